From an optimization exercise on the open Yosys and OpenROAD flow, aimed at small area; shortcuts taken in it are not production practice. Function was checked by simulation only, so behaviour that the tests miss may differ from the original. Runs are listed by start time; runs that overlapped did not see each other's results, and the first one shown may already differ from the original design. Some runs may be left out. An edit can pass the tests and still lose a function that they never use. Power figures rest on the tool's default switching activity, not on a simulated workload.

## design/flow/design.v

```verilog
`timescale 1ns/1ps
module master_ahb(
  input  logic        clk_master,
  input  logic        rst_master,
  input  logic        HREADY,          
  input  logic [31:0] HRDATA,          
  input  logic [31:0] data_top,
  input  logic        write_top,       
  input  logic [3:0]  beat_length,     
  input  logic        enb,             
  input  logic [31:0] addr_top,
  input  logic        wrap_enb,        
  output logic [31:0] HADDR,
  output logic        HWRITE,
  output logic [2:0]  HSIZE,
  output logic [31:0] HWDATA,
  output logic [2:0]  HBURST,
  output logic [1:0]  HTRANS,
  output logic fifo_empty,
  output logic fifo_full
);
  typedef enum logic [2:0] {
    S_IDLE                = 3'b000,
    S_WRITE_ADDR          = 3'b001,
    S_WRITE_DATA          = 3'b010
  } state_t;
  state_t present_state, next_state;
  logic [31:0] addr_internal;
  logic [3:0]  count;         
  logic [3:0]  wr_ptr;
  logic [3:0]  rd_ptr;
  localparam int MEM_DEPTH = 16;
  logic [31:0] mem [0:MEM_DEPTH-1];
  logic next_HWRITE;
  logic [2:0] next_HSIZE;                
  logic [31:0] next_HWDATA;
  logic [2:0] next_HBURST;
  logic [1:0] next_HTRANS;
  logic [4:0] fifo_count;  
  logic push, pop;
  assign push = write_top && (fifo_count < MEM_DEPTH);
  assign pop  = (present_state == S_WRITE_DATA) && HREADY &&
                (HBURST == 3'b011 || HBURST == 3'b000) && (fifo_count > 0);
  assign fifo_empty = (fifo_count == 0);
  assign fifo_full  = (fifo_count >= MEM_DEPTH-1);  
  always_ff @(posedge clk_master or posedge rst_master) begin
    if (rst_master) begin
      wr_ptr        <= 4'd0;
      rd_ptr        <= 4'd0;
      addr_internal <= 32'h0;
      count         <= 4'd0;
      present_state <= S_IDLE;
      HWRITE        <= 1'b0;
      HSIZE         <= 3'b010;
      HWDATA        <= 32'h0;
      HBURST        <= 3'b000;
      HTRANS        <= 2'b00;
      fifo_count    <= 5'd0;
      for (int i = 0; i < MEM_DEPTH; i = i + 1) mem[i] <= 32'h0;
    end else begin
      if (push) begin
        mem[wr_ptr] <= data_top;
        wr_ptr <= wr_ptr + 1'b1;
      end
      if (pop) begin
        rd_ptr <= rd_ptr + 1'b1;
      end
      if (push && !pop)
        fifo_count <= fifo_count + 1'b1;
      else if (pop && !push)
        fifo_count <= fifo_count - 1'b1;
      present_state <= next_state;
      HWRITE <= next_HWRITE;
      HSIZE  <= next_HSIZE;
      HWDATA <= next_HWDATA;
      HBURST <= next_HBURST;
      HTRANS <= next_HTRANS;
      if (present_state == S_IDLE && next_state == S_WRITE_ADDR) begin
        addr_internal <= addr_top;
        count <= 4'd0;
      end
      if (present_state == S_WRITE_DATA && HREADY) begin
        if (HBURST == 3'b011) begin  
          count <= count + 1'b1;
          if (!wrap_enb) begin
            addr_internal <= addr_internal + 32'h4;
          end else begin
            if (addr_internal[3:0] == 4'hC)  
              addr_internal <= addr_internal - 32'hC;  
            else
              addr_internal <= addr_internal + 32'h4;
          end
        end else if (HBURST == 3'b000) begin  
          count <= 4'd0;  
        end
      end
    end
  end
  always_comb begin
    next_state    = present_state;
    next_HWRITE   = 1'b0;
    next_HSIZE    = 3'b010;
    next_HWDATA   = 32'h0;                 
    next_HBURST   = 3'b000;
    next_HTRANS   = 2'b00;
    case (present_state)
      S_IDLE: begin
        if (enb && HREADY && (fifo_count > 0)) begin
          if (beat_length == 1 && !wrap_enb) begin
            next_HWRITE = 1'b1;
            next_HBURST = 3'b000;  
            next_state = S_WRITE_ADDR;
          end else if (beat_length == 4) begin
            next_HWRITE = 1'b1;
            next_HBURST = 3'b011;  
            next_state = S_WRITE_ADDR;
          end
        end
      end
      S_WRITE_ADDR: begin
        next_HWRITE = 1'b1;
        next_HSIZE  = 3'b010;   
        next_HBURST = HBURST;   
        next_HTRANS = 2'b10;    
        next_state = S_WRITE_DATA;
      end
      S_WRITE_DATA: begin
        next_HWRITE = 1'b1;
        next_HSIZE  = 3'b010;
        next_HBURST = HBURST;   
        if (HBURST == 3'b000) begin
          if (fifo_count > 0)
            next_HWDATA = mem[rd_ptr];   
          else
            next_HWDATA = data_top;
          next_HTRANS = 2'b10;
          if (HREADY) next_state = S_IDLE;
        end
        else if (HBURST == 3'b011) begin
          if (fifo_count > 0) begin
            next_HWDATA = mem[rd_ptr];
          end else begin
            next_HWDATA = 32'h0;  
          end
          next_HTRANS = 2'b11;  
          if ((count == 4'd3) && HREADY) next_state = S_IDLE;
        end
      end
      default: next_state = S_IDLE;
    endcase
  end
  assign HADDR = addr_internal;
endmodule
```

## design/flow/constraint.sdc

```tcl
create_clock -name core_clock -period 5.0 [get_ports {clk_master}]
set_input_delay 1.0000 -clock core_clock [delete_from_list [all_inputs] [get_ports {clk_master}]]
set_output_delay 1.0000 -clock core_clock [all_outputs]
set_load 0.01 [all_outputs]
```

## design/flow/config.mk

```make
export PLATFORM = sky130hd
export DESIGN_NAME = master_ahb
export DESIGN_NICKNAME = master_ahb
export VERILOG_FILES = /design/flow/design.v
export SDC_FILE = /design/flow/constraint.sdc
export NUM_CORES = 4
export LEC_CHECK = 0
export CAP_MARGIN = 20
export CORE_MARGIN = 2
export CORE_UTILIZATION = 40
export PLACE_DENSITY = 0.6
export SLEW_MARGIN = 20
```

## design/flow/run.sh

```bash
#!/bin/bash
# synth_recipe.tcl (not shown) runs the flow's synth.tcl, then flattens the netlist and writes it again
# the make line also repeats each setting of config.mk as NAME=value (left out here)
make -C /OpenROAD-flow-scripts/flow DESIGN_CONFIG=/design/flow/config.mk WORK_HOME=/design/flow/orfs CLKGATE_MAP_FILE= SYNTH_SCRIPT=/design/flow/synth_recipe.tcl finish
```

==> results.toml, run 1 <==
[sta]
period_share = 0.7441
min_period_ns = 3.720
fin_tns_setup_ns = 0
clock_skew_ns = 0.03060
finalHoldViolCount = 0
maxSlewViolCount = 0
setup_viol = 0
worst_pin_slew_ns = 1.168
fmax_mhz = 268.8
rsz0062_at_grt = "false"
slew_headroom = 0.2195

[layout]
syn_to_final_growth_pct = 17.55
final-instance-count-excl-fill = 3198
layout.cells.most_common = "dfrtp_1"
fillerInstances = 5877
drive_gt1_frac = 0.3181
fin_area_mm2 = 0.03192
seqCellArea_mm2 = 0.01502
multi_input_area_mm2 = 0.01135
layout_common_cells = "dfrtp_1, mux2_2, clkdlybuf4s50_1"
final_nets = 2392

[hold_path]
holdPathStages = 1
hold_class = "reg2reg"
holdPathEnd = "present_state[1]"
hold_start = "present_state[2]"

[clock_network]
path_clk_slew_ns = 0.06
clockBufferDepth = 3
insertion_delay_ns = 0.62
cts_tree = "done"
ctsResizeCount = 0
cts-buffers-inserted = 67
clock_sinks = 600
cts_root_buf = "clkbuf_16"
ctsHoldBuffers = 0
cts_max_level = 3
post_cts_buffers = 0

[power_and_ir_drop]
total_power_w = 0.01766
leakagePower_nw = 14.18
peakVddDrop_uv = 282.9
power_density_mw_per_mm2 = 553.2

[worst_setup_path]
worst_setup_path_end_kind = "output port"
crit_slowest_cell = "clkdlybuf4s50_1"
path_delay_family = "buffers and inverters"
reg2reg_setup_slack_ns = 1.30
reg2reg_from = "rd_ptr[0]"
required_ns = 4.00
cp_max_fo = 7
cp.arrival_ns = 2.72
r2r_end = "HWDATA[30]"
critPathBufInv = 2
slowest_delay_ns = 0.61
critPathKind = "reg2out"
reg2regPathDepth = 8
startpoint_type = "flop"
cp_cell_sequence = "or4_1 > or2_1 > inv_2 > clkdlybuf4s50_1"

[place]
io_buffers = 144
hpwl_mm = 50.35
routabilityCongestion = 0.8631
dp.cells = 3074
placedInstanceArea_mm2 = 0.02960

[synth]
synth_top_area_frac = 0.5529
syn-mean-instance-area_um2 = 12.43
async_flop_share = 1.000
synthTopCellsByArea = "dfrtp_1, mux2_2, a22oi_1"
synth_top_cell_by_area = "dfrtp_1"
yosys_warnings = 2
ys.flop_type = "dfrtp_1"
synth_cell_type_count = 74
netlist_instances = 2185
ys_seq_elements = 600
netlist_area_mm2 = 0.02715
ys_seq_area_frac = 0.5529
synth-edff-count = 0

[route]
firstDrtPassIters = 8
drtAntennaViolNets = 0
vias_per_cell = 6.066
routed_wl_mm = 87.87
drc = 0
vias = 19398
drtIter0Drc = 1719
drt-wirelength-per-cell_um = 27.48

[global_route]
grt_pass1_vias = 20143
grt_usage = 0.2506
antenna_found_initial = 5
grt-ovfl-total = 0
grt_pass1_wl_mm = 131.0
grt_max_degree = 112

[floorplanning]
die_w_um = 264.5
core_area_mm2 = 0.06716
initial_core_util = 0.4043
die_area_mm2 = 0.06998
fp-row-count = 95
boundaryPins = 181
die_h_um = 264.5

[flow_run]
maxCapViolations = 0

[status]
status = "timing/DRC/antenna clean"
==> through the flow <==
step | hold WS (ns) | util | setup slack, ns
floorplan | 0.4369 | - | -4.183
global placement | 0.4534 | 0.4407 | 1.046
detailed placement | 0.4554 | 0.4407 | 1.045
CTS | 0.4651 | 0.4749 | 1.240
global route | 0.4920 | 0.4752 | 1.141
finish | 0.4711 | 0.4753 | 1.280
==> synthesized netlist by cell type (16+ instances only) <==
library cell,instances
nor2_1,65
a21oi_1,58
clkbuf_1,106
a31oi_1,16
nand4_1,28
a211oi_1,18
a22oi_1,96
and3_1,17
inv_1,18
buf_1,60
o22ai_1,19
dfrtp_1,600
a221oi_1,24
buf_2,26
nand3_1,50
nand2_1,115
nor2b_1,22
mux2_2,524
a222oi_1,25
nor3_1,27
a22o_1,32
o21ai_0,71
==> sequential cells by signal, summed over array words and instances, names as in the netlist, 2 cells and up <==
register       count
HTRANS             2
wr_ptr             4
rd_ptr             4
fifo_count         5
HWDATA            32
mem              512
present_state      3
count              4
addr_internal     32
==> worst max path at each step <==
stage                   from            end  slack, ns  depth (start not counted)
2_1_floorplan     rst_master      HBURST[0]      -4.18                          1
3_3_place_gp          HREADY  fifo_count[4]       1.05                         12
3_5_place_dp          HREADY  fifo_count[4]       1.05                         12
4_1_cts        fifo_count[1]     fifo_empty       1.24                          4
5_1_grt            rd_ptr[0]     HWDATA[30]       1.14                          8
6_report       fifo_count[1]     fifo_empty       1.28                          4
==> final cells by class <==
class / instances / share of cell area
clock buffer: 101 / 0.06354
inverter: 20 / 0.002470
clock inverter: 20 / 0.008310
sequential: 600 / 0.4705
antenna: 2 / 0.0001568
timing repair buffer: 211 / 0.06523
tap: 873 / 0.03422
multi-input combinational: 1371 / 0.3555
==> power by group <==
group,total [W],internal (W),switching [W]
sequential,0.00802,0.00688,0.00113
clock,0.00513,0.00308,0.00205
combinational,0.00451,0.00242,0.00209
total,0.0177,0.0124,0.00528
==> metal layers <==
metal | up-vias | track usage | routed length, µm
li1 | 8265 | - | -
met1 | 10254 | 0.3333 | 37160
met2 | 683 | 0.4070 | 41810
met3 | 190 | 0.04152 | 5459
met4 | 6 | 0.1060 | 3411
met5 | - | 0 | 34
==> cells by family (layout without fill, tap and decap cells) <==
logic type | Yosys count | in the layout | synth area share
buffers and inverters | 217 | 352 | 0.03189
xor gates and xnor gates | 13 | 13 | 0.004193
muxes | 536 | 536 | 0.2222
adders and majority gates | 15 | 15 | 0.007188
DFF | 600 | 600 | 0.5529
other | 2 | 7 | 0.0002766
AOI/OAI and AO/OA | 428 | 428 | 0.1131
and+or+nand+nor | 374 | 374 | 0.06824
==> run 2: changes to the inputs <==
==> design/flow/design.v (replaced) <==
`timescale 1ns/1ps
module master_ahb(
  input  logic        clk_master,
  input  logic        rst_master,
  input  logic        HREADY,
  input  logic [31:0] HRDATA,
  input  logic [31:0] data_top,
  input  logic        write_top,
  input  logic [3:0]  beat_length,
  input  logic        enb,
  input  logic [31:0] addr_top,
  input  logic        wrap_enb,
  output logic [31:0] HADDR,
  output logic        HWRITE,
  output logic [2:0]  HSIZE,
  output logic [31:0] HWDATA,
  output logic [2:0]  HBURST,
  output logic [1:0]  HTRANS,
  output logic fifo_empty,
  output logic fifo_full
);
  logic [31:0] mem [0:15];
  logic [4:0]  fifo_count;    
  logic [3:0]  hw_ptr;        
  logic        hw_valid;      
  logic        st_addr, st_data;   
  logic        burst;              
  logic [1:0]  count;              
  logic push, pop, empty, shift, start;
  assign empty = (fifo_count == 5'd0);
  assign push  = write_top && !fifo_count[4];
  assign pop   = st_data && HREADY && !empty;
  assign start = !st_addr && !st_data && enb && HREADY && !empty &&
                 ((beat_length == 4'd1 && !wrap_enb) || beat_length == 4'd4);
  assign shift = push || empty;
  assign fifo_empty = empty;
  assign fifo_full  = fifo_count[4] || (fifo_count[3:0] == 4'hF);
  always_ff @(posedge clk_master) begin
    if (shift) begin
      mem[0] <= data_top;
      for (int i = 1; i < 16; i++) mem[i] <= mem[i-1];
    end
  end
  always_ff @(posedge clk_master) begin
    if (empty) hw_ptr <= 4'd0;
    else       hw_ptr <= fifo_count[3:0] - 4'd1 + {3'b0, push};
  end
  always_ff @(posedge clk_master or posedge rst_master) begin
    if (rst_master) begin
      fifo_count <= 5'd0;
      hw_valid   <= 1'b0;
      st_addr    <= 1'b0;
      st_data    <= 1'b0;
      burst      <= 1'b0;
      count      <= 2'd0;
      HADDR      <= 32'h0;
      HWRITE     <= 1'b0;
      HTRANS     <= 2'b00;
    end else begin
      if (push && !pop)      fifo_count <= fifo_count + 5'd1;
      else if (pop && !push) fifo_count <= fifo_count - 5'd1;
      hw_valid <= st_data && (!empty || !burst);
      HWRITE    <= start || st_addr || st_data;
      HTRANS[1] <= st_addr || st_data;
      HTRANS[0] <= st_data && burst;
      if (start) begin
        burst <= (beat_length == 4'd4);
        HADDR <= addr_top;
        count <= 2'd0;
      end else if (!st_addr && !st_data) begin
        burst <= 1'b0;
      end
      st_addr <= start;
      if (st_addr)
        st_data <= 1'b1;
      else if (st_data && HREADY && (!burst || count == 2'd3))
        st_data <= 1'b0;
      if (st_data && HREADY && burst) begin
        count <= count + 2'd1;
        if (wrap_enb && HADDR[3:0] == 4'hC)
          HADDR[3:2] <= 2'b00;
        else
          HADDR[31:2] <= HADDR[31:2] + 30'd1;
      end
    end
  end
  logic [15:0] rsel;
  always_comb begin
    for (int i = 0; i < 16; i++) rsel[i] = hw_valid && (hw_ptr == i[3:0]);
  end
  always_comb begin
    HWDATA = 32'h0;
    for (int i = 0; i < 16; i++) HWDATA = HWDATA | (mem[i] & {32{rsel[i]}});
  end
  assign HSIZE  = 3'b010;
  assign HBURST = {1'b0, burst, burst};
endmodule
==> results.toml, run 2 <==
[worst_setup_path]
cp.arrival_ns = 3.67
required_ns = 4.00
startpoint_type = "flop"
critPathBufInv = 2
cp_cell_sequence = "nand3_1 > nor2_4 > buf_4 > a22oi_1 > nand2_1 > or4_1 > clkdlybuf4s50_1"
reg2reg_from = "fifo_count[1]"
critPathKind = "reg2out"
r2r_end = "HADDR[14]"
reg2reg_setup_slack_ns = 1.89
path_delay_family = "simple AND/OR/NAND/NOR gates"
crit_slowest_cell = "nor2_4"
cp_max_fo = 23
worst_setup_path_end_kind = "output port"
reg2regPathDepth = 6
slowest_delay_ns = 0.91

[layout]
fillerInstances = 4364
largest_reg_flops = 512
multi_input_area_mm2 = 0.004324
largest_register = "mem"
final_nets = 1600
layout.cells.most_common = "edfxtp_1"
diodes = 0
syn_to_final_growth_pct = 21.35
drive_gt1_frac = 0.1005
seqCellArea_mm2 = 0.01661
layout_common_cells = "edfxtp_1, a22oi_1, nand2_1"
top_regs = "mem: 512 flops, HADDR: 32 flops, fifo_count: 5 flops"

[sta]
worst_pin_slew_ns = 1.045
min_period_ns = 4.669
slew_headroom = 0.2998
finalHoldViolCount = 0
setup_viol = 0
fin_tns_setup_ns = 0
fmax_mhz = 214.2
rsz0062_at_grt = "false"
period_share = 0.9337
clock_skew_ns = 0.03173
maxSlewViolCount = 0

[power_and_ir_drop]
total_power_w = 0.01471
peakVddDrop_uv = 286.6
swShare = 0.2696
p_clk_frac = 0.305
power_density_mw_per_mm2 = 573.4
seq_power_share = 0.578
switching_power_w = 0.003964
p_int_w = 0.01074
leakagePower_nw = 9.090
combPwrFrac = 0.117

[synth]
netlist_instances = 1311
netlist_area_mm2 = 0.02113
async_flop_share = 0.08185
synth-edff-count = 512
synthTopCellsByArea = "edfxtp_1, a22oi_1, dfrtp_1"
synth_cell_type_count = 62
synth_top_area_frac = 0.7275
ys_seq_area_frac = 0.7857
ys_seq_elements = 562
synth.most_common_cell = "edfxtp_1"
synth_top_cell_by_area = "edfxtp_1"
ys.flop_type = "edfxtp_1"
yosys_warnings = 2
yosys-top-cells-count = "edfxtp_1, a22oi_1, nand2_1, clkbuf_1, dfrtp_1"
syn-mean-instance-area_um2 = 16.12

[floorplanning]
die_h_um = 233.9
die_w_um = 233.9
boundaryPins = 181
core_area_mm2 = 0.05245
initial_core_util = 0.4030
die_area_mm2 = 0.05469
fp-row-count = 84

[route]
vias = 12733
drtIter0Drc = 1180
vias_per_cell = 5.736
routed_wl_mm = 51.38
drt-wirelength-per-cell_um = 23.15
drtAntennaViolNets = 0
firstDrtPassIters = 5
drc = 0

[clock_network]
insertion_delay_ns = 0.62
clockBufferDepth = 3
cts_root_buf = "clkbuf_16"
ctsHoldBuffers = 0
clock_sinks = 562
path_clk_slew_ns = 0.06
cts-buffers-inserted = 57
cts_tree = "done"
post_cts_buffers = 0
cts_max_level = 2
ctsResizeCount = 0

[hold_path]
holdPathStages = 0
hold_start = "mem[9][21]"
holdPathEnd = "mem[10][21]"
hold_class = "reg2reg"

[place]
routabilityCongestion = 0.8304
io_buffers = 144
hpwl_mm = 28.48

[global_route]
grt_usage = 0.1872
grt-ovfl-total = 0
grt_pass1_vias = 12602
grt_pass1_wl_mm = 77.13
antenna_found_initial = 3
grt_max_degree = 118

[status]
status = "timing/DRC/antenna clean"

[flow_run]
maxCapViolations = 0
[run 2: changes by cell type after synthesis, moves of 55 or more]
cell | before | now
edfxtp_1 | 0 | 512
mux2_2 | 524 | 3
o21ai_0 | 71 | 16
buf_1 | 60 | 0
a22oi_1 | 96 | 256
dfrtp_1 | 600 | 46
[run 2: cells by family (layout without fill, tap and decap cells)]
group,Yosys count,after routing,share of synthesized area
AO/OA/AOI/OAI,327,327,0.1140
XOR/XNOR,8,8,0.003315
adder cells (fa/ha/maj),9,9,0.005684
buffers and inverters,79,298,0.01593
flip-flops,562,562,0.7857
multiplexers,4,4,0.002072
other,2,4,0.0003554
AND/OR/NAND/NOR,320,320,0.07288
[run 2: worst max-delay path by stage]
stage                   start  cells after the start    endpoint  slack [ns]
CTS                 hw_ptr[2]                      7  HWDATA[15]        0.26
detailed placement  hw_ptr[2]                      7  HWDATA[15]        0.95
global placement    hw_ptr[2]                      7   HWDATA[3]        0.99
finish              hw_ptr[2]                      7  HWDATA[15]        0.33
global route        hw_ptr[2]                      7  HWDATA[15]        0.20
floorplan           write_top                      2   mem[0][0]        1.41
[run 2: layer usage]
| layer | track usage | wire, µm | vias to the layer above |
|---|---|---|---|
| met5 | 0 | 43 | - |
| met1 | 0.2689 | 22100 | 6439 |
| li1 | - | - | 5596 |
| met4 | 0.06131 | 1277 | 6 |
| met2 | 0.2828 | 23350 | 597 |
| met3 | 0.04304 | 4606 | 95 |
[run 2: cell type report]
| cell class | count | share of cell area |
|---|---|---|
| repair buffers | 177 | 0.07074 |
| multi-input cells | 672 | 0.1686 |
| flip-flops and latches | 562 | 0.6475 |
| clock buffers | 70 | 0.05835 |
| well taps | 688 | 0.03357 |
| inverters | 15 | 0.002293 |
| clock inverters | 36 | 0.01893 |
[run 2: power by group through the flow]
stage	sequential, W	combinational, W	clock, W
after global placement	0.00850	0.00170	0
after floorplan	0.00835	0.000920	0
after global routing	0.00870	0.00190	0.00474
final	0.00850	0.00173	0.00448
after detailed placement	0.00854	0.00175	0
after CTS	0.00850	0.00175	0.00458
[run 2: through the flow]
step,utilization,std cells,setup WS [ns],hold slack (ns),instance area (µm²)
6_report,0.4890,2220,0.3313,0.4271,25650
2_1_floorplan,-,1313,1.410,0.4268,21160
4_1_cts,0.4890,2220,0.2557,0.4239,25640
3_5_place_dp,0.4512,2114,0.9493,0.4335,23660
5_1_grt,0.4890,2220,0.1977,0.4271,25650
3_3_place_gp,0.4512,2114,0.9873,0.4297,23660
==> run 3: changes to the inputs <==
--- a/design/flow/config.mk
+++ b/design/flow/config.mk
@@ -7,6 +7,7 @@
 export LEC_CHECK = 0
 export CAP_MARGIN = 20
 export CORE_MARGIN = 2
-export CORE_UTILIZATION = 40
+export CORE_UTILIZATION = 60
+export CTS_BUF_LIST = sky130_fd_sc_hd__clkbuf_4
 export PLACE_DENSITY = 0.6
 export SLEW_MARGIN = 20
==> results.toml, run 3 <==
[sta]
maxSlewViolCount = 0
fmax_mhz = 212.2
min_period_ns = 4.712
setup_slack_ns = 0.2881
slew_headroom = 0.4127
period_share = 0.9424
rsz0062_at_grt = "false"
clock_skew_ns = 0.04801
setup_viol = 0
worst_pin_slew_ns = 0.8742
fin_tns_setup_ns = 0
finalHoldViolCount = 0

[floorplanning]
core_area_mm2 = 0.03463
boundaryPins = 181
die_w_um = 191.7
fp-row-count = 68
initial_core_util = 0.6103
die_area_mm2 = 0.03674
die_h_um = 191.7

[worst_setup_path]
required_ns = 4.00
cp.arrival_ns = 3.71
critPathBufInv = 2
startpoint_type = "flop"
crit_path_start = "hw_ptr[2]"
reg2reg_from = "fifo_count[1]"
worst_setup_path_end_kind = "output port"
path_delay_family = "simple AND/OR/NAND/NOR gates"
crit_slowest_cell = "nor2_4"
critPathKind = "reg2out"
cp_cell_sequence = "or3b_2 > nor2_4 > buf_12 > a22oi_1 > nand2_1 > or4_1 > clkdlybuf4s50_1"
cp_max_fo = 17
slowest_delay_ns = 0.65

[synth]
yosys-top-cells-count = "edfxtp_1, a22oi_1, nand2_1, clkbuf_1, dfrtp_1"
netlist_instances = 1311
ys_seq_area_frac = 0.7857
synth_cell_type_count = 62
async_flop_share = 0.08185
netlist_area_mm2 = 0.02113
ys_seq_elements = 562
yosys_warnings = 2
synthTopCellsByArea = "edfxtp_1, a22oi_1, dfrtp_1"
synth-edff-count = 512
ys.flop_type = "edfxtp_1"
synth_top_cell_by_area = "edfxtp_1"
synth.most_common_cell = "edfxtp_1"
syn-mean-instance-area_um2 = 16.12
synth_top_area_frac = 0.7275

[clock_network]
clockBufferDepth = 3
cts_tree = "done"
cts-buffers-inserted = 141
ctsHoldBuffers = 0
cts_root_buf = "clkbuf_4"
clock_sinks = 562
cts_max_level = 4
path_clk_slew_ns = 0.07
insertion_delay_ns = 0.82

[layout]
multi_input_area_mm2 = 0.004334
final_nets = 1686
largest_reg_flops = 512
largest_register = "mem"
seqCellArea_mm2 = 0.01661
fillerInstances = 2224
top_regs = "mem: 512 flops, HADDR: 32 flops, fifo_count: 5 flops"
layout.cells.most_common = "edfxtp_1"
syn_to_final_growth_pct = 19.00
drive_gt1_frac = 0.1674
layout_common_cells = "edfxtp_1, a22oi_1, clkbuf_4"

[global_route]
antenna_found_initial = 2
grt_pass1_vias = 13274
grt_pass1_wl_mm = 74.84
grt-ovfl-total = 0
grt_usage = 0.2742
grt_max_degree = 107

[route]
drt-wirelength-per-cell_um = 23.09
routed_wl_mm = 48.78
firstDrtPassIters = 5
vias = 13094
drtAntennaViolNets = 0
drtIter0Drc = 1256
vias_per_cell = 6.200
drc = 0

[power_and_ir_drop]
leakagePower_nw = 9.185
power_density_mw_per_mm2 = 553.9
peakVddDrop_uv = 316.0

[place]
routabilityCongestion = 0.8055
io_buffers = 144
hpwl_mm = 27.16
post-place-ws_ns = 0.9921

[status]
status = "timing/DRC/antenna clean"

[flow_run]
maxCapViolations = 0

[hold_path]
hold_start = "mem[3][0]"
hold_class = "reg2reg"
[run 3: cell count changes in the layout (fill, tap and decap cells not counted), moves of 4 or more]
cell / before / now
bufinv_16: 9 / 3
clkinv_2: 11 / 4
clkinvlp_4: 6 / 2
inv_2: 1 / 6
clkbuf_4: 0 / 197
clkbuf_1: 12 / 0
clkinv_1: 6 / 17
buf_12: 10 / 15
clkbuf_16: 58 / 0
[run 3: final timing paths]
path	to	cells past startpoint	slack, ns
max	HWDATA[2]	7	0.29
min	mem[4][0]	0	0.42
max reg2reg	fifo_count[4]	11	2.14
min reg2reg	mem[4][0]	0	0.42
max in group asynchronous	count[1]	2	3.83
min in group asynchronous	fifo_count[0]	2	0.66
[run 3: what timing repair did]
item / 4_1_cts / 5_1_grt
resized for setup: 0 / 2
setup buffers: 0 / 0
setup endpoints to repair: 0 / 3
[run 3: per-stage QoR]
step	total power (W)	utilization	cell area (µm²)	hold WS [ns]	cells
after floorplan	0.009265	-	21160	0.4268	1313
after global placement	0.01017	0.6770	23440	0.4289	1883
after detailed placement	0.01027	0.6770	23440	0.4324	1883
after CTS	0.01403	0.7257	25130	0.4202	2110
after global routing	0.01462	0.7263	25150	0.4171	2112
final	0.01393	0.7263	25150	0.4197	2112
[run 3: per-layer routing]
| metal | wire, µm | GRT usage |
|---|---|---|
| met4 | 1011 | 0.09527 |
| met5 | 0 | 0 |
| met2 | 22990 | 0.4149 |
| met3 | 4645 | 0.07181 |
| met1 | 20130 | 0.3912 |
[run 3: cell families (layout without fill, tap and decap cells)]
kind of cell    count (synthesis)  count (layout)  share of synthesized area
compound gates                327             327                     0.1140
xor+xnor                        8               8                   0.003315
fa+ha+maj                       9               9                   0.005684
buf+inv                        79             421                    0.01593
flops                         562             562                     0.7857
mux                             4               4                   0.002072
other cells                     2               6                  0.0003554
simple gates                  320             320                    0.07288
[run 3: final cells by class]
class,instances,area share
sequential,562,0.6603
multi-input combinational,672,0.1723
timing repair buffer,179,0.07522
clock buffer,197,0.05880
tap,455,0.02264
clock inverter,30,0.008209
inverter,15,0.002338
antenna,2,0.0001990
[run 3: worst reg2reg max path, cell delays in order (launching register included)]
cell and delay, ns:
dfrtp_1 0.45, or2_1 0.24, or4_4 0.48, nand3_1 0.12
ha_1 0.18, inv_1 0.10, fa_1 0.41, a21o_1 0.20
a21oi_1 0.18, xnor2_1 0.13, nor2_1 0.06, xor2_1 0.14
[run 3: where the power goes]
part	switching, W	internal (W)	leakage, nW
Sequential	0.000974	0.00751	5.47
Clock	0.00177	0.00196	1.01
Combinational	0.00110	0.000616	2.71
==> run 4: changes to the inputs <==
==> design/flow/flow/run.sh (new file) <==
#!/bin/bash
set -euo pipefail
cd "$(dirname "$0")/.."
export BUFFER_PORTS_ARGS="-buffer_cell sky130_fd_sc_hd__buf_1"
export CTS_ARGS="-sink_clustering_enable -repair_clock_nets -dont_use_dummy_load -buf_list sky130_fd_sc_hd__clkbuf_16 -sink_clustering_size 24 -sink_clustering_max_diameter 60"
bash standard.sh finish > flow_make.log 2>&1
==> design/flow/standard.sh (new file) <==
#!/bin/bash
# synth_recipe.tcl (not shown) runs the flow's synth.tcl, then flattens the netlist and writes it again
# the make line also repeats each setting of config.mk as NAME=value (left out here)
make -C /OpenROAD-flow-scripts/flow DESIGN_CONFIG=/design/flow/config.mk WORK_HOME=/design/flow/orfs CLKGATE_MAP_FILE= SYNTH_SCRIPT=/design/flow/synth_recipe.tcl "${@:-finish}"
--- a/design/flow/config.mk
+++ b/design/flow/config.mk
@@ -8,6 +8,5 @@
 export CAP_MARGIN = 20
 export CORE_MARGIN = 2
 export CORE_UTILIZATION = 60
-export CTS_BUF_LIST = sky130_fd_sc_hd__clkbuf_4
 export PLACE_DENSITY = 0.6
 export SLEW_MARGIN = 20
removed: design/flow/run.sh
==> results.toml, run 4 <==
[status]
status = "timing/DRC/antenna clean"

[global_route]
grt_max_degree = 108
grt_pass1_vias = 12174
grt-ovfl-total = 0
antenna_found_initial = 0
grt_pass1_wl_mm = 71.79
grt_usage = 0.2634

[worst_setup_path]
cp.arrival_ns = 3.08
critPathKind = "reg2out"
startpoint_type = "flop"
reg2regPathDepth = 11
reg2reg_from = "fifo_count[2]"
r2r_end = "fifo_count[4]"
required_ns = 4.00
slowest_delay_ns = 0.60
cp_cell_sequence = "or3b_2 > nor2_4 > buf_4 > a22oi_1 > nand2_1 > or4_1 > buf_1"
cp_max_fo = 21
crit_slowest_cell = "or3b_2"
reg2reg_setup_slack_ns = 2.14
worst_setup_path_end_kind = "output port"

[sta]
worst_pin_slew_ns = 0.9517
clock_skew_ns = 0.04322
maxSlewViolCount = 0
min_period_ns = 4.084
fmax_mhz = 244.9
whs_ns = 0.4066
period_share = 0.8168
finalHoldViolCount = 0
rsz0062_at_grt = "false"
slew_headroom = 0.3607
fin_tns_setup_ns = 0
setup_viol = 0

[route]
firstDrtPassIters = 6
vias = 12420
drt-wirelength-per-cell_um = 24.89
routed_wl_mm = 47.80
drtIter0Drc = 1192
drc = 0
drtAntennaViolNets = 0
vias_per_cell = 6.469

[clock_network]
cts_max_level = 2
post_cts_buffers = 0
insertion_delay_ns = 0.56
cts_tree = "done"
cts_root_buf = "clkbuf_16"
clock_sinks = 562
path_clk_slew_ns = 0.08
clockBufferDepth = 3
ctsHoldBuffers = 0
ctsResizeCount = 0
cts-buffers-inserted = 37

[flow_run]
maxCapViolations = 0

[synth]
ys_seq_area_frac = 0.7857
yosys-top-cells-count = "edfxtp_1, a22oi_1, nand2_1, clkbuf_1, dfrtp_1"
synth.most_common_cell = "edfxtp_1"
yosys_warnings = 2
netlist_instances = 1311
synth-edff-count = 512
netlist_area_mm2 = 0.02113
syn-mean-instance-area_um2 = 16.12
ys_seq_elements = 562
synth_cell_type_count = 62
synth_top_cell_by_area = "edfxtp_1"
synthTopCellsByArea = "edfxtp_1, a22oi_1, dfrtp_1"
async_flop_share = 0.08185
ys.flop_type = "edfxtp_1"
synth_top_area_frac = 0.7275

[layout]
layout_common_cells = "edfxtp_1, a22oi_1, nand2_1"
diodes = 0
drive_gt1_frac = 0.07099
multi_input_area_mm2 = 0.004319
syn_to_final_growth_pct = 10.52
layout.cells.most_common = "edfxtp_1"
seqCellArea_mm2 = 0.01661
largest_reg_flops = 512
fillerInstances = 2434
largest_register = "mem"
final_nets = 1582
top_regs = "mem: 512 flops, HADDR: 32 flops, fifo_count: 5 flops"

[floorplanning]
die_w_um = 191.7
fp-row-count = 68
core_area_mm2 = 0.03463
die_h_um = 191.7
initial_core_util = 0.6103
boundaryPins = 181
die_area_mm2 = 0.03674

[power_and_ir_drop]
power_density_mw_per_mm2 = 543.0
peakVddDrop_uv = 442.4
leakagePower_nw = 8.228

[place]
hpwl_mm = 27.08
io_buffers = 144
routabilityCongestion = 0.8190

[hold_path]
holdPathStages = 0
hold_start = "mem[9][17]"
hold_class = "reg2reg"
holdPathEnd = "mem[10][17]"
## run 4: cell counts after synthesis
Identical to the previous run, type by type.
## run 4: per-layer routing
| metal | vias to the layer above | track usage | routed length [µm] |
|---|---|---|---|
| li1 | 5519 | - | - |
| met1 | 6262 | 0.3944 | 19970 |
| met2 | 568 | 0.4041 | 22690 |
| met3 | 71 | 0.04586 | 4136 |
| met4 | 0 | 0.07515 | 1002 |
| met5 | - | 0 | 0 |
## run 4: critical path, delay by kind of cell (launching register included)
family	cells	cell delay (ns)
AOI/OAI and AO/OA	1	0.17
buffers and inverters	2	0.75
DFF	1	0.40
and+or+nand+nor	4	1.21
## run 4: kinds of logic (layout without fill, tap and decap cells)
kind of cell    count (synthesis)  after routing  synth area share
xor+xnor                        8              8          0.003315
buf+inv                        79            231           0.01593
other cells                     2              4         0.0003554
flops                         562            562            0.7857
mux                             4              4          0.002072
simple gates                  320            320           0.07288
compound gates                327            327            0.1140
fa+ha+maj                       9              9          0.005684
## run 4: how the worst max path moves through the flow
| stage | end | from | cells past startpoint |
|---|---|---|---|
| final | HWDATA[20] | hw_ptr[2] | 7 |
| after global routing | HWDATA[3] | hw_ptr[2] | 7 |
| after CTS | HWDATA[0] | hw_ptr[2] | 7 |
| after detailed placement | HWDATA[0] | hw_ptr[2] | 7 |
| after global placement | HWDATA[0] | hw_ptr[2] | 7 |
| after floorplan | mem[0][0] | write_top | 2 |
## run 4: power breakdown
group          total, W  internal [W]  switching, W  leakage, nW
logic           0.00146      0.000374       0.00109         2.30
clock network   0.00275       0.00132       0.00143        0.456
registers       0.00847       0.00751      0.000960         5.47
## run 4: layout make-up
| type | instances | area share |
|---|---|---|
| inverters | 15 | 0.002518 |
| repair buffers | 179 | 0.03760 |
| well taps | 455 | 0.02437 |
| flip-flops and latches | 562 | 0.7109 |
| multi-input cells | 672 | 0.1849 |
| clock buffers | 37 | 0.03964 |
## run 4: through the flow
| step | worst slack, ns | utilization | cell area (µm²) | power, W | std cells |
|---|---|---|---|---|---|
| 2_1_floorplan | 1.410 | - | 21160 | 0.009265 | 1313 |
| 6_report | 0.9159 | 0.6745 | 23360 | 0.01268 | 1920 |
| 3_3_place_gp | 1.427 | 0.6477 | 22430 | 0.009919 | 1883 |
| 4_1_cts | 0.8295 | 0.6745 | 23360 | 0.01278 | 1920 |
| 5_1_grt | 0.7458 | 0.6745 | 23360 | 0.01325 | 1920 |
| 3_5_place_dp | 1.416 | 0.6477 | 22430 | 0.01002 | 1883 |
==> run 5: changes to the inputs <==
==> design/flow/flow/run.sh (replaced) <==
#!/bin/bash
set -euo pipefail
cd "$(dirname "$0")/.."
export BUFFER_PORTS_ARGS="-buffer_cell sky130_fd_sc_hd__buf_1"
export CTS_ARGS="-sink_clustering_enable -repair_clock_nets -dont_use_dummy_load -buf_list sky130_fd_sc_hd__clkbuf_8 -sink_clustering_size 16 -sink_clustering_max_diameter 50"
bash standard.sh finish > flow_make.log 2>&1
==> results.toml, run 5 <==
[synth]
synth_fa_ha_area_frac = 0.005684
synth_top_family_by_area = "compound AO/OA/AOI/OAI gates"
ys_seq_elements = 562
ys.flop_type = "edfxtp_1"
synthTopCellsByArea = "edfxtp_1, a22oi_1, dfrtp_1"
synthMuxAreaShare = 0.002072
synthXorXnorAreaFrac = 0.003315
netlist_area_mm2 = 0.02113
ys_seq_area_frac = 0.7857
synth_top_cell_by_area = "edfxtp_1"
synth_compound_area_frac = 0.1140
syn-mean-instance-area_um2 = 16.12
synth-simple-area-share = 0.07288
synth-edff-count = 512
async_flop_share = 0.08185
synth_top_area_frac = 0.7275
synth_cell_type_count = 62
synth.most_common_cell = "edfxtp_1"
yosys_warnings = 2
netlist_instances = 1311
yosys-top-cells-count = "edfxtp_1, a22oi_1, nand2_1, clkbuf_1, dfrtp_1"

[layout]
diodes = 0
fillerInstances = 2493
final_nets = 1593
drive_gt1_frac = 0.07791
syn_to_final_growth_pct = 9.265
largest_register = "mem"
multi_input_area_mm2 = 0.004319
final_core_util = 0.6669
layout_common_cells = "edfxtp_1, a22oi_1, nand2_1"
top_regs = "mem: 512 flops, HADDR: 32 flops, fifo_count: 5 flops"
seqCellArea_mm2 = 0.01661
layout.cells.most_common = "edfxtp_1"
largest_reg_flops = 512

[power_and_ir_drop]
leakagePower_nw = 8.117
power_density_mw_per_mm2 = 528.0
peakVddDrop_uv = 301.3

[floorplanning]
core_area_mm2 = 0.03463
die_h_um = 191.7
initial_core_util = 0.6103
fp-row-count = 68
die_w_um = 191.7
die_area_mm2 = 0.03674
boundaryPins = 181

[global_route]
grt_max_degree = 108
grt_pass1_vias = 12202
grt_pass1_wl_mm = 72.17
grt-ovfl-total = 0
antenna_found_initial = 0
grt_usage = 0.2644

[sta]
rsz0062_at_grt = "false"
fmax_mhz = 240.1
min_period_ns = 4.165
worst_pin_slew_ns = 0.9499
clock_skew_ns = 0.06668
fin_tns_setup_ns = 0
maxSlewViolCount = 0
slew_headroom = 0.3652
period_share = 0.8329
setup_viol = 0
finalHoldViolCount = 0

[worst_setup_path]
worst_setup_path_end_kind = "output port"
required_ns = 4.00
path_delay_family = "simple AND/OR/NAND/NOR gates"
critPathKind = "reg2out"
startpoint_type = "flop"
critPathBufInv = 2
cp.arrival_ns = 3.16
slowest_delay_ns = 0.83
cp_max_fo = 22
crit_slowest_cell = "nor2_4"
cp_cell_sequence = "nand3_1 > nor2_4 > buf_4 > a22oi_1 > nand2_1 > or4_1 > buf_1"

[clock_network]
post_cts_buffers = 0
clock_sinks = 562
ctsHoldBuffers = 0
clockBufferDepth = 3
insertion_delay_ns = 0.65
cts_max_level = 2
cts_root_buf = "clkbuf_8"
cts_tree = "done"
path_clk_slew_ns = 0.10
ctsResizeCount = 0
cts-buffers-inserted = 48

[route]
drt-wirelength-per-cell_um = 24.85
vias = 12451
drtIter0Drc = 1223
vias_per_cell = 6.448
drc = 0
firstDrtPassIters = 5
routed_wl_mm = 47.98
drtAntennaViolNets = 0

[place]
routabilityCongestion = 0.8190
hpwl_mm = 27.08
io_buffers = 144

[flow_run]
maxCapViolations = 0

[status]
status = "timing/DRC/antenna clean"

[hold_path]
hold_class = "reg2reg"
[run 5: through the flow]
stage                     worst slack, ns  hold WS (ns)  std cells  total power, W  area, µm²
after floorplan                     1.410        0.4268       1313        0.009265      21160
after global placement              1.427        0.4290       1883        0.009919      22430
after detailed placement            1.416        0.4342       1883         0.01002      22430
after CTS                          0.7161        0.4234       1931         0.01228      23090
after global routing               0.6503        0.4330       1931         0.01276      23090
final                              0.8353        0.4258       1931         0.01219      23090
[run 5: cells by family after synthesis]
logic type      count (synthesis)
mux                             4
buf+inv                        79
compound gates                327
xor+xnor                        8
other cells                     2
flops                         562
simple gates                  320
fa+ha+maj                       9
[run 5: cell type report]
| class | instances | area share |
|---|---|---|
| sequential | 562 | 0.7191 |
| multi-input combinational | 672 | 0.1870 |
| timing repair buffer | 179 | 0.03804 |
| clock buffer | 48 | 0.02861 |
| tap | 455 | 0.02465 |
| inverter | 15 | 0.002547 |
[run 5: worst paths after layout]
check                              startpoint       endpoint  slack [ns]  cells past startpoint
worst max-delay path                hw_ptr[2]      HWDATA[3]        0.84                      7
worst min register to register     mem[10][0]     mem[11][0]        0.43                      0
worst max register to register  fifo_count[1]  fifo_count[4]        2.08                     11
min in group asynchronous          rst_master  fifo_count[1]        0.48                      2
max in group asynchronous          rst_master      HTRANS[0]        3.97                      2
worst min-delay path               mem[10][0]     mem[11][0]        0.43                      0
[run 5: metal layers]
metal  wire length [µm]  up-vias  share of wire  track usage
li1                   -     5524              -            -
met1              20150     6262           0.42       0.3989
met2              22420      582           0.47       0.4022
met3               4493       83          0.094      0.05463
met4                921        0          0.019      0.06183
met5                  0        -              0            0
[run 5: where the power goes]
| part | internal [W] | total, W | switching [W] | leakage, nW |
|---|---|---|---|---|
| Combinational | 0.000374 | 0.00146 | 0.00109 | 2.30 |
| Clock | 0.000858 | 0.00226 | 0.00140 | 0.345 |
| Sequential | 0.00751 | 0.00847 | 0.000960 | 5.47 |
[run 5: worst register-to-register path: stages, from the launching register on]
cell and delay (ns):
dfrtp_1 0.49, or2_1 0.25, or4_4 0.47, nand3_1 0.12, ha_1 0.18, inv_1 0.10, fa_1 0.42, a21o_1 0.20
a21oi_1 0.17, xnor2_1 0.13, nor2_1 0.06, xor2_1 0.15
==> run 6: changes to the inputs <==
--- a/design/flow/design.v
+++ b/design/flow/design.v
@@ -54,13 +54,11 @@
       burst      <= 1'b0;
       count      <= 2'd0;
       HADDR      <= 32'h0;
-      HWRITE     <= 1'b0;
       HTRANS     <= 2'b00;
     end else begin
       if (push && !pop)      fifo_count <= fifo_count + 5'd1;
       else if (pop && !push) fifo_count <= fifo_count - 5'd1;
       hw_valid <= st_data && (!empty || !burst);
-      HWRITE    <= start || st_addr || st_data;
       HTRANS[1] <= st_addr || st_data;
       HTRANS[0] <= st_data && burst;
       if (start) begin
@@ -92,6 +90,7 @@
     HWDATA = 32'h0;
     for (int i = 0; i < 16; i++) HWDATA = HWDATA | (mem[i] & {32{rsel[i]}});
   end
+  assign HWRITE = st_addr || HTRANS[1];
   assign HSIZE  = 3'b010;
   assign HBURST = {1'b0, burst, burst};
 endmodule
==> results.toml, run 6 <==
[route]
drc = 0
vias_per_cell = 6.458
drtAntennaViolNets = 0
drt-wirelength-per-cell_um = 24.65
vias = 12412
firstDrtPassIters = 5
routed_wl_mm = 47.38
drtIter0Drc = 1379

[clock_network]
ctsResizeCount = 0
ctsHoldBuffers = 0
post_cts_buffers = 0
path_clk_slew_ns = 0.10
clockBufferDepth = 3
cts-buffers-inserted = 47
cts_tree = "done"
clock_sinks = 561
cts_root_buf = "clkbuf_8"
cts_max_level = 2
insertion_delay_ns = 0.64

[sta]
fmax_mhz = 239.2
clock_skew_ns = 0.05343
slew_headroom = 0.4165
whs_ns = 0.3944
maxSlewViolCount = 0
min_period_ns = 4.181
period_share = 0.8361
setup_viol = 0
finalHoldViolCount = 0
rsz0062_at_grt = "false"
worst_pin_slew_ns = 0.8732
setup_slack_ns = 0.8194

[layout]
diodes = 0
drive_gt1_frac = 0.07907
seqCellArea_mm2 = 0.01658
syn_to_final_growth_pct = 9.256
final-instance-count-excl-fill = 1922
largest_register = "mem"
top_regs = "mem: 512 flops, HADDR: 32 flops, fifo_count: 5 flops"
layout.cells.most_common = "edfxtp_1"
multi_input_area_mm2 = 0.004334
fin_area_mm2 = 0.02310
layout_common_cells = "edfxtp_1, a22oi_1, nand2_1"
fillerInstances = 2412
largest_reg_flops = 512
final_nets = 1584

[synth]
synth-edff-count = 512
yosys-top-cells-count = "edfxtp_1, a22oi_1, nand2_1, clkbuf_1, dfrtp_1"
synth_compound_area_frac = 0.1168
synth_cell_type_count = 65
synth-simple-area-share = 0.07137
netlist_instances = 1305
ys_seq_area_frac = 0.7842
ys.flop_type = "edfxtp_1"
synth_top_cell_by_area = "edfxtp_1"
synth.most_common_cell = "edfxtp_1"
yosys_warnings = 2
async_flop_share = 0.08021
netlist_area_mm2 = 0.02114
synth_top_family_by_area = "compound AO/OA/AOI/OAI gates"
synthXorXnorAreaFrac = 0.002900
synth_top_area_frac = 0.7272
synthTopCellsByArea = "edfxtp_1, a22oi_1, dfrtp_1"
ys_seq_elements = 561
synthMuxAreaShare = 0.001479
synth_fa_ha_area_frac = 0.005681
syn-mean-instance-area_um2 = 16.20

[place]
post-place-ws_ns = 1.441
dp.cells = 1875
placedInstanceArea_mm2 = 0.02245
hpwl_mm = 27.76
io_buffers = 144
routabilityCongestion = 0.7857

[worst_setup_path]
worst_setup_path_end_kind = "output port"
cp_cell_sequence = "or3b_2 > nor3_4 > buf_4 > a22oi_1 > nand2_1 > or4_1 > buf_1"
reg2reg_setup_slack_ns = 2.16
crit_slowest_cell = "nor3_4"
crit_path_start = "hw_valid"
r2r_end = "fifo_count[4]"
reg2regPathDepth = 10
required_ns = 4.00
startpoint_type = "flop"
critPathKind = "reg2out"
reg2reg_from = "fifo_count[2]"
cp.arrival_ns = 3.18
critPathCapture = "HWDATA[24]"
slowest_delay_ns = 0.67
cp_max_fo = 12

[power_and_ir_drop]
total_power_w = 0.01219
power_density_mw_per_mm2 = 527.9
peakVddDrop_uv = 310.9
leakagePower_nw = 8.034

[global_route]
grt_usage = 0.2615
antenna_found_initial = 0
grt_util_met1 = 0.3850
grt-ovfl-total = 0
grtUsageMet3 = 0.05153
top_usage_layer = "met2"
grt_use_met2 = 0.3993
grt_max_degree = 137
grt_pass1_wl_mm = 71.40
grt_pass1_vias = 12068

[floorplanning]
core_area_mm2 = 0.03463
initial_core_util = 0.6106
boundaryPins = 181
die_w_um = 191.7
die_h_um = 191.7
fp-row-count = 68
die_area_mm2 = 0.03675

[hold_path]
hold_class = "reg2reg"

[flow_run]
maxCapViolations = 0

[status]
status = "timing/DRC/antenna clean"
-- run 6: cell types whose count changed after synthesis, moves of 4 or more --
cell,change
nor3_1,-10
nor2_1,-4
nand2_1,-6
and4_1,+5
a22oi_1,-6
or3_1,-4
nand4_1,+9
buf_2,+8
-- run 6: worst min-delay path by stage --
stage	slack (ns)	startpoint	depth (start not counted)	to
after floorplan	0.43	mem[13][20]	0	mem[14][20]
after global placement	0.43	mem[7][0]	0	mem[8][0]
after detailed placement	0.43	mem[2][25]	0	mem[3][25]
after CTS	0.39	mem[9][31]	0	mem[10][31]
after global routing	0.42	mem[7][19]	0	mem[8][19]
final	0.39	mem[9][31]	0	mem[10][31]
-- run 6: logic make-up after synthesis --
logic type / after synthesis
flip-flops: 561
XOR/XNOR: 7
AO/OA/AOI/OAI: 333
other: 2
multiplexers: 3
buffers and inverters: 82
adder cells (fa/ha/maj): 9
AND/OR/NAND/NOR: 308
-- run 6: cell type report --
| type | instances | share of cell area |
|---|---|---|
| sequential | 561 | 0.7178 |
| multi-input combinational | 664 | 0.1876 |
| timing repair buffer | 183 | 0.03987 |
| clock buffer | 47 | 0.02800 |
| tap | 455 | 0.02465 |
| inverter | 12 | 0.002058 |
-- run 6: layer usage --
| metal | share of wire | vias up |
|---|---|---|
| met5 | 0 | - |
| met4 | 0.023 | 0 |
| met3 | 0.088 | 70 |
| met2 | 0.47 | 575 |
| met1 | 0.42 | 6245 |
| li1 | - | 5522 |
-- run 6: through the flow --
step             util  setup TNS, ns
2_1_floorplan       -       -2432.43
3_3_place_gp   0.6484              0
3_5_place_dp   0.6484              0
4_1_cts        0.6671              0
5_1_grt        0.6671              0
6_report       0.6671              0
-- run 6: report_power, final --
group	leakage (nW)	internal, W	switching (W)
Sequential	5.46	0.00750	0.000973
Clock	0.338	0.000841	0.00139
Combinational	2.24	0.000399	0.00109
-- run 6: critical path, delay by kind of cell (launching register included) --
kind	cells	cell delay, ns
and+or+nand+nor	4	1.51
buffers and inverters	2	0.55
DFF	1	0.39
AOI/OAI and AO/OA	1	0.12
==> run 7: changes to the inputs <==
==> design/flow/flow/run.sh (replaced) <==
#!/bin/bash
set -euo pipefail
cd "$(dirname "$0")/.."
export BUFFER_PORTS_ARGS="-buffer_cell sky130_fd_sc_hd__buf_1"
export CTS_ARGS="-sink_clustering_enable -repair_clock_nets -dont_use_dummy_load -buf_list sky130_fd_sc_hd__clkbuf_4 -sink_clustering_size 10 -sink_clustering_max_diameter 40"
bash standard.sh finish > flow_make.log 2>&1
==> results.toml, run 7 <==
[worst_setup_path]
required_ns = 4.00
reg2reg_from = "fifo_count[3]"
cp.arrival_ns = 3.32
worst_setup_path_end_kind = "output port"
startpoint_type = "flop"
cp_max_fo = 12
crit_path_start = "hw_valid"
critPathKind = "reg2out"
reg2regPathDepth = 10

[route]
vias_per_cell = 6.467
vias = 12624
drtIter0Drc = 1367
drt-wirelength-per-cell_um = 24.44
firstDrtPassIters = 5
drc = 0
routed_wl_mm = 47.71
drtAntennaViolNets = 0

[synth]
yosys-top-cells-count = "edfxtp_1, a22oi_1, nand2_1, clkbuf_1, dfrtp_1"
synth.most_common_cell = "edfxtp_1"
synth_top_cell_by_area = "edfxtp_1"
ys_seq_elements = 561
ys.flop_type = "edfxtp_1"
syn-mean-instance-area_um2 = 16.20
netlist_area_mm2 = 0.02114
yosys_warnings = 2
synth-edff-count = 512
synth_top_area_frac = 0.7272
ys_seq_area_frac = 0.7842
synthTopCellsByArea = "edfxtp_1, a22oi_1, dfrtp_1"
async_flop_share = 0.08021
netlist_instances = 1305
synth_cell_type_count = 65

[layout]
fin_area_mm2 = 0.02303
final_nets = 1613
largest_register = "mem"
drive_gt1_frac = 0.09693
layout_common_cells = "edfxtp_1, a22oi_1, nand2_1"
largest_reg_flops = 512
syn_to_final_growth_pct = 8.906
final-instance-count-excl-fill = 1952
top_regs = "mem: 512 flops, HADDR: 32 flops, fifo_count: 5 flops"
layout.cells.most_common = "edfxtp_1"

[sta]
period_share = 0.8648
worst_pin_slew_ns = 0.8662
setup_slack_ns = 0.6759
rsz0062_at_grt = "false"
min_period_ns = 4.324
maxSlewViolCount = 0
fin_tns_setup_ns = 0
finalHoldViolCount = 0
clock_skew_ns = 0.1037
fmax_mhz = 231.3
setup_viol = 0
slew_headroom = 0.4212

[power_and_ir_drop]
total_power_w = 0.01207
power_density_mw_per_mm2 = 524.2
peakVddDrop_uv = 310.8
leakagePower_nw = 8.045

[global_route]
grt_max_degree = 137
grt_pass1_vias = 12253
grt-ovfl-total = 0
grt_pass1_wl_mm = 72.33
antenna_found_initial = 1
grt_usage = 0.2655

[clock_network]
clockBufferDepth = 3
path_clk_slew_ns = 0.10
cts_max_level = 3
cts_root_buf = "clkbuf_4"
clock_sinks = 561
ctsHoldBuffers = 0
post_cts_buffers = 0
ctsResizeCount = 0
cts_tree = "done"
cts-buffers-inserted = 76
insertion_delay_ns = 0.78

[floorplanning]
die_w_um = 191.7
initial_core_util = 0.6106
fp-row-count = 68
die_h_um = 191.7
die_area_mm2 = 0.03675
boundaryPins = 181
core_area_mm2 = 0.03463

[place]
post-place-ws_ns = 1.441
placedInstanceArea_mm2 = 0.02245
routabilityCongestion = 0.7857
hpwl_mm = 27.76
io_buffers = 144
dp.cells = 1875

[hold_path]
hold_start = "mem[9][15]"
holdPathStages = 0
hold_class = "reg2reg"

[flow_run]
maxCapViolations = 0

[status]
status = "timing/DRC/antenna clean"
==> run 7: path summary, 6_finish.rpt <==
check                                end  slack, ns
hold / removal               mem[10][15]       0.37
min in group asynchronous  fifo_count[1]       0.39
hold reg to reg              mem[10][15]       0.37
setup reg to reg           fifo_count[4]       2.15
max in group asynchronous      HTRANS[1]       4.16
setup / recovery              HWDATA[12]       0.68
==> run 7: where the power goes <==
group / internal, W / switching [W] / total [W]
combinational: 0.000399 / 0.00109 / 0.00149
clock: 0.000700 / 0.00141 / 0.00211
sequential: 0.00749 / 0.000978 / 0.00847
==> run 7: cell families (layout without fill, tap and decap cells) <==
kind of cell / Yosys count / count (layout) / share of synthesized area
AND/OR/NAND/NOR: 308 / 308 / 0.07137
AO/OA/AOI/OAI: 333 / 333 / 0.1168
flip-flops: 561 / 561 / 0.7842
multiplexers: 3 / 3 / 0.001479
adder cells (fa/ha/maj): 9 / 9 / 0.005681
other: 2 / 5 / 0.0003552
XOR/XNOR: 7 / 7 / 0.002900
buffers and inverters: 82 / 271 / 0.01716
==> run 7: stage by stage <==
step	utilization	hold slack, ns
6_report	0.6649	0.3663
5_1_grt	0.6649	0.2863
3_5_place_dp	0.6484	0.4335
3_3_place_gp	0.6484	0.4279
4_1_cts	0.6649	0.2976
2_1_floorplan	-	0.4264
==> run 7: metal layers <==
layer | share of wire | GRT usage
met2 | 0.47 | 0.4022
met5 | 0 | 0
met1 | 0.42 | 0.3891
met3 | 0.091 | 0.06486
met4 | 0.022 | 0.07544
==> run 7: final cells by class <==
type	count	area [µm²]
antenna	1	2.502
clock buffer	76	570.5
fill	2442	11600
inverter	12	47.55
multi-input combinational	664	4334
sequential	561	16580
tap	455	569.3
timing repair buffer	183	920.9
==> run 7: worst max-delay path: stages, from the launching register on <==
cell and delay [ns]:
dfrtp_1 0.39, or3b_2 0.59, nor3_4 0.67, buf_4 0.37, a22oi_1 0.12, nand2_1 0.11
or4_1 0.10, buf_1 0.24
==> run 8: changes to the inputs <==
==> design/flow/flow/run.sh (replaced) <==
#!/bin/bash
# The standard layout (standard.sh) with these changes:
#  - after the standard synthesis, its combinational cells are re-mapped for
#    area (flow/remap.tcl; registers untouched);
#  - port buffers use the smallest buffer (buf_1);
#  - clock tree synthesis without dummy loads, with small clkbuf_4 clusters.
# Each tool's output goes to a log file in this folder (and ORFS's own logs
# under orfs/logs).
set -euo pipefail
cd "$(dirname "$0")/.."
W=$PWD
export BUFFER_PORTS_ARGS="-buffer_cell sky130_fd_sc_hd__buf_1"
export CTS_ARGS="-sink_clustering_enable -repair_clock_nets -dont_use_dummy_load -buf_list sky130_fd_sc_hd__clkbuf_4 -sink_clustering_size 10 -sink_clustering_max_diameter 40"

# 1. standard synthesis, unchanged
bash standard.sh synth > flow_synth.log 2>&1

# 2. re-map the combinational logic
R=$W/orfs/results/$FLOW_PLATFORM/master_ahb/base
cp "$R/1_2_yosys.v" "$W/standard_synth.v"
YOSYS=yosys
if [[ -x "$FLOW_HOME/../tools/install/yosys/bin/yosys" ]]; then YOSYS="$FLOW_HOME/../tools/install/yosys/bin/yosys"; fi
export REMAP_LIB="$FLOW_HOME/platforms/$FLOW_PLATFORM/lib/sky130_fd_sc_hd__tt_025C_1v80.lib"
export REMAP_DONT_USE="$(sed -n '/DONT_USE_CELLS/,/^$/p' "$FLOW_HOME/platforms/$FLOW_PLATFORM/config.mk" | grep -o 'sky130_fd_sc_hd__[a-z0-9_]*' | tr '\n' ' ')"
export REMAP_IN="$W/standard_synth.v" REMAP_OUT="$W/remapped.v" REMAP_DIR="$W" REMAP_SCRIPT="$W/flow/remap.abc"
"$YOSYS" -c "$W/flow/remap.tcl" > remap_yosys.log 2>&1
cp "$W/remapped.v" "$R/1_2_yosys.v"
sleep 1
touch "$R/1_2_yosys.v"

# 3. the rest of the standard layout, from the re-mapped netlist
bash standard.sh finish > flow_finish.log 2>&1
==> design/flow/flow/remap.abc (new file) <==
strash
&get -n
&fraig -x
&put
scorr
dc2
strash
&get -n
&dch -f
&nf -a -R 1000
&put
==> design/flow/flow/remap.tcl (new file) <==
# Re-map the combinational cells of the standard synthesis netlist for area.
# Flip-flop cells are kept as black boxes, so every register keeps its
# instance name, its cell type and its connections; only the logic between
# registers and ports is re-mapped (ABC, area-oriented), with the platform's
# don't-use cells excluded.
yosys -import
set lib $::env(REMAP_LIB)
read_liberty -ignore_miss_func $lib
blackbox sky130_fd_sc_hd__df* sky130_fd_sc_hd__edf* sky130_fd_sc_hd__sdf* sky130_fd_sc_hd__sedf* sky130_fd_sc_hd__dl* sky130_fd_sc_hd__conb_1
read_verilog $::env(REMAP_IN)
hierarchy -top $::env(FLOW_TOP)
tee -o $::env(REMAP_DIR)/remap_before.txt stat -liberty $lib
flatten
opt -fast
set dont_use {}
foreach c $::env(REMAP_DONT_USE) { lappend dont_use -dont_use $c }
abc -liberty $lib {*}$dont_use -script $::env(REMAP_SCRIPT)
# flatten dropped the cell modules: read them back as black boxes so that
# the checks below know the cells' pin directions
read_liberty -lib -overwrite $lib
# wires named after the flattened cells' pins (cell.pin) get internal names
yosys rename -hide w:*.*
setundef -zero
splitnets
opt_clean -purge
hilomap -singleton -hicell sky130_fd_sc_hd__conb_1 HI -locell sky130_fd_sc_hd__conb_1 LO
insbuf -buf sky130_fd_sc_hd__buf_1 A X
opt_clean -purge
check -assert -mapped
hierarchy -top $::env(FLOW_TOP)
tee -o $::env(REMAP_DIR)/remap_after.txt stat -liberty $lib
write_verilog -noattr -nohex -nodec $::env(REMAP_OUT)
==> results.toml, run 8 <==
[status]
status = "timing/DRC/antenna clean"

[clock_network]
cts_tree = "done"
cts_root_buf = "clkbuf_4"
path_clk_slew_ns = 0.11
cts_max_level = 3
clockBufferDepth = 3
insertion_delay_ns = 0.73
ctsHoldBuffers = 0
post_cts_buffers = 0
cts-buffers-inserted = 71
ctsResizeCount = 0
clock_sinks = 561

[layout]
seqCellArea_mm2 = 0.01658
fillerInstances = 2274
syn_to_final_growth_pct = 10.34
final_nets = 1443
largest_reg_flops = 512
top_regs = "mem: 512 flops, HADDR: 32 flops, fifo_count: 5 flops"
layout.cells.most_common = "edfxtp_1"
largest_register = "mem"
layout_common_cells = "edfxtp_1, buf_1, a222oi_1"
drive_gt1_frac = 0.09288
multi_input_area_mm2 = 0.003573

[floorplanning]
core_area_mm2 = 0.03270
boundaryPins = 181
fp-row-count = 66
die_area_mm2 = 0.03492
initial_core_util = 0.6136
die_h_um = 186.9
die_w_um = 186.9

[sta]
min_period_ns = 4.278
slew_headroom = 0.3751
setup_viol = 0
finalHoldViolCount = 0
whs_ns = 0.3891
clock_skew_ns = 0.06556
worst_pin_slew_ns = 0.9316
rsz0062_at_grt = "false"
fin_tns_setup_ns = 0
maxSlewViolCount = 0
fmax_mhz = 233.8
period_share = 0.8556

[route]
drc = 0
drtAntennaViolNets = 0
routed_wl_mm = 44.73
drtIter0Drc = 1745
vias = 11876
firstDrtPassIters = 10
vias_per_cell = 6.676
drt-wirelength-per-cell_um = 25.14

[global_route]
grt_pass1_vias = 11592
grt_pass1_wl_mm = 68.34
antenna_found_initial = 2
grt_usage = 0.2578
grt-ovfl-total = 0
grt_max_degree = 97

[worst_setup_path]
worst_setup_path_end_kind = "output port"
critPathBufInv = 3
critPathKind = "reg2out"
cp.depth = 8
crit_slowest_cell = "nor3_2"
cp_common_cell = "buf_4"
path_delay_family = "simple AND/OR/NAND/NOR gates"
required_ns = 4.00
cp_max_fo = 11
slowest_delay_ns = 0.64
cp_cell_sequence = "nand3b_1 > nor3_2 > buf_4 > buf_4 > a22oi_1 > and4_1 > nand3_1 > buf_1"
reg2regPathDepth = 7
startpoint_type = "flop"
cp.arrival_ns = 3.28

[place]
io_buffers = 144
hpwl_mm = 25.66
routabilityCongestion = 0.7717

[synth]
netlist_area_mm2 = 0.02007
syn-mean-instance-area_um2 = 18.44
netlist_instances = 1088
yosys_warnings = 2

[power_and_ir_drop]
peakVddDrop_uv = 538.7
power_density_mw_per_mm2 = 509.3
leakagePower_nw = 7.207

[hold_path]
hold_class = "in2async"

[flow_run]
maxCapViolations = 0
## run 8: layer usage
layer | global-route usage | share of wire
met5 | 0 | 0
met4 | 0.07570 | 0.022
met3 | 0.05028 | 0.11
met2 | 0.3813 | 0.45
met1 | 0.3966 | 0.42
## run 8: metrics by stage
step	cells	setup slack, ns	utilization	area, µm²	total power, W
6_report	1779	0.7220	0.6771	22140	0.01128
5_1_grt	1778	0.5762	0.6770	22140	0.01182
4_1_cts	1777	0.6504	0.6769	22140	0.01136
3_5_place_dp	1706	1.152	0.6606	21600	0.009334
3_3_place_gp	1706	1.208	0.6606	21600	0.009264
2_1_floorplan	1090	0.8911	-	20090	0.008704
## run 8: final timing paths
kind | slack, ns | end | startpoint
worst max-delay path | 0.72 | HWDATA[26] | hw_ptr[0]
worst min-delay path | 0.39 | HADDR[27] | rst_master
worst max register to register | 1.57 | HADDR[21] | fifo_count[1]
worst min register to register | 0.39 | mem[4][0] | mem[3][0]
max in group asynchronous | 4.17 | HADDR[24] | rst_master
min in group core_clock | 0.39 | mem[4][0] | mem[3][0]
## run 8: area by class of cell
class,count,share of cell area
antenna,2,0.0002260
clock buffer,71,0.02407
inverter,6,0.001017
multi-input combinational,517,0.1614
sequential,561,0.7489
tap,442,0.02498
timing repair buffer,180,0.03944
## run 8: tightest hold or removal path: stages
cell and delay, ns:
buf_1 0.07, clkinv_1 0.04, buf_4 0.46
## run 8: where the power goes
part | internal, W | switching [W]
Sequential | 0.00723 | 0.000834
Combinational | 0.000278 | 0.000911
Clock | 0.000657 | 0.00137
==> run 9: changes to the inputs <==
--- a/design/flow/flow/run.sh
+++ b/design/flow/flow/run.sh
@@ -10,7 +10,7 @@
 cd "$(dirname "$0")/.."
 W=$PWD
 export BUFFER_PORTS_ARGS="-buffer_cell sky130_fd_sc_hd__buf_1"
-export CTS_ARGS="-sink_clustering_enable -repair_clock_nets -dont_use_dummy_load -buf_list sky130_fd_sc_hd__clkbuf_4 -sink_clustering_size 10 -sink_clustering_max_diameter 40"
+export CTS_ARGS="-sink_clustering_enable -repair_clock_nets -dont_use_dummy_load -buf_list \"sky130_fd_sc_hd__clkbuf_8 sky130_fd_sc_hd__clkbuf_16\" -root_buf sky130_fd_sc_hd__clkbuf_16 -sink_clustering_buffer sky130_fd_sc_hd__clkbuf_8 -sink_clustering_size 24 -sink_clustering_max_diameter 40"
 
 # 1. standard synthesis, unchanged
 bash standard.sh synth > flow_synth.log 2>&1
==> results.toml, run 9 <==
[status]
status = "timing/DRC/antenna clean"

[sta]
fin_tns_setup_ns = 0
slew_headroom = 0.3546
fmax_mhz = 242.8
period_share = 0.8238
whs_ns = 0.4302
setup_viol = 0
rsz0062_at_grt = "false"
maxSlewViolCount = 0
worst_pin_slew_ns = 0.9622
clock_skew_ns = 0.03864
finalHoldViolCount = 0
min_period_ns = 4.119

[floorplanning]
die_h_um = 186.9
initial_core_util = 0.6136
die_w_um = 186.9
boundaryPins = 181
fp-row-count = 66
core_area_mm2 = 0.03270
die_area_mm2 = 0.03492

[hold_path]
holdPathStages = 0
hold_start = "mem[6][22]"
holdPathEnd = "mem[7][22]"
hold_class = "reg2reg"

[clock_network]
ctsHoldBuffers = 0
cts_max_level = 2
path_clk_slew_ns = 0.09
post_cts_buffers = 0
cts_root_buf = "clkbuf_16"
cts_tree = "done"
clock_sinks = 561
clockBufferDepth = 3
ctsResizeCount = 0
cts-buffers-inserted = 56
insertion_delay_ns = 0.55

[layout]
top_regs = "mem: 512 flops, HADDR: 32 flops, fifo_count: 5 flops"
layout.cells.most_common = "edfxtp_1"
final_nets = 1428
layout_common_cells = "edfxtp_1, buf_1, a222oi_1"
fin_area_mm2 = 0.02243
fillerInstances = 2206
largest_register = "mem"
largest_reg_flops = 512
drive_gt1_frac = 0.08258
final_core_util = 0.6860
syn_to_final_growth_pct = 11.80

[worst_setup_path]
worst_setup_path_end_kind = "output port"
reg2reg_setup_slack_ns = 1.56
reg2regPathDepth = 7
reg2reg_from = "fifo_count[1]"
r2r_end = "HADDR[21]"
critPathKind = "reg2out"
startpoint_type = "flop"
required_ns = 4.00
cp_max_fo = 11
cp.arrival_ns = 3.12

[global_route]
grt_util_met1 = 0.3962
grtUsageMet3 = 0.04878
grt_usage = 0.2574
grt_pass1_vias = 11501
grt-ovfl-total = 0
grt_max_degree = 97
top_usage_layer = "met1"
grt_use_met2 = 0.3779
grt_pass1_wl_mm = 68.14
antenna_found_initial = 1

[route]
drt-wirelength-per-cell_um = 25.48
routed_wl_mm = 44.93
vias_per_cell = 6.652
drc = 0
drtAntennaViolNets = 0
vias = 11728
drtIter0Drc = 1729
firstDrtPassIters = 6

[place]
io_buffers = 144
placedInstanceArea_mm2 = 0.02160
routabilityCongestion = 0.7717
hpwl_mm = 25.66

[synth]
netlist_area_mm2 = 0.02007
netlist_instances = 1088
syn-mean-instance-area_um2 = 18.44
yosys_warnings = 2

[power_and_ir_drop]
peakVddDrop_uv = 518.6
leakagePower_nw = 7.309
power_density_mw_per_mm2 = 524.7

[flow_run]
maxCapViolations = 0
-- run 9: metal layers --
layer | part of all wire | vias to the layer above
met1 | 0.42 | 5886
met5 | 0 | -
met3 | 0.11 | 69
li1 | - | 5116
met4 | 0.020 | 0
met2 | 0.45 | 657
-- run 9: through the flow --
step | power, W | cells | setup slack (ns)
floorplan | 0.008704 | 1090 | 0.8911
global placement | 0.009264 | 1706 | 1.208
global route | 0.01229 | 1762 | 0.7680
CTS | 0.01184 | 1762 | 0.8603
detailed placement | 0.009334 | 1706 | 1.152
finish | 0.01177 | 1763 | 0.8811
-- run 9: critical path, stage by stage, from the launching register on --
cell and delay (ns):
dfxtp_1 0.33, nand3b_1 0.37, nor3_2 0.64, buf_4 0.34, buf_4 0.27, a22oi_1 0.12, and4_1 0.23, nand3_1 0.09
buf_1 0.18
-- run 9: worst max path at each step --
| stage | start | end | slack (ns) | depth (start not counted) |
|---|---|---|---|---|
| global route | hw_ptr[0] | HWDATA[26] | 0.77 | 8 |
| finish | hw_ptr[0] | HWDATA[26] | 0.88 | 8 |
| CTS | hw_ptr[0] | HWDATA[26] | 0.86 | 8 |
| global placement | HREADY | HADDR[27] | 1.21 | 14 |
| detailed placement | HREADY | HADDR[27] | 1.15 | 14 |
| floorplan | hw_valid | HWDATA[18] | 0.89 | 5 |
-- run 9: report_power, final --
part / internal [W] / total (W) / leakage (nW) / switching [W]
registers: 0.00724 / 0.00807 / 5.45 / 0.000834
clock network: 0.00109 / 0.00251 / 0.428 / 0.00142
logic: 0.000278 / 0.00119 / 1.43 / 0.000915
total: 0.00860 / 0.0118 / 7.31 / 0.00317
-- run 9: final cells by class --
| class | count | area (µm²) | share of cell area |
|---|---|---|---|
| Antenna cell | 1 | 2.502 | 0.0001116 |
| Clock buffer | 56 | 827.0 | 0.03687 |
| Inverter | 6 | 22.52 | 0.001004 |
| Timing Repair Buffer | 180 | 873.3 | 0.03893 |
| Sequential cell | 561 | 16580 | 0.7391 |
| Tap cell | 442 | 553.0 | 0.02465 |
| Multi-Input combinational cell | 517 | 3573 | 0.1593 |
==> run 10: changes to the inputs <==
--- a/design/flow/flow/run.sh
+++ b/design/flow/flow/run.sh
@@ -10,7 +10,7 @@
 cd "$(dirname "$0")/.."
 W=$PWD
 export BUFFER_PORTS_ARGS="-buffer_cell sky130_fd_sc_hd__buf_1"
-export CTS_ARGS="-sink_clustering_enable -repair_clock_nets -dont_use_dummy_load -buf_list \"sky130_fd_sc_hd__clkbuf_8 sky130_fd_sc_hd__clkbuf_16\" -root_buf sky130_fd_sc_hd__clkbuf_16 -sink_clustering_buffer sky130_fd_sc_hd__clkbuf_8 -sink_clustering_size 24 -sink_clustering_max_diameter 40"
+export CTS_ARGS="-sink_clustering_enable -repair_clock_nets -dont_use_dummy_load -buf_list sky130_fd_sc_hd__clkbuf_4 -sink_clustering_size 10 -sink_clustering_max_diameter 40"
 
 # 1. standard synthesis, unchanged
 bash standard.sh synth > flow_synth.log 2>&1
--- a/design/flow/config.mk
+++ b/design/flow/config.mk
@@ -7,6 +7,6 @@
 export LEC_CHECK = 0
 export CAP_MARGIN = 20
 export CORE_MARGIN = 2
-export CORE_UTILIZATION = 60
-export PLACE_DENSITY = 0.6
+export CORE_UTILIZATION = 75
+export PLACE_DENSITY = 0.8
 export SLEW_MARGIN = 20
==> results.toml, run 10 <==
[power_and_ir_drop]
seq_power_share = 0.721
switching_power_w = 0.003146
leakagePower_nw = 7.171
swShare = 0.2791
combPwrFrac = 0.105
p_clk_frac = 0.175
power_density_mw_per_mm2 = 513.9
p_int_w = 0.008126
peakVddDrop_uv = 550.0

[place]
hpwl_mm = 26.28
routabilityCongestion = 0.8294
post-place-ws_ns = 1.194
io_buffers = 144

[worst_setup_path]
path_delay_family = "simple AND/OR/NAND/NOR gates"
startpoint_type = "flop"
critPathKind = "reg2out"
cp_max_fo = 20
crit_slowest_cell = "nor2_4"
cp.arrival_ns = 3.26
required_ns = 4.00
cp_cell_sequence = "nand2b_1 > nor2_4 > buf_4 > a222oi_1 > and4_1 > nand3_1 > buf_1"
critPathBufInv = 2
worst_setup_path_end_kind = "output port"
slowest_delay_ns = 0.82

[layout]
largest_register = "mem"
top_regs = "mem: 512 flops, HADDR: 32 flops, fifo_count: 5 flops"
syn_to_final_growth_pct = 9.316
fillerInstances = 1187
layout_common_cells = "edfxtp_1, buf_1, a222oi_1"
final_nets = 1437
drive_gt1_frac = 0.08879
largest_reg_flops = 512
final_core_util = 0.8394
layout.cells.most_common = "edfxtp_1"

[global_route]
antenna_found_initial = 1
grt-ovfl-total = 0
grt_usage = 0.3228
grt_pass1_wl_mm = 67.83
grt_pass1_vias = 11895
grt_max_degree = 102

[clock_network]
clockBufferDepth = 3
ctsResizeCount = 0
path_clk_slew_ns = 0.11
post_cts_buffers = 0
cts_root_buf = "clkbuf_4"
ctsHoldBuffers = 0
cts-buffers-inserted = 67
insertion_delay_ns = 0.74
cts_tree = "done"
cts_max_level = 3
clock_sinks = 561

[floorplanning]
fp-row-count = 59
initial_core_util = 0.7678
core_area_mm2 = 0.02613
boundaryPins = 181
die_area_mm2 = 0.02808
die_w_um = 167.6
die_h_um = 167.6

[synth]
netlist_area_mm2 = 0.02007
netlist_instances = 1088
syn-mean-instance-area_um2 = 18.44
yosys_warnings = 2

[sta]
worst_pin_slew_ns = 0.9943
fin_tns_setup_ns = 0
fmax_mhz = 234.6
clock_skew_ns = 0.1030
period_share = 0.8524
setup_slack_ns = 0.7382
maxSlewViolCount = 0
setup_viol = 0
finalHoldViolCount = 0
min_period_ns = 4.262
slew_headroom = 0.3356
rsz0062_at_grt = "false"

[route]
drtAntennaViolNets = 0
routed_wl_mm = 44.77
firstDrtPassIters = 10
drc = 0
vias = 12095
drt-wirelength-per-cell_um = 26.89
drtIter0Drc = 2288
vias_per_cell = 7.264

[hold_path]
hold_class = "reg2reg"

[status]
status = "timing/DRC/antenna clean"

[flow_run]
maxCapViolations = 0
-- run 10: cell type report --
class | count | area, µm² | area share
sequential | 561 | 16580 | 0.7559
multi-input combinational | 517 | 3573 | 0.1629
timing repair buffer | 178 | 833.3 | 0.03799
clock buffer | 67 | 503.0 | 0.02293
tap | 335 | 419.2 | 0.01911
inverter | 6 | 22.52 | 0.001027
antenna | 1 | 2.502 | 0.0001141
-- run 10: per-layer routing --
layer	vias to the layer above	track usage	wire, µm
met5	-	0	0
met4	0	0.1127	1207
met3	116	0.07351	6553
met2	1004	0.4839	20640
met1	5829	0.4851	16370
li1	5146	-	-
-- run 10: path summary, 6_finish.rpt --
check / startpoint / to / cells after the start / slack [ns]
min reg2reg: mem[13][18] / mem[14][18] / 0 / 0.36
min: mem[13][18] / mem[14][18] / 0 / 0.36
max reg2reg: fifo_count[1] / HADDR[22] / 7 / 1.63
min in group asynchronous: rst_master / fifo_count[2] / 3 / 0.41
max in group asynchronous: rst_master / HADDR[16] / 3 / 4.14
max: hw_ptr[3] / HWDATA[7] / 7 / 0.74
-- run 10: power groups by stage --
| stage | combinational [W] | clock (W) | sequential [W] |
|---|---|---|---|
| floorplan | 0.000733 | 0 | 0.00797 |
| global placement | 0.00114 | 0 | 0.00806 |
| detailed placement | 0.00119 | 0 | 0.00817 |
| CTS | 0.00118 | 0.00200 | 0.00810 |
| global route | 0.00130 | 0.00217 | 0.00826 |
| finish | 0.00118 | 0.00197 | 0.00812 |
-- run 10: stage by stage --
step                      area [µm²]  total power [W]  instances  hold WS (ns)
after floorplan                20090         0.008704       1090        0.4211
after global placement         21430         0.009207       1597        0.4273
after detailed placement       21430         0.009353       1597        0.4334
after CTS                      21930          0.01127       1664        0.3505
after global routing           21930          0.01172       1665        0.3759
final                          21930          0.01127       1665        0.3640
==> run 11: changes to the inputs <==
==> design/flow/flow/remap.abc (replaced) <==
strash
 &get -n
 &fraig -x
 &put
 scorr
 dc2
 dc2
 dc2
 strash
 &get -n
 &dch -f
 &nf -a -R 1000
 &put
--- a/design/flow/config.mk
+++ b/design/flow/config.mk
@@ -7,6 +7,6 @@
 export LEC_CHECK = 0
 export CAP_MARGIN = 20
 export CORE_MARGIN = 2
-export CORE_UTILIZATION = 75
-export PLACE_DENSITY = 0.8
+export CORE_UTILIZATION = 60
+export PLACE_DENSITY = 0.6
 export SLEW_MARGIN = 20
==> results.toml, run 11 <==
[status]
status = "timing/DRC/antenna clean"

[route]
vias = 11691
drtAntennaViolNets = 0
firstDrtPassIters = 6
routed_wl_mm = 45.27
drtIter0Drc = 1773
drt-wirelength-per-cell_um = 25.68
vias_per_cell = 6.631
drc = 0

[layout]
drive_gt1_frac = 0.1015
syn_to_final_growth_pct = 10.83
final_nets = 1428
top_regs = "mem: 512 flops, HADDR: 32 flops, fifo_count: 5 flops"
largest_reg_flops = 512
largest_register = "mem"
layout_common_cells = "edfxtp_1, buf_1, a222oi_1"
final_core_util = 0.6776
layout.cells.most_common = "edfxtp_1"

[global_route]
grt-ovfl-total = 0
antenna_found_initial = 1
grt_usage = 0.2606
grt_max_degree = 107
grt_pass1_wl_mm = 68.17
grt_pass1_vias = 11424

[floorplanning]
initial_core_util = 0.6114
die_w_um = 186.5
boundaryPins = 181
fp-row-count = 66
die_h_um = 186.5
die_area_mm2 = 0.03480
core_area_mm2 = 0.03270

[sta]
slew_headroom = 0.3427
finalHoldViolCount = 0
clock_skew_ns = 0.06343
period_share = 0.8706
min_period_ns = 4.353
maxSlewViolCount = 0
rsz0062_at_grt = "false"
worst_pin_slew_ns = 0.9837
fin_tns_setup_ns = 0
setup_viol = 0
fmax_mhz = 229.7
whs_ns = 0.2641

[place]
hpwl_mm = 25.24
io_buffers = 144
routabilityCongestion = 0.7893

[worst_setup_path]
cp.arrival_ns = 3.35
required_ns = 4.00
critPathKind = "reg2out"
worst_setup_path_end_kind = "output port"
startpoint_type = "flop"
cp_max_fo = 24

[synth]
netlist_area_mm2 = 0.01999
syn-mean-instance-area_um2 = 18.72
netlist_instances = 1068
yosys_warnings = 2

[clock_network]
cts_tree = "done"
cts-buffers-inserted = 71
ctsHoldBuffers = 0
post_cts_buffers = 0
clockBufferDepth = 3
cts_max_level = 3
ctsResizeCount = 0
clock_sinks = 561
cts_root_buf = "clkbuf_4"
path_clk_slew_ns = 0.12
insertion_delay_ns = 0.76

[power_and_ir_drop]
power_density_mw_per_mm2 = 509.5
leakagePower_nw = 7.274
peakVddDrop_uv = 274.3

[hold_path]
hold_class = "in2async"

[flow_run]
maxCapViolations = 0
[run 11: worst paths after layout]
kind                                      end        from  slack [ns]  cells after the start
worst max-delay path                HWDATA[1]   hw_ptr[3]        0.65                      7
worst min-delay path            fifo_count[4]  rst_master        0.26                      2
worst max register to register      HADDR[31]       burst        0.66                     20
worst min register to register     mem[2][20]  mem[1][20]        0.40                      0
max in group asynchronous           HADDR[31]  rst_master        4.17                      3
min in group core_clock            mem[2][20]  mem[1][20]        0.40                      0
[run 11: final cells by class]
class | count | area, µm²
Antenna cell | 1 | 2.502
Clock buffer | 71 | 533.0
Fill cell | 2283 | 10540
Inverter | 6 | 27.53
Multi-Input combinational cell | 497 | 3506
Sequential cell | 561 | 16580
Tap cell | 442 | 553.0
Timing Repair Buffer | 185 | 955.9
[run 11: routing by layer]
| metal | track usage | part of all wire | up-vias |
|---|---|---|---|
| li1 | - | - | 5096 |
| met1 | 0.4003 | 0.42 | 5800 |
| met2 | 0.3756 | 0.45 | 729 |
| met3 | 0.06865 | 0.11 | 66 |
| met4 | 0.07265 | 0.019 | 0 |
| met5 | 0 | 0 | - |
[run 11: worst max-delay path, cell delays in order (launching register included)]
cell      delay (ns)
dfxtp_1         0.50
nand2_1         0.30
nor2_4          0.84
buf_4           0.36
a222oi_1        0.13
and4_1          0.20
nand3_1         0.09
buf_1           0.17
[run 11: power by group]
| part | switching (W) | total, W | internal, W |
|---|---|---|---|
| Sequential | 0.000815 | 0.00801 | 0.00719 |
| Clock | 0.00141 | 0.00206 | 0.000657 |
| Combinational | 0.000917 | 0.00122 | 0.000304 |
[run 11: per-stage QoR]
| stage | total power (W) | cell area [µm²] | setup WS [ns] | std cells |
|---|---|---|---|---|
| 2_1_floorplan | 0.008735 | 20030 | -0.4072 | 1070 |
| 3_3_place_gp | 0.009239 | 21600 | 0.2340 | 1690 |
| 3_5_place_dp | 0.009306 | 21600 | 0.1507 | 1690 |
| 4_1_cts | 0.01135 | 22130 | 0.5437 | 1761 |
| 5_1_grt | 0.01182 | 22160 | 0.1594 | 1763 |
| 6_report | 0.01129 | 22160 | 0.6469 | 1763 |
==> run 12: changes to the inputs <==
--- a/design/flow/flow/run.sh
+++ b/design/flow/flow/run.sh
@@ -10,7 +10,7 @@
 cd "$(dirname "$0")/.."
 W=$PWD
 export BUFFER_PORTS_ARGS="-buffer_cell sky130_fd_sc_hd__buf_1"
-export CTS_ARGS="-sink_clustering_enable -repair_clock_nets -dont_use_dummy_load -buf_list sky130_fd_sc_hd__clkbuf_4 -sink_clustering_size 10 -sink_clustering_max_diameter 40"
+export CTS_ARGS="-sink_clustering_enable -repair_clock_nets -dont_use_dummy_load -buf_list sky130_fd_sc_hd__clkbuf_4 -sink_clustering_size 12 -sink_clustering_max_diameter 30"
 
 # 1. standard synthesis, unchanged
 bash standard.sh synth > flow_synth.log 2>&1
==> design/flow/flow/remap.abc (replaced) <==
strash
&get -n
&fraig -x
&put
scorr
dc2
strash
&get -n
&dch -f
&nf -a -R 1000
&put
==> results.toml, run 12 <==
[clock_network]
clockBufferDepth = 3
ctsHoldBuffers = 0
clock_sinks = 561
cts_root_buf = "clkbuf_4"
insertion_delay_ns = 0.78
cts-buffers-inserted = 101
path_clk_slew_ns = 0.11
post_cts_buffers = 0
ctsResizeCount = 0
cts_tree = "done"
cts_max_level = 3

[place]
io_buffers = 144
routabilityCongestion = 0.7717
placedInstanceArea_mm2 = 0.02160
hpwl_mm = 25.66

[worst_setup_path]
required_ns = 4.00
startpoint_type = "flop"
worst_setup_path_end_kind = "output port"
reg2reg_setup_slack_ns = 1.52
critPathKind = "reg2out"
cp_max_fo = 11
cp.arrival_ns = 3.30

[synth]
netlist_area_mm2 = 0.02007
syn-mean-instance-area_um2 = 18.44
yosys_warnings = 2
netlist_instances = 1088

[global_route]
grt_pass1_wl_mm = 69.08
grt_usage = 0.2613
antenna_found_initial = 2
grt-ovfl-total = 0
grt_pass1_vias = 11888
grt_max_degree = 97

[route]
drt-wirelength-per-cell_um = 25.07
vias = 11932
drc = 0
routed_wl_mm = 45.35
drtAntennaViolNets = 0
vias_per_cell = 6.596
drtIter0Drc = 1677
firstDrtPassIters = 6

[sta]
slew_headroom = 0.3631
maxSlewViolCount = 0
finalHoldViolCount = 0
worst_pin_slew_ns = 0.9494
min_period_ns = 4.305
rsz0062_at_grt = "false"
clock_skew_ns = 0.07982
fin_tns_setup_ns = 0
fmax_mhz = 232.3
setup_viol = 0
whs_ns = 0.3261
period_share = 0.8610

[power_and_ir_drop]
power_density_mw_per_mm2 = 520.5
peakVddDrop_uv = 605.2
swShare = 0.2755
combPwrFrac = 0.103
p_clk_frac = 0.204
total_power_w = 0.01164
seq_power_share = 0.693
switching_power_w = 0.003208
leakagePower_nw = 7.345
p_int_w = 0.008434

[floorplanning]
die_area_mm2 = 0.03492
fp-row-count = 66
die_h_um = 186.9
core_area_mm2 = 0.03270
initial_core_util = 0.6136
boundaryPins = 181
die_w_um = 186.9

[layout]
largest_register = "mem"
fin_area_mm2 = 0.02237
drive_gt1_frac = 0.1128
final_nets = 1473
fillerInstances = 2252
largest_reg_flops = 512
layout_common_cells = "edfxtp_1, buf_1, a222oi_1"
layout.cells.most_common = "edfxtp_1"
final_core_util = 0.6840
top_regs = "mem: 512 flops, HADDR: 32 flops, fifo_count: 5 flops"
syn_to_final_growth_pct = 11.47

[flow_run]
maxCapViolations = 0

[status]
status = "timing/DRC/antenna clean"

[hold_path]
hold_class = "in2async"
[run 12: critical path: stages (launching register included)]
cell and delay [ns]:
dfxtp_1 0.33, nand3b_1 0.37, nor3_2 0.63, buf_4 0.35, buf_4 0.26, a22oi_1 0.12
and4_1 0.23, nand3_1 0.09, buf_1 0.18
[run 12: through the flow]
step           setup slack, ns  cells
5_1_grt                 0.5118   1808
4_1_cts                 0.6215   1807
2_1_floorplan           0.8911   1090
3_3_place_gp             1.208   1706
3_5_place_dp             1.152   1706
6_report                0.6951   1809
[run 12: path summary, 6_finish.rpt]
check	from	end	cells past startpoint
max	hw_ptr[0]	HWDATA[26]	8
min	rst_master	fifo_count[4]	3
max reg2reg	fifo_count[1]	HADDR[21]	7
min reg2reg	mem[14][17]	mem[15][17]	0
max in group asynchronous	rst_master	HADDR[14]	3
min in group core_clock	mem[14][17]	mem[15][17]	0
[run 12: final cells by class]
class,count,area [µm²],share of cell area
diodes,2,5.005,0.0002238
clock buffers,101,758.2,0.03390
inverters,6,22.52,0.001007
multi-input cells,517,3573,0.1598
flip-flops and latches,561,16580,0.7413
well taps,442,553.0,0.02473
repair buffers,180,873.3,0.03905
[run 12: power groups by stage]
stage | combinational (W) | sequential, W | clock, W
2_1_floorplan | 0.000733 | 0.00797 | 0
3_3_place_gp | 0.00118 | 0.00808 | 0
3_5_place_dp | 0.00121 | 0.00813 | 0
4_1_cts | 0.00120 | 0.00806 | 0.00245
5_1_grt | 0.00132 | 0.00824 | 0.00264
6_report | 0.00120 | 0.00807 | 0.00237
[run 12: routing by layer]
layer | up-vias | part of all wire | global-route usage
li1 | 5245 | - | -
met1 | 5920 | 0.43 | 0.3960
met2 | 701 | 0.45 | 0.3815
met3 | 66 | 0.10 | 0.06173
met4 | 0 | 0.017 | 0.08333
met5 | - | 0 | 0
==> run 13: changes to the inputs <==
--- a/design/flow/flow/run.sh
+++ b/design/flow/flow/run.sh
@@ -10,7 +10,7 @@
 cd "$(dirname "$0")/.."
 W=$PWD
 export BUFFER_PORTS_ARGS="-buffer_cell sky130_fd_sc_hd__buf_1"
-export CTS_ARGS="-sink_clustering_enable -repair_clock_nets -dont_use_dummy_load -buf_list sky130_fd_sc_hd__clkbuf_4 -sink_clustering_size 12 -sink_clustering_max_diameter 30"
+export CTS_ARGS="-sink_clustering_enable -repair_clock_nets -dont_use_dummy_load -buf_list sky130_fd_sc_hd__clkbuf_4 -sink_clustering_size 10 -sink_clustering_max_diameter 40"
 
 # 1. standard synthesis, unchanged
 bash standard.sh synth > flow_synth.log 2>&1
--- a/design/flow/config.mk
+++ b/design/flow/config.mk
@@ -5,8 +5,8 @@
 export SDC_FILE = /design/flow/constraint.sdc
 export NUM_CORES = 4
 export LEC_CHECK = 0
-export CAP_MARGIN = 20
+export CAP_MARGIN = 0
 export CORE_MARGIN = 2
 export CORE_UTILIZATION = 60
 export PLACE_DENSITY = 0.6
-export SLEW_MARGIN = 20
+export SLEW_MARGIN = 0
==> results.toml, run 13 <==
[status]
status = "timing/DRC/antenna clean"

[layout]
layout.cells.most_common = "edfxtp_1"
top_regs = "mem: 512 flops, HADDR: 32 flops, fifo_count: 5 flops"
final_nets = 1443
drive_gt1_frac = 0.09288
fillerInstances = 2274
layout_common_cells = "edfxtp_1, buf_1, a222oi_1"
syn_to_final_growth_pct = 10.34
largest_reg_flops = 512
largest_register = "mem"

[sta]
rsz0062_at_grt = "false"
setup_viol = 0
finalHoldViolCount = 0
clock_skew_ns = 0.06556
maxSlewViolCount = 0
fmax_mhz = 233.8
worst_pin_slew_ns = 0.9316
whs_ns = 0.3891
fin_tns_setup_ns = 0
period_share = 0.8556
min_period_ns = 4.278
slew_headroom = 0.3751

[worst_setup_path]
reg2regPathDepth = 7
worst_setup_path_end_kind = "output port"
required_ns = 4.00
startpoint_type = "flop"
critPathKind = "reg2out"
cp_common_cell = "buf_4"
cp.arrival_ns = 3.28
cp_max_fo = 11
cp_cell_sequence = "nand3b_1 > nor3_2 > buf_4 > buf_4 > a22oi_1 > and4_1 > nand3_1 > buf_1"
slowest_delay_ns = 0.64
crit_slowest_cell = "nor3_2"

[clock_network]
insertion_delay_ns = 0.73
ctsResizeCount = 0
cts_root_buf = "clkbuf_4"
ctsHoldBuffers = 0
clock_sinks = 561
cts_tree = "done"
path_clk_slew_ns = 0.11
cts-buffers-inserted = 71
post_cts_buffers = 0
cts_max_level = 3
clockBufferDepth = 3

[route]
vias_per_cell = 6.676
drt-wirelength-per-cell_um = 25.14
vias = 11876
routed_wl_mm = 44.73
firstDrtPassIters = 10
drc = 0
drtIter0Drc = 1745
drtAntennaViolNets = 0

[power_and_ir_drop]
p_int_w = 0.008163
leakagePower_nw = 7.207
power_density_mw_per_mm2 = 509.3
swShare = 0.2761
p_clk_frac = 0.180
switching_power_w = 0.003113
combPwrFrac = 0.105
peakVddDrop_uv = 538.7
seq_power_share = 0.715

[global_route]
grt_max_degree = 97
grt_pass1_vias = 11592
grt_pass1_wl_mm = 68.34
grt-ovfl-total = 0
grt_usage = 0.2578
antenna_found_initial = 2

[place]
hpwl_mm = 25.66
io_buffers = 144
routabilityCongestion = 0.7717

[floorplanning]
initial_core_util = 0.6136
boundaryPins = 181
die_h_um = 186.9
core_area_mm2 = 0.03270
die_area_mm2 = 0.03492
fp-row-count = 66
die_w_um = 186.9

[synth]
netlist_area_mm2 = 0.02007
syn-mean-instance-area_um2 = 18.44
netlist_instances = 1088
yosys_warnings = 2

[flow_run]
maxCapViolations = 0

[hold_path]
hold_class = "in2async"
## run 13: layout make-up
cell class	instances	area, µm²	share of cell area
diodes	2	5.005	0.0002260
clock buffers	71	533.0	0.02407
inverters	6	22.52	0.001017
multi-input cells	517	3573	0.1614
flip-flops and latches	561	16580	0.7489
well taps	442	553.0	0.02498
repair buffers	180	873.3	0.03944
## run 13: per-layer routing
layer / share of wire / GRT usage
met1: 0.42 / 0.3966
met2: 0.45 / 0.3813
met3: 0.11 / 0.05028
met4: 0.022 / 0.07570
met5: 0 / 0
## run 13: path summary, 6_finish.rpt
path                                    start          to  slack (ns)
worst max-delay path                hw_ptr[0]  HWDATA[26]        0.72
worst min-delay path               rst_master   HADDR[27]        0.39
worst max register to register  fifo_count[1]   HADDR[21]        1.57
worst min register to register      mem[3][0]   mem[4][0]        0.39
max in group asynchronous          rst_master   HADDR[24]        4.17
min in group core_clock             mem[3][0]   mem[4][0]        0.39
## run 13: metrics by stage
stage          total power [W]    util  setup slack (ns)  instances  area, µm²
2_1_floorplan         0.008704       -            0.8911       1090      20090
3_3_place_gp          0.009264  0.6606             1.208       1706      21600
3_5_place_dp          0.009334  0.6606             1.152       1706      21600
4_1_cts                0.01136  0.6769            0.6504       1777      22140
5_1_grt                0.01182  0.6770            0.5762       1778      22140
6_report               0.01128  0.6771            0.7220       1779      22140
## run 13: critical path: cells and delay by family (launching register included)
kind	cells	cell delay (ns)
simple gates	4	1.32
buf+inv	3	0.78
flops	1	0.34
compound gates	1	0.12
## run 13: power by group through the flow
stage	registers, W	clock network [W]	logic [W]
after floorplan	0.00797	0	0.000733
after global placement	0.00808	0	0.00118
after detailed placement	0.00813	0	0.00121
after CTS	0.00805	0.00210	0.00120
after global routing	0.00823	0.00227	0.00132
final	0.00806	0.00202	0.00119
==> run 14: changes to the inputs <==
--- a/design/flow/design.v
+++ b/design/flow/design.v
@@ -42,6 +42,12 @@
     end
   end
   always_ff @(posedge clk_master) begin
+    if (start)
+      count <= 2'd0;
+    else if (st_data && HREADY && burst)
+      count <= count + 2'd1;
+  end
+  always_ff @(posedge clk_master) begin
     if (empty) hw_ptr <= 4'd0;
     else       hw_ptr <= fifo_count[3:0] - 4'd1 + {3'b0, push};
   end
@@ -52,7 +58,6 @@
       st_addr    <= 1'b0;
       st_data    <= 1'b0;
       burst      <= 1'b0;
-      count      <= 2'd0;
       HADDR      <= 32'h0;
       HTRANS     <= 2'b00;
     end else begin
@@ -64,7 +69,6 @@
       if (start) begin
         burst <= (beat_length == 4'd4);
         HADDR <= addr_top;
-        count <= 2'd0;
       end else if (!st_addr && !st_data) begin
         burst <= 1'b0;
       end
@@ -74,7 +78,6 @@
       else if (st_data && HREADY && (!burst || count == 2'd3))
         st_data <= 1'b0;
       if (st_data && HREADY && burst) begin
-        count <= count + 2'd1;
         if (wrap_enb && HADDR[3:0] == 4'hC)
           HADDR[3:2] <= 2'b00;
         else
==> design/flow/config.mk (replaced) <==
export PLATFORM = sky130hd
export DESIGN_NAME = master_ahb
export DESIGN_NICKNAME = master_ahb
export VERILOG_FILES = /design/flow/design.v
export SDC_FILE = /design/flow/constraint.sdc
export NUM_CORES = 4
export LEC_CHECK = 0
export CAP_MARGIN = 20
export CORE_MARGIN = 2
export CORE_UTILIZATION = 75
export PLACE_DENSITY = 0.8
export SLEW_MARGIN = 20
==> results.toml, run 14 <==
[route]
drtAntennaViolNets = 0
drc = 0
vias = 12147
firstDrtPassIters = 19
vias_per_cell = 7.309
drt-wirelength-per-cell_um = 27.02
drtIter0Drc = 2309
routed_wl_mm = 44.92

[sta]
setup_slack_ns = 0.6133
period_share = 0.8773
worst_pin_slew_ns = 1.111
slew_headroom = 0.2574
fin_tns_setup_ns = 0
min_period_ns = 4.387
maxSlewViolCount = 0
clock_skew_ns = 0.08501
whs_ns = 0.3727
setup_viol = 0
rsz0062_at_grt = "false"
fmax_mhz = 228.0
finalHoldViolCount = 0

[hold_path]
hold_class = "in2async"

[floorplanning]
die_h_um = 167.4
die_area_mm2 = 0.02803
fp-row-count = 59
boundaryPins = 181
die_w_um = 167.4
core_area_mm2 = 0.02613
initial_core_util = 0.7665

[clock_network]
ctsHoldBuffers = 0
post_cts_buffers = 0
cts_max_level = 3
insertion_delay_ns = 0.75
cts-buffers-inserted = 68
clock_sinks = 561
clockBufferDepth = 3
path_clk_slew_ns = 0.10
ctsResizeCount = 0
cts_tree = "done"
cts_root_buf = "clkbuf_4"

[layout]
largest_register = "mem"
top_regs = "mem: 512 flops, HADDR: 32 flops, fifo_count: 5 flops"
drive_gt1_frac = 0.09201
fillerInstances = 1259
final-instance-count-excl-fill = 1662
layout.cells.most_common = "edfxtp_1"
final_nets = 1434
layout_common_cells = "edfxtp_1, buf_1, a222oi_1"
syn_to_final_growth_pct = 9.419
largest_reg_flops = 512
fin_area_mm2 = 0.02192

[worst_setup_path]
reg2reg_setup_slack_ns = 1.82
critPathKind = "reg2out"
cp_max_fo = 22
required_ns = 4.00
startpoint_type = "flop"
worst_setup_path_end_kind = "output port"
reg2reg_from = "fifo_count[0]"
cp.arrival_ns = 3.39
r2r_end = "HADDR[30]"
reg2regPathDepth = 8
crit_path_start = "hw_ptr[1]"

[global_route]
antenna_found_initial = 1
grt-ovfl-total = 0
grt_usage = 0.3246
grt_max_degree = 103
grt_pass1_wl_mm = 68.01
grt_pass1_vias = 11987

[flow_run]
maxCapViolations = 0

[synth]
syn-mean-instance-area_um2 = 18.53
yosys_warnings = 2
netlist_instances = 1081
netlist_area_mm2 = 0.02003

[power_and_ir_drop]
peakVddDrop_uv = 531.2
power_density_mw_per_mm2 = 529.7
leakagePower_nw = 7.144

[place]
io_buffers = 144
placedInstanceArea_mm2 = 0.02141
post-place-ws_ns = 1.379
hpwl_mm = 26.28
routabilityCongestion = 0.8553
dp.cells = 1593

[status]
status = "timing/DRC/antenna clean"
==> run 14: per-stage QoR <==
stage                 util  total power (W)
global route        0.8387          0.01207
finish              0.8387          0.01161
floorplan                -         0.008972
global placement    0.8191         0.009529
CTS                 0.8386          0.01160
detailed placement  0.8191         0.009670
==> run 14: how the worst max path moves through the flow <==
stage                     slack (ns)         end  cells after the start
after CTS                       0.60  HWDATA[21]                      7
after global routing            0.47  HWDATA[21]                      7
after floorplan                 0.77  HWDATA[23]                      6
after global placement          1.48  HWDATA[21]                      7
final                           0.61  HWDATA[15]                      7
after detailed placement        1.38  HWDATA[21]                      7
==> run 14: critical path, cell delays in order, from the launching register on <==
cell and delay, ns:
dfxtp_1 0.53, nand2b_1 0.31, nor2_4 0.83, buf_4 0.38
a22oi_1 0.13, and4_1 0.22, nand3_1 0.11, buf_1 0.17
==> run 14: cell type report <==
cell class	instances	area, µm²	area share
tap	335	419.2	0.01912
clock buffer	68	510.5	0.02329
multi-input combinational	510	3550	0.1619
timing repair buffer	181	843.3	0.03847
antenna	1	2.502	0.0001142
sequential	561	16570	0.7560
inverter	6	22.52	0.001028
==> run 14: per-layer routing <==
layer / wire [µm] / track usage
met1: 16420 / 0.4801
met3: 6300 / 0.07563
met2: 20860 / 0.4862
met4: 1327 / 0.1278
met5: 0 / 0
==> run 14: where the power goes <==
part           internal [W]  switching, W  leakage (nW)
sequential          0.00740      0.000968          5.44
combinational      0.000295      0.000967          1.39
clock              0.000630       0.00135         0.313
==> run 15: changes to the inputs <==
--- a/design/flow/design.v
+++ b/design/flow/design.v
@@ -42,12 +42,6 @@
     end
   end
   always_ff @(posedge clk_master) begin
-    if (start)
-      count <= 2'd0;
-    else if (st_data && HREADY && burst)
-      count <= count + 2'd1;
-  end
-  always_ff @(posedge clk_master) begin
     if (empty) hw_ptr <= 4'd0;
     else       hw_ptr <= fifo_count[3:0] - 4'd1 + {3'b0, push};
   end
@@ -58,6 +52,7 @@
       st_addr    <= 1'b0;
       st_data    <= 1'b0;
       burst      <= 1'b0;
+      count      <= 2'd0;
       HADDR      <= 32'h0;
       HTRANS     <= 2'b00;
     end else begin
@@ -69,6 +64,7 @@
       if (start) begin
         burst <= (beat_length == 4'd4);
         HADDR <= addr_top;
+        count <= 2'd0;
       end else if (!st_addr && !st_data) begin
         burst <= 1'b0;
       end
@@ -78,6 +74,7 @@
       else if (st_data && HREADY && (!burst || count == 2'd3))
         st_data <= 1'b0;
       if (st_data && HREADY && burst) begin
+        count <= count + 2'd1;
         if (wrap_enb && HADDR[3:0] == 4'hC)
           HADDR[3:2] <= 2'b00;
         else
--- a/design/flow/flow/run.sh
+++ b/design/flow/flow/run.sh
@@ -10,7 +10,7 @@
 cd "$(dirname "$0")/.."
 W=$PWD
 export BUFFER_PORTS_ARGS="-buffer_cell sky130_fd_sc_hd__buf_1"
-export CTS_ARGS="-sink_clustering_enable -repair_clock_nets -dont_use_dummy_load -buf_list sky130_fd_sc_hd__clkbuf_4 -sink_clustering_size 10 -sink_clustering_max_diameter 40"
+export CTS_ARGS="-sink_clustering_enable -repair_clock_nets -dont_use_dummy_load -buf_list sky130_fd_sc_hd__clkbuf_8 -sink_clustering_size 20 -sink_clustering_max_diameter 45"
 
 # 1. standard synthesis, unchanged
 bash standard.sh synth > flow_synth.log 2>&1
--- a/design/flow/config.mk
+++ b/design/flow/config.mk
@@ -7,6 +7,6 @@
 export LEC_CHECK = 0
 export CAP_MARGIN = 20
 export CORE_MARGIN = 2
-export CORE_UTILIZATION = 75
-export PLACE_DENSITY = 0.8
+export CORE_UTILIZATION = 60
+export PLACE_DENSITY = 0.6
 export SLEW_MARGIN = 20
==> results.toml, run 15 <==
[route]
vias = 11617
vias_per_cell = 6.619
drc = 0
drtIter0Drc = 1822
firstDrtPassIters = 6
drt-wirelength-per-cell_um = 25.41
drtAntennaViolNets = 0
routed_wl_mm = 44.60

[floorplanning]
die_area_mm2 = 0.03492
die_h_um = 186.9
initial_core_util = 0.6136
die_w_um = 186.9
core_area_mm2 = 0.03270
fp-row-count = 66
boundaryPins = 181

[clock_network]
cts_max_level = 2
clockBufferDepth = 3
ctsHoldBuffers = 0
cts-buffers-inserted = 48
ctsResizeCount = 0
path_clk_slew_ns = 0.09
cts_tree = "done"
insertion_delay_ns = 0.64
clock_sinks = 561
cts_root_buf = "clkbuf_8"
post_cts_buffers = 0

[worst_setup_path]
reg2reg_setup_slack_ns = 1.56
required_ns = 4.00
cp_max_fo = 11
reg2regPathDepth = 7
reg2reg_from = "fifo_count[1]"
critPathKind = "reg2out"
r2r_end = "HADDR[21]"
worst_setup_path_end_kind = "output port"
cp.arrival_ns = 3.15
startpoint_type = "flop"

[hold_path]
holdPathStages = 0
hold_start = "mem[10][9]"
hold_class = "reg2reg"
holdPathEnd = "mem[11][9]"

[synth]
netlist_area_mm2 = 0.02007
netlist_instances = 1088
syn-mean-instance-area_um2 = 18.44
yosys_warnings = 2

[sta]
slew_headroom = 0.3653
worst_pin_slew_ns = 0.9462
clock_skew_ns = 0.09134
fmax_mhz = 241.0
rsz0062_at_grt = "false"
min_period_ns = 4.149
setup_slack_ns = 0.8508
setup_viol = 0
fin_tns_setup_ns = 0
finalHoldViolCount = 0
period_share = 0.8298
maxSlewViolCount = 0

[global_route]
grt_pass1_wl_mm = 67.78
grt_pass1_vias = 11438
grt_max_degree = 97
grt_usage = 0.2549
antenna_found_initial = 1
grt-ovfl-total = 0

[power_and_ir_drop]
power_density_mw_per_mm2 = 515.7
leakagePower_nw = 7.226
peakVddDrop_uv = 635.8

[layout]
final-instance-count-excl-fill = 1755
largest_reg_flops = 512
top_regs = "mem: 512 flops, HADDR: 32 flops, fifo_count: 5 flops"
layout_common_cells = "edfxtp_1, buf_1, a222oi_1"
syn_to_final_growth_pct = 10.97
layout.cells.most_common = "edfxtp_1"
multi_input_area_mm2 = 0.003573
seqCellArea_mm2 = 0.01658
fillerInstances = 2233
drive_gt1_frac = 0.07698
largest_register = "mem"
final_nets = 1420

[place]
hpwl_mm = 25.66
post-place-ws_ns = 1.152
dp.cells = 1706
routabilityCongestion = 0.7717
io_buffers = 144

[status]
status = "timing/DRC/antenna clean"

[flow_run]
maxCapViolations = 0
run 15: critical path, cell delays in order, from the launching register on:
cell,delay (ns)
dfxtp_1,0.33
nand3b_1,0.37
nor3_2,0.63
buf_4,0.35
buf_4,0.27
a22oi_1,0.12
and4_1,0.23
nand3_1,0.09
buf_1,0.18
run 15: where the power goes:
part,switching (W),internal (W),total [W]
Clock,0.00137,0.000857,0.00223
Combinational,0.000914,0.000278,0.00119
Sequential,0.000830,0.00723,0.00806
Total,0.00312,0.00837,0.0115
run 15: final cells by class:
cell class,instances,share of cell area
clock buffer,48,0.02967
inverter,6,0.001011
tap,442,0.02484
timing repair buffer,180,0.03922
multi-input combinational,517,0.1605
antenna,1,0.0001124
sequential,561,0.7447
run 15: how the worst max path moves through the flow:
stage	start	end	cells after the start
global route	hw_ptr[0]	HWDATA[26]	8
floorplan	hw_valid	HWDATA[18]	5
global placement	HREADY	HADDR[27]	14
CTS	hw_ptr[0]	HWDATA[26]	8
finish	hw_ptr[0]	HWDATA[26]	8
detailed placement	HREADY	HADDR[27]	14
run 15: per-stage QoR:
stage / util / instance area, µm² / hold WS, ns / power (W)
2_1_floorplan: - / 20090 / 0.4211 / 0.008704
3_3_place_gp: 0.6606 / 21600 / 0.4258 / 0.009264
3_5_place_dp: 0.6606 / 21600 / 0.4316 / 0.009334
4_1_cts: 0.6808 / 22260 / 0.4086 / 0.01154
5_1_grt: 0.6808 / 22260 / 0.4129 / 0.01200
6_report: 0.6809 / 22270 / 0.4081 / 0.01148
run 15: per-layer routing:
layer	GRT usage	up-vias	wire, µm
li1	-	5105	-
met1	0.3963	5835	19090
met3	0.04822	67	4445
met4	0.06563	0	799
met2	0.3783	610	20260
met5	0	-	0
==> run 16: changes to the inputs <==
--- a/design/flow/design.v
+++ b/design/flow/design.v
@@ -42,6 +42,12 @@
     end
   end
   always_ff @(posedge clk_master) begin
+    if (start)
+      count <= 2'd0;
+    else if (st_data && HREADY && burst)
+      count <= count + 2'd1;
+  end
+  always_ff @(posedge clk_master) begin
     if (empty) hw_ptr <= 4'd0;
     else       hw_ptr <= fifo_count[3:0] - 4'd1 + {3'b0, push};
   end
@@ -52,7 +58,6 @@
       st_addr    <= 1'b0;
       st_data    <= 1'b0;
       burst      <= 1'b0;
-      count      <= 2'd0;
       HADDR      <= 32'h0;
       HTRANS     <= 2'b00;
     end else begin
@@ -64,7 +69,6 @@
       if (start) begin
         burst <= (beat_length == 4'd4);
         HADDR <= addr_top;
-        count <= 2'd0;
       end else if (!st_addr && !st_data) begin
         burst <= 1'b0;
       end
@@ -74,7 +78,6 @@
       else if (st_data && HREADY && (!burst || count == 2'd3))
         st_data <= 1'b0;
       if (st_data && HREADY && burst) begin
-        count <= count + 2'd1;
         if (wrap_enb && HADDR[3:0] == 4'hC)
           HADDR[3:2] <= 2'b00;
         else
--- a/design/flow/flow/run.sh
+++ b/design/flow/flow/run.sh
@@ -10,7 +10,7 @@
 cd "$(dirname "$0")/.."
 W=$PWD
 export BUFFER_PORTS_ARGS="-buffer_cell sky130_fd_sc_hd__buf_1"
-export CTS_ARGS="-sink_clustering_enable -repair_clock_nets -dont_use_dummy_load -buf_list sky130_fd_sc_hd__clkbuf_8 -sink_clustering_size 20 -sink_clustering_max_diameter 45"
+export CTS_ARGS="-sink_clustering_enable -repair_clock_nets -dont_use_dummy_load -buf_list sky130_fd_sc_hd__clkbuf_4 -sink_clustering_size 10 -sink_clustering_max_diameter 40"
 
 # 1. standard synthesis, unchanged
 bash standard.sh synth > flow_synth.log 2>&1
--- a/design/flow/config.mk
+++ b/design/flow/config.mk
@@ -7,6 +7,7 @@
 export LEC_CHECK = 0
 export CAP_MARGIN = 20
 export CORE_MARGIN = 2
-export CORE_UTILIZATION = 60
-export PLACE_DENSITY = 0.6
+export CORE_UTILIZATION = 75
+export GPL_TIMING_DRIVEN = 0
+export PLACE_DENSITY = 0.8
 export SLEW_MARGIN = 20
==> results.toml, run 16 <==
[status]
status = "timing/DRC/antenna clean"

[sta]
worst_pin_slew_ns = 0.9293
setup_slack_ns = 0.5671
period_share = 0.8866
maxSlewViolCount = 0
fmax_mhz = 225.6
rsz0062_at_grt = "false"
fin_tns_setup_ns = 0
clock_skew_ns = 0.06661
min_period_ns = 4.433
slew_headroom = 0.3766
finalHoldViolCount = 0
setup_viol = 0

[clock_network]
cts-buffers-inserted = 67
ctsResizeCount = 0
cts_root_buf = "clkbuf_4"
insertion_delay_ns = 0.73
clock_sinks = 561
post_cts_buffers = 0
clockBufferDepth = 3
ctsHoldBuffers = 0
path_clk_slew_ns = 0.10
cts_max_level = 3
cts_tree = "done"

[floorplanning]
die_h_um = 167.4
core_area_mm2 = 0.02613
initial_core_util = 0.7665
boundaryPins = 181
die_w_um = 167.4
fp-row-count = 59
die_area_mm2 = 0.02803

[synth]
netlist_area_mm2 = 0.02003
syn-mean-instance-area_um2 = 18.53
netlist_instances = 1081
yosys_warnings = 2

[power_and_ir_drop]
leakagePower_nw = 7.259
power_density_mw_per_mm2 = 526.6
peakVddDrop_uv = 685.2
total_power_w = 0.01174

[layout]
syn_to_final_growth_pct = 11.29
layout.cells.most_common = "edfxtp_1"
multi_input_area_mm2 = 0.003551
largest_reg_flops = 512
largest_register = "mem"
layout_common_cells = "edfxtp_1, buf_1, a222oi_1"
seqCellArea_mm2 = 0.01657
top_regs = "mem: 512 flops, HADDR: 32 flops, fifo_count: 5 flops"
fillerInstances = 1176
fin_area_mm2 = 0.02229
drive_gt1_frac = 0.09241
final_nets = 1439

[worst_setup_path]
reg2regPathDepth = 7
crit_path_start = "hw_ptr[2]"
startpoint_type = "flop"
cp_max_fo = 8
reg2reg_setup_slack_ns = 1.67
worst_setup_path_end_kind = "output port"
reg2reg_from = "fifo_count[1]"
cp.arrival_ns = 3.43
r2r_end = "HADDR[30]"
required_ns = 4.00
critPathKind = "reg2out"

[place]
io_buffers = 144
placedInstanceArea_mm2 = 0.02179
post-place-ws_ns = 0.9801
routabilityCongestion = 0.8217
hpwl_mm = 28.90

[flow_run]
maxCapViolations = 0

[global_route]
grt-ovfl-total = 0
grt_usage = 0.3346
grt_pass1_wl_mm = 69.79
grt_pass1_vias = 12250
antenna_found_initial = 1
grt_max_degree = 110

[route]
firstDrtPassIters = 19
drt-wirelength-per-cell_um = 28.00
drtIter0Drc = 2277
routed_wl_mm = 46.68
vias = 12226
vias_per_cell = 7.334
drtAntennaViolNets = 0
drc = 0

[hold_path]
hold_class = "in2async"
==> run 16: per-stage QoR <==
step / hold slack (ns) / std cells / util
4_1_cts: 0.1221 / 1666 / 0.8529
5_1_grt: 0.1148 / 1667 / 0.8531
2_1_floorplan: 0.4211 / 1083 / -
6_report: 0.1420 / 1667 / 0.8531
3_3_place_gp: 0.4251 / 1562 / 0.8042
3_5_place_dp: 0.4319 / 1599 / 0.8337
==> run 16: how the worst max path moves through the flow <==
stage,slack (ns),end,cells past startpoint
2_1_floorplan,0.77,HWDATA[23],6
3_3_place_gp,-2.75,HWDATA[23],7
3_5_place_dp,0.98,HADDR[30],7
4_1_cts,0.56,HWDATA[6],9
5_1_grt,0.41,HWDATA[6],9
6_report,0.57,HWDATA[6],9
==> run 16: power breakdown <==
part           total, W  switching, W  internal [W]
combinational   0.00135      0.000994      0.000358
sequential      0.00840       0.00100       0.00739
clock           0.00199       0.00137      0.000621
total            0.0117       0.00337       0.00837
==> run 16: layout make-up <==
| class | instances | share of cell area |
|---|---|---|
| clock buffer | 67 | 0.02256 |
| multi-input combinational | 510 | 0.1593 |
| tap | 335 | 0.01880 |
| buffer | 6 | 0.001010 |
| sequential | 561 | 0.7433 |
| inverter | 6 | 0.001066 |
| timing repair buffer | 181 | 0.05383 |
| antenna | 1 | 0.0001123 |
==> run 16: routing by layer <==
metal / share of wire / track usage / up-vias
li1: - / - / 5144
met1: 0.35 / 0.4756 / 5830
met2: 0.47 / 0.5118 / 1112
met3: 0.15 / 0.09832 / 140
met4: 0.026 / 0.1164 / 0
met5: 0 / 0 / -
==> run 16: critical path, stage by stage (launching register included) <==
cell and delay (ns):
dfxtp_1 0.34, nand3b_1 0.37, nor3_2 0.70, buf_4 0.35, buf_6 0.16, buf_4 0.20, a222oi_1 0.16, and4_1 0.26
nand3_1 0.06, buf_1 0.15

port drivers added, routing unchanged:
The results above use ideal ports. As a check the final layouts listed here were re-extracted and re-timed, cells and wires unchanged.
Step 1 assumes that a clkbuf_16 drives the clock port and a buf_2 every other input.
Step 2 also shifts input and output timing later by t, the mid clock arrival at the registers, as if the neighbouring blocks saw the same clock.
a / b / c = ideal ports / drivers / drivers and shift; a / b = the first two.
| run | t (ns) | setup WS [ns] | worst slew at a driven data input, ns |
|---|---|---|---|
| run 1 | 0.658 | 1.280 / 1.224 / 0.974 | 0.10 |
| run 2 | 0.667 | 0.331 / 0.274 / 0.942 | 0.08 |
| run 3 | 0.849 | 0.288 / 0.237 / 1.085 | 0.06 |
| run 4 | 0.595 | 0.916 / 0.863 / 1.458 | 0.07 |
| run 5 | 0.667 | 0.835 / 0.788 / 1.456 | 0.07 |
| run 6 | 0.662 | 0.819 / 0.768 / 1.430 | 0.07 |
| run 7 | 0.776 | 0.676 / 0.623 / 1.399 | 0.07 |
| run 8 | 0.742 | 0.722 / 0.675 / 1.150 | 0.07 |
| run 9 | 0.593 | 0.881 / 0.826 / 1.122 | 0.07 |
| run 10 | 0.733 | 0.738 / 0.689 / 1.135 | 0.10 |
| run 11 | 0.774 | 0.647 / 0.597 / 0.091 | 0.06 |
| run 12 | 0.793 | 0.695 / 0.646 / 1.144 | 0.07 |
| run 13 | 0.742 | 0.722 / 0.675 / 1.150 | 0.07 |
| run 14 | 0.764 | 0.613 / 0.561 / 1.250 | 0.06 |
| run 15 | 0.639 | 0.851 / 0.802 / 1.112 | 0.07 |
| run 16 | 0.736 | 0.567 / 0.520 / 1.256 | 0.06 |
After both steps setup and hold are still met in every run listed. For run 11, which loses most, drivers alone change the setup slack by -0.050 ns; drivers and shift together by -0.556 ns.
